From an optimization exercise on the open Yosys and OpenROAD flow, aimed at small area; shortcuts taken in it are not production practice.
Only simulation tests tie the RTL to the original design; equivalence was not proved.
The runs stand in the order in which they began. Some may have run side by side, so a run need not build on the results above it, and the first need not be the original design.
Not every run is shown, and edits may drop behaviour that the tests do not exercise.
The clock port is modelled as an ideal driver; clocking choices that lean on that would not hold on a real chip.

--- config.mk ---
export PLATFORM = sky130hd
export DESIGN_NAME = top_module
export DESIGN_NICKNAME = top_module
export VERILOG_FILES = /design/flow/design.v
export SDC_FILE = /design/flow/constraint.sdc
export NUM_CORES = 4
export LEC_CHECK = 0
export CAP_MARGIN = 20
export CORE_MARGIN = 2
export CORE_UTILIZATION = 40
export SLEW_MARGIN = 20
--- constraint.sdc ---
create_clock -name core_clock -period 10.0 [get_ports {clk}]
set_input_delay 2.0000 -clock core_clock [delete_from_list [all_inputs] [get_ports {clk}]]
set_output_delay 2.0000 -clock core_clock [all_outputs]
set_load 0.01 [all_outputs]
--- design.v ---
`timescale 1ns / 1ps
module clk_divider(
	input clk_in,
	input rst,
	input [2:0] hit,
	output reg divided_clk,
	output tick
    );
parameter [24:0] toggle_value = 25'd400;
parameter [20:0] step_value = 21'd40;
reg[24:0] cnt;
wire wrap = (cnt == (toggle_value - (hit * step_value)));
assign tick = wrap && !divided_clk;
always@(posedge clk_in or posedge rst)
begin
	if (rst==1) begin
		cnt <= 0;
		divided_clk <= 0;
	end
	else begin
		if (wrap) begin
			cnt <= 0;
			divided_clk <= ~divided_clk;
		end
		else begin
			cnt <= cnt +1;
			divided_clk <= divided_clk;
		end
	end
end
endmodule
`timescale 1ns / 1ps
module debouncer1(
    input clk,
    input reset,
    input button_push,
    output reg clean
    );
    reg [19:0] deb_count;
    reg output_exist;
    parameter top_count=14'd20;
    reg [19:0] n_deb_count;
    reg n_clean;
    reg n_output_exist;
    always @(*) begin
        n_deb_count = deb_count;
        n_clean = clean;
        n_output_exist = output_exist;
        if (button_push == 1) begin
            if (n_output_exist == 0) begin
                if (n_deb_count != top_count)
                    n_deb_count = n_deb_count + 16'd1;
            end
            else begin
                n_clean = 0;
            end
        end
        else begin
            n_clean = 0;
            n_deb_count = 0;
            n_output_exist = 0;
        end
        if (n_deb_count == top_count) begin
            n_clean = 1;
            n_output_exist = 1;
            n_deb_count = 0;
        end
    end
    always @(posedge clk) begin
        if (reset) begin
            deb_count <= 0;
            clean <= 0;
            output_exist <= 0;
        end else begin
            deb_count <= n_deb_count;
            clean <= n_clean;
            output_exist <= n_output_exist;
        end
    end
endmodule
`timescale 1ns / 1ps
module mov_ball(
    input clk,
    input slow_tick,
    input reset,
    input button1,
    input button2,
    input squash_switch,
    output reg [15:0] led,
    output reg [1:0] player1_score,
    output reg [1:0] player2_score,
    output reg [2:0] hit,
    output reg [2:0] player1_match_score,
    output reg [2:0] player2_match_score
    );
    reg [2:0] hit_wire;
    reg [3:0] state;
    reg direction;
    reg [1:0] serving_player;
    reg [1:0] missed_player;
    reg [1:0] temp_player1_score;
    reg [1:0] temp_player2_score;
    reg button1_pressed;
    reg button2_pressed;
    reg [25:0] button_counter;
    reg [2:0] temp_match_score_p1;
    reg [2:0] temp_match_score_p2;
    reg [2:0] player1_pen_count;
    reg [2:0] player2_pen_count;
    parameter SERVE = 4'b0001,
              PLAY = 4'b0010,
              UPDATE_SCORE = 4'b0011,
              PENALTY = 4'b0100;
    parameter [25:0] PRESS_WINDOW = 26'd1000;
    reg n_b1p, n_b2p;
    reg [25:0] n_bcnt;
    always @(*) begin
        n_b1p = button1_pressed;
        n_b2p = button2_pressed;
        n_bcnt = button_counter;
        if((button1 == 1) && !n_b1p)
            n_b1p = 1;
        else if((button2 == 1) && !n_b2p)
            n_b2p = 1;
        if(n_bcnt >= PRESS_WINDOW) begin
            n_b1p = 0;
            n_b2p = 0;
            n_bcnt = 26'd0;
        end
        else begin
            if(n_b1p == 1 || n_b2p == 1)
                n_bcnt = n_bcnt + 1;
        end
    end
    always @(posedge clk) begin
        if(reset == 1) begin
            button1_pressed <= 0;
            button2_pressed <= 0;
            button_counter <= 0;
        end
        else begin
            button1_pressed <= n_b1p;
            button2_pressed <= n_b2p;
            button_counter <= n_bcnt;
        end
    end
    reg [15:0] n_led;
    reg [3:0] n_state;
    reg n_direction;
    reg [1:0] n_serving_player;
    reg [1:0] n_missed_player;
    reg [1:0] n_t1s, n_t2s;
    reg [1:0] n_p1s, n_p2s;
    reg [2:0] n_hit_wire, n_hit;
    reg [2:0] n_tm1, n_tm2;
    reg [2:0] n_p1m, n_p2m;
    reg [2:0] n_pc1, n_pc2;
    reg clr_pc1, clr_pc2;
    always @(*) begin
        n_led = led;
        n_state = state;
        n_direction = direction;
        n_serving_player = serving_player;
        n_missed_player = missed_player;
        n_t1s = temp_player1_score;
        n_t2s = temp_player2_score;
        n_p1s = player1_score;
        n_p2s = player2_score;
        n_hit_wire = hit_wire;
        n_hit = hit;
        n_tm1 = temp_match_score_p1;
        n_tm2 = temp_match_score_p2;
        n_p1m = player1_match_score;
        n_p2m = player2_match_score;
        n_pc1 = player1_pen_count;
        n_pc2 = player2_pen_count;
        clr_pc1 = 0;
        clr_pc2 = 0;
        if(squash_switch == 1) begin
            n_serving_player = 2'b10;
            if (n_pc2 == 3'b000) begin
                n_led = 16'b0000000000000001;
                n_pc2 = 3'b001;
                n_direction = 1;
            end
            else begin
                if(button2_pressed == 1 && n_led[0] == 1) begin
                    n_tm2 = n_tm2 + 1;
                    n_hit_wire = n_hit_wire + 1;
                    n_direction = ~n_direction;
                end
                if(n_direction == 0)
                    n_led = n_led << 1;
                if(n_led[15] == 1)
                    n_direction = ~n_direction;
                if(n_direction == 1)
                    n_led = n_led >> 1;
            end
            n_p2m = n_tm2;
            n_hit = n_hit_wire;
        end
        else begin
            case(state)
                SERVE: begin
                    if(serving_player == 2'b01)
                        n_led = 16'b1000000000000000;
                    else if(serving_player == 2'b10)
                        n_led = 16'b0000000000000001;
                    if(button1_pressed == 1) begin
                        n_direction = 0;
                        n_state = PLAY;
                    end
                    else if(button2_pressed == 1) begin
                        n_direction = 1;
                        n_state = PLAY;
                    end
                    n_pc1 = 3'b000;
                    n_pc2 = 3'b000;
                end
                PLAY: begin
                    if(n_direction == 1)
                        n_led = n_led << 1;
                    else
                        n_led = n_led >> 1;
                    if(n_led[15] == 1 && button1_pressed == 1) begin
                        n_direction = ~n_direction;
                        n_state = PLAY;
                        n_hit_wire = n_hit_wire + 1;
                        n_hit = n_hit_wire;
                        clr_pc1 = 1;
                    end
                    else if(n_led[15] == 0 && button1_pressed == 1) begin
                        if(n_pc1 < 3'b011) begin
                            n_pc1 = n_pc1 + 3'b001;
                            n_state = PLAY;
                        end
                        else begin
                            n_missed_player = 2'b01;
                            n_serving_player = 2'b01;
                            n_state = UPDATE_SCORE;
                            clr_pc1 = 1;
                            clr_pc2 = 1;
                        end
                    end
                    else if(n_led[15] == 1 && button1_pressed == 0) begin
                        n_missed_player = 2'b01;
                        clr_pc1 = 1;
                        clr_pc2 = 1;
                        n_state = UPDATE_SCORE;
                    end
                    if(n_led[0] == 1 && button2_pressed == 1) begin
                        n_direction = ~n_direction;
                        n_state = PLAY;
                        n_hit_wire = n_hit_wire + 1;
                        n_hit = n_hit_wire;
                        clr_pc2 = 1;
                        clr_pc1 = 1;
                    end
                    else if(n_led[0] == 0 && button2_pressed == 1) begin
                        if(n_pc2 < 3'b011) begin
                            n_pc2 = n_pc2 + 3'b001;
                            n_state = PLAY;
                        end
                        else begin
                            n_missed_player = 2'b10;
                            n_serving_player = 2'b10;
                            n_state = UPDATE_SCORE;
                            clr_pc2 = 1;
                            clr_pc1 = 1;
                        end
                    end
                    else if(n_led[0] == 1 && button2_pressed == 0) begin
                        n_missed_player = 2'b10;
                        clr_pc2 = 1;
                        clr_pc1 = 1;
                        n_state = UPDATE_SCORE;
                    end
                end
                UPDATE_SCORE: begin
                    n_pc1 = 3'b000;
                    n_pc2 = 3'b000;
                    if(missed_player == 2'b01) begin
                        n_t2s = n_t2s + 1;
                        n_state = SERVE;
                        if(n_t2s == 3) begin
                            n_tm2 = n_tm2 + 1;
                            n_t2s = 0;
                            n_t1s = 0;
                            n_p2m = n_tm2;
                        end
                    end
                    else if(missed_player == 2'b10) begin
                        n_t1s = n_t1s + 1;
                        n_state = SERVE;
                        if(n_t1s == 3) begin
                            n_tm1 = n_tm1 + 1;
                            n_t1s = 0;
                            n_t2s = 0;
                            n_p1m = n_tm1;
                        end
                    end
                    if(serving_player == 2'b01)
                        n_serving_player = 2'b10;
                    else
                        n_serving_player = 2'b01;
                    n_p1s = n_t1s;
                    n_p2s = n_t2s;
                end
                default: ;
            endcase
        end
        if(clr_pc1) n_pc1 = 3'b000;
        if(clr_pc2) n_pc2 = 3'b000;
    end
    always @(posedge clk or posedge reset) begin
        if(reset) begin
            state <= SERVE;
            led <= 16'b0000000000000001;
            direction <= 1'b0;
            serving_player <= 2'b10;
            temp_player1_score <= 2'b00;
            temp_player2_score <= 2'b00;
            player1_score <= 2'b00;
            player2_score <= 2'b00;
            player1_match_score <= 3'b000;
            player2_match_score <= 3'b000;
            temp_match_score_p1 <= 3'b000;
            temp_match_score_p2 <= 3'b000;
            hit_wire <= 3'b000;
            hit <= 3'b000;
            player1_pen_count <= 3'b000;
            player2_pen_count <= 3'b000;
        end
        else if(slow_tick) begin
            state <= n_state;
            led <= n_led;
            direction <= n_direction;
            serving_player <= n_serving_player;
            temp_player1_score <= n_t1s;
            temp_player2_score <= n_t2s;
            player1_score <= n_p1s;
            player2_score <= n_p2s;
            player1_match_score <= n_p1m;
            player2_match_score <= n_p2m;
            temp_match_score_p1 <= n_tm1;
            temp_match_score_p2 <= n_tm2;
            hit_wire <= n_hit_wire;
            hit <= n_hit;
            player1_pen_count <= n_pc1;
            player2_pen_count <= n_pc2;
        end
    end
    always @(posedge clk) begin
        if(!reset && slow_tick)
            missed_player <= n_missed_player;
    end
endmodule
`timescale 1ns / 1ps
module SevenSegmentLED(clk,rst,AN_In,C_In,AN_Out,C_Out);
input clk,rst;
input [55:0] C_In;
input [7:0] AN_In;
output reg [7:0] AN_Out;
output reg [6:0] C_Out;
reg [2:0] LEDCounter;
reg [16:0] clkCounter;
reg slowClk;
parameter TOGGLE = 17'd10;
wire slow_tick = !slowClk && (clkCounter != TOGGLE) && (clkCounter > TOGGLE/2);
always @ (posedge clk or posedge rst)
begin
    if(rst)
    begin
        AN_Out <= 0;
        C_Out <= 0;
        LEDCounter <= 0;
    end
    else if(slow_tick)
    begin
        LEDCounter <= LEDCounter + 1;
        AN_Out <= ~((8'd1 << LEDCounter)&AN_In);
        C_Out <= ~C_In[LEDCounter*7+:7];
    end
end
always @ (posedge clk or posedge rst)
begin
    if(rst)
    begin
        clkCounter <= 0;
        slowClk <= 0;
    end
    else
    begin
        if(clkCounter == TOGGLE)
        begin
            slowClk <= 0;
            clkCounter <= 0;
        end
        else if(clkCounter > TOGGLE/2)
        begin
            slowClk <= 1;
            clkCounter <= clkCounter + 1;
        end
        else
        begin
            slowClk <= 0;
            clkCounter <= clkCounter + 1;
        end
    end
end
endmodule
`timescale 1ns / 1ps
module SevenLEDDemo(clk,rst,player1_score, player2_score, player1_match_score, player2_match_score, squash_switch, AN_Out,C_Out);
input clk,rst;
input [1:0] player1_score;
input [1:0] player2_score;
input [2:0] player1_match_score;
input [2:0] player2_match_score;
input squash_switch;
output [7:0] AN_Out;
output [6:0] C_Out;
reg [7:0] AN_In; 
reg [55:0] C_In;
reg [4:0] condition;
parameter NUM_0 = 7'b0111111,
          NUM_1 = 7'b0000110, 
          NUM_2 = 7'b1011011,
          NUM_3 = 7'b1001111,
          NUM_4 = 7'b1100110,
          NUM_5 = 7'b1101101,
          NUM_6 = 7'b1111101,
          NUM_7 = 7'b1100111,
          NUM_8 = 7'b1111111,
          NUM_9 = 7'b1100111,
          CHAR_P = 7'b1110011;
reg [6:0] p1_match_variable, p2_match_variable;
reg [6:0] p1_score_variable, p2_score_variable;
reg [6:0] p1_win_p_variable, p2_win_p_variable;
reg normal_or_winning;
SevenSegmentLED SevenSegmentLED(.clk(clk),.rst(rst),.AN_In(AN_In),.C_In(C_In),.AN_Out(AN_Out),.C_Out(C_Out));
always @ (posedge clk or posedge rst)
begin
    if(rst)
    begin
        AN_In <= 8'h0;
        C_In <= 56'h0;
        C_In <= {NUM_0, 7'd0, NUM_0, 7'd0, 7'd0, NUM_0, 7'd0, NUM_0};
    end
    else begin
        if(squash_switch == 1) begin
            if(player2_match_score == 3'b000) begin
                p2_match_variable = NUM_0;
            end
            else if(player2_match_score == 3'b001) begin
                p2_match_variable = NUM_1;
            end
            else if(player2_match_score == 3'b010) begin
                p2_match_variable = NUM_2;
            end
            else if(player2_match_score == 3'b011) begin
                p2_match_variable = NUM_3;
            end
            else if(player2_match_score == 3'b100) begin
                p2_match_variable = NUM_4;
            end
            else if(player2_match_score == 3'b101) begin
                p2_match_variable = NUM_5;
            end
            else if(player2_match_score == 3'b110) begin
                p2_match_variable = NUM_6;
            end
            else if(player2_match_score == 3'b111) begin
                p2_match_variable = NUM_7;
            end
            AN_In <= 8'b11100111;
            C_In <= {7'd0, 7'd0, 7'd0, 7'd0, 7'd0, 7'd0, p2_match_variable, 7'd0};
        end
        else begin
            if(player1_match_score == 3'b011 || player2_match_score == 3'b011) begin
        if(player1_match_score == 3'b011) begin
            AN_In <= 8'b11100111;
            C_In <= {7'd0,CHAR_P,NUM_1,7'd0,7'd0, 7'd0,7'd0,7'd0};
        end
        else if(player2_match_score == 3'b011) begin
            AN_In <= 8'b11100111;
            C_In <= {7'd0,7'd0,7'd0,7'd0,7'd0, CHAR_P,NUM_2,7'd0};
        end
    end
    else begin 
        if(player1_match_score == 3'b000) begin
            p1_match_variable = 7'b0111111;  
        end
        else if(player1_match_score == 3'b001) begin
            p1_match_variable = 7'b0000110;  
        end
        else if(player1_match_score == 3'b010) begin
            p1_match_variable = 7'b1011011;
        end
        if(player2_match_score == 3'b000) begin
            p2_match_variable = 7'b0111111;  
        end
        else if(player2_match_score == 3'b001) begin
            p2_match_variable = 7'b0000110;  
        end
        else if(player2_match_score == 3'b010) begin
            p2_match_variable = 7'b1011011;
        end
        if(player1_score == 2'b00) begin 
            p1_score_variable = 7'b0111111;  
        end
        else if(player1_score == 2'b01) begin
            p1_score_variable = 7'b0000110;
        end
        else if(player1_score == 2'b010) begin
            p1_score_variable = NUM_2;
        end
        if(player2_score == 2'b00) begin 
            p2_score_variable = 7'b0111111;  
        end
        else if(player2_score == 2'b01) begin
            p2_score_variable = 7'b0000110;
        end
        else if(player2_score == 2'b010) begin
            p2_score_variable = NUM_2;
        end
        AN_In <= 8'b11100111;
        C_In <= {p1_match_variable,7'd0,p1_score_variable,7'd0,7'd0, p2_score_variable,7'd0,p2_match_variable};
    end
            end
        end
end
endmodule
`timescale 1ns / 1ps
module top_module(clk, reset, led, player1_button, player2_button, squash_switch, AN_Out, C_Out);
    input clk;
    input reset;
    input player1_button;
    input player2_button;
    input squash_switch;
    output wire [15:0] led;
    output [7:0] AN_Out;
    output [6:0] C_Out;
    wire divided_clk_output;
    wire slow_tick;
    wire player1_wire_output;
    wire player2_wire_output;
    wire [1:0] player1_score_wire;
    wire [1:0] player2_score_wire;
    wire [2:0] hit_wire;
    wire [2:0] player1_match_score_wire;
    wire [2:0] player2_match_score_wire;
    clk_divider c1(.clk_in(clk), .rst(reset), .hit(hit_wire), .divided_clk(divided_clk_output), .tick(slow_tick));
    mov_ball m1(.clk(clk), .slow_tick(slow_tick), .reset(reset), .button1(player1_wire_output), .button2(player2_wire_output), .squash_switch(squash_switch), .led(led), .player1_score(player1_score_wire), .player2_score(player2_score_wire), .hit(hit_wire), .player1_match_score(player1_match_score_wire), .player2_match_score(player2_match_score_wire));
    debouncer1 d2(.clk(clk), .reset(reset), .button_push(player1_button), .clean(player1_wire_output));
    debouncer1 d3(.clk(clk), .reset(reset), .button_push(player2_button), .clean(player2_wire_output));
    SevenLEDDemo s1(.clk(clk), .rst(reset), .player1_score(player1_score_wire), .player2_score(player2_score_wire), .player1_match_score(player1_match_score_wire), .player2_match_score(player2_match_score_wire), .squash_switch(squash_switch), .AN_Out(AN_Out), .C_Out(C_Out));
endmodule
--- run.sh ---
#!/bin/bash
# synth_recipe.tcl (not shown) runs the flow's synth.tcl, then flattens the netlist and writes it again
# the make line also repeats each setting of config.mk as NAME=value (left out here)
make -C /OpenROAD-flow-scripts/flow DESIGN_CONFIG=/design/flow/config.mk WORK_HOME=/design/flow/orfs CLKGATE_MAP_FILE= SYNTH_SCRIPT=/design/flow/synth_recipe.tcl finish
==> flow_summary_export.csv, run 1 <==
group,metric,value,unit
critical_path,reg2regPathDepth,12,
synthesis,postSynthAreaPerCell,9.38,sq um
routing,routedWlPerCell,14.8,um
critical_path,arrival,4.91,ns
timing,fin_crit_sh,44.4,%
worst_hold_path,hold_path_class,"reg -> reg",
grt,grt_pass1_vias,9331,
clock_tree,cts_sinks,243,
timing,skew,0.00986,ns
clock_tree,post-cts-setup-buffers,0,
flow_run,maxCapViolCount,0,
grt,gr-total-overflow,0,
synthesis,synth_edf_count,30,
final_layout,num_antenna_cells,0,
synthesis,seq_area_frac_synth,46.2,%
timing,hold_violations,0,
timing,tns,0,ns
timing,fmax,225,MHz
clock_tree,post_cts_resized,0,
critical_path,r2r_start,"m1.hit[0]",
routing,first_iter_violations,519,
synthesis,synthAdderAreaFrac,3.91,%
synthesis,synth_top_family_by_area,"simple AND/OR/NAND/NOR gates",
floorplan,die_w,183,um
synthesis,muxShareOfSynthArea,3.94,%
grt,grt_max_degree,93,
final_layout,drive_gt1_share,8.86,%
routing,vias,9668,
synthesis,synth_cells,1364,
clock_tree,cts_max_path_buffers,3,
critical_path,cp_max_fo,92,
floorplan,initial_core_util,40.5,%
clock_tree,clkSlewWorstSetupHoldPaths,0.06,ns
floorplan,dieArea,0.0334,sq mm
synthesis,synth_compound_area_share,14.7,%
clock_tree,ctsHtreeMaxLevel,1,
timing,slew_headroom,34.8,%
synthesis,synth-main-ff-cell,"dfrtp_1",
routing,drtPass1Iterations,5,
final_layout,num-nets-final,1424,
clock_tree,clock_latency,0.53,ns
timing,rsz0062_at_grt,"false",
synthesis,async_flop_share,58.0,%
timing,tightestPinTransition,0.978,ns
clock_tree,hold_buffers,0,
floorplan,core_area,0.0316,sq mm
clock_tree,cts_root_buf,"clkbuf_16",
place,finalWeightedCongestion,0.845,
clock_tree,cts_tree,"built",
synthesis,synthSimpleGateAreaFrac,20.8,%
routing,finalWirelength,26600,um
timing,final-setup-viol-count,0,
grt,grt_use_total,16.3,%
routing,via_per_inst,5.37,
grt,antenna_found_initial,0,
routing,drcViolationCount,0,
worst_hold_path,hp-start,"m1.button_counter[9]",
synthesis,ys_seq_elements,243,
critical_path,cp.required,10.46,ns
floorplan,fp-row-count,65,
synthesis,yosys.area_share.xor_xnor,6.85,%
timing,min_period,4.44,ns
floorplan,ios,36,
worst_hold_path,hold_depth,2,
synthesis,syn_area,0.0128,sq mm
floorplan,fp.dieH,183,um
grt,grt_pass1_wl,46100,um
final_layout,synthToLayoutAreaGrowth,12.8,%
critical_path,end_kind,"register",
critical_path,worstSetupStartpoint,"reset",
critical_path,crit_type,"in -> reg",
run_status,status,"finished clean",
synthesis,synth.distinct_cells,79,
synthesis,synth_warnings,5,
routing,final_antenna_net_count,0,
place,hpwl,18000,um
timing,drv_slew,0,
critical_path,start_kind,"input port",
clock_tree,cts_made_buffers,27,
place,portBuffers,35,
-- sequential cells by signal, summed over array words and instances (netlist names), 7 cells and up --
register and cells:
s1.SevenSegmentLED.AN_Out 7, s1.p2_score_variable 7, d2.deb_count 20, s1.p2_match_variable 7, s1.C_In 36, m1.button_counter 26, c1.cnt 25, m1.led 16
s1.SevenSegmentLED.clkCounter 17, d3.deb_count 20, s1.SevenSegmentLED.C_Out 7, s1.p1_match_variable 7, s1.p1_score_variable 7
-- logic make-up (layout without fill, tap and decap cells) --
kind of cell | Yosys count | count (layout)
XOR/XNOR | 100 | 100
flip-flops | 243 | 243
multiplexers | 47 | 47
buffers and inverters | 119 | 139
AO/OA/AOI/OAI | 288 | 288
other | 2 | 17
AND/OR/NAND/NOR | 525 | 525
adder cells (fa/ha/maj) | 40 | 40
-- per-layer routing --
metal / GRT usage (%) / share of wire [%] / vias up
li1: - / - / 4838
met4: 4.22 / 2.4 / 0
met2: 26.9 / 46 / 176
met3: 2.08 / 3.3 / 47
met1: 22.6 / 48 / 4607
met5: 0 / 0 / -
-- path summary, 6_finish.rpt --
check	end	slack, ns
max reg2reg	m1.player2_match_score[1]	5.95
min in group asynchronous	c1.cnt[0]	2.15
min	m1.button_counter[9]	0.47
max	d3.deb_count[4]	5.56
max in group asynchronous	s1.C_In[7]	6.65
min reg2reg	m1.button_counter[9]	0.47
-- cell usage after synthesis, types with 29 or more instances --
cell type / number / area (sq um)
a21oi_1: 102 / 510
and3_1: 29 / 181
clkbuf_1: 56 / 210
dfrtp_1: 114 / 2850
dfxtp_1: 72 / 1440
edfxtp_1: 30 / 901
ha_1: 40 / 500
inv_1: 49 / 184
nand2_1: 115 / 432
nand3_1: 50 / 250
nor2_1: 158 / 593
nor3_1: 33 / 165
o21ai_0: 60 / 300
xnor2_1: 46 / 403
xor2_1: 54 / 473
-- critical path, cell delays in order --
cell and delay (ns):
clkdlybuf4s50_1 0.39, buf_4 0.21, inv_6 0.58, buf_4 0.70, nand2_1 0.51, a41oi_1 0.33, nor2b_1 0.15
-- layout make-up --
| cell class | instances | area [sq um] |
|---|---|---|
| fill | 3050 | 17100 |
| multi-input combinational | 1017 | 6480 |
| sequential | 243 | 5900 |
| clock buffer | 37 | 753 |
| tap | 402 | 503 |
| timing repair buffer | 41 | 395 |
| clock inverter | 12 | 191 |
| inverter | 49 | 189 |
-- placed cells by master (no fill, tap or decap), types with 6 or more instances in the layout --
cell type        count
xnor2_1             46
o21a_1              22
xor2_1              54
and4_1               7
mux2i_1             26
a21o_1              12
o31ai_1              7
conb_1              17
a221oi_1             6
clkbuf_16           27
dfxtp_1             72
and2_1              12
and3_1              29
ha_1                40
nand2_1            115
nand2b_1            14
clkbuf_1             6
dfstp_2             27
o221ai_1            15
inv_1               48
a31oi_1              8
nor4b_1              6
mux2_2              19
clkdlybuf4s50_1     35
nand4_1             22
nor2_1             158
o21ai_0             60
or3_1                9
nor3_1              32
nor2b_1             18
buf_4                6
a211oi_1            14
dfrtp_1            114
a21oi_1            102
nor4_1              16
nand3_1             50
or2_2                6
edfxtp_1            30
-- per-stage QoR --
step	cells	util [%]	setup slack (ns)	cell area [sq um]	hold slack, ns
3_3_place_gp	1752	42.7	4.88	13500	0.447
6_report	1801	45.7	5.56	14400	0.469
2_1_floorplan	1379	-	4.01	12800	0.434
3_5_place_dp	1752	42.7	4.80	13500	0.455
4_1_cts	1801	45.7	5.38	14400	0.469
5_1_grt	1801	45.7	5.12	14400	0.487
Power of run 1 is not shown: the default activity estimate is doubtful for this run.
==> run 2: changes to the inputs <==
==> design.v (replaced) <==
`timescale 1ns / 1ps
module clk_divider(
    input clk_in,
    input rst,
    input [2:0] hit,
    output tick
    );
reg [8:0] cnt;
reg half;
reg [8:0] limit;
always @(*) begin
    case (hit)
        3'd0: limit = 9'd400;
        3'd1: limit = 9'd360;
        3'd2: limit = 9'd320;
        3'd3: limit = 9'd280;
        3'd4: limit = 9'd240;
        3'd5: limit = 9'd200;
        3'd6: limit = 9'd160;
        default: limit = 9'd120;
    endcase
end
wire wrap = (cnt == limit);
assign tick = wrap && !half;
always @(posedge clk_in or posedge rst) begin
    if (rst) begin
        cnt <= 0;
        half <= 0;
    end
    else if (wrap) begin
        cnt <= 0;
        half <= ~half;
    end
    else
        cnt <= cnt + 1'b1;
end
endmodule
`timescale 1ns / 1ps
module debouncer1(
    input clk,
    input reset,
    input button_push,
    output clean
    );
    reg [4:0] c;
    assign clean = (c == 5'd20);
    always @(posedge clk) begin
        if (reset || !button_push)
            c <= 0;
        else if (c != 5'd21)
            c <= c + 1'b1;
    end
endmodule
`timescale 1ns / 1ps
module mov_ball(
    input clk,
    input slow_tick,
    input reset,
    input button1,
    input button2,
    input squash_switch,
    output [15:0] led,
    output reg [1:0] player1_score,
    output reg [1:0] player2_score,
    output reg [2:0] hit,
    output reg [2:0] player1_match_score,
    output reg [2:0] player2_match_score
    );
    localparam SERVE = 2'b00, PLAY = 2'b01, UPD1 = 2'b10, UPD2 = 2'b11;
    localparam [9:0] PRESS_WINDOW = 10'd1000;
    reg b1p, b2p;
    reg [9:0] bcnt;
    wire bwin = (bcnt == PRESS_WINDOW);
    wire set1 = button1 && !b1p;
    wire set2 = !set1 && button2 && !b2p;
    always @(posedge clk) begin
        if (reset || bwin) begin
            b1p <= 0;
            b2p <= 0;
            bcnt <= 0;
        end
        else begin
            if (set1) b1p <= 1;
            if (set2) b2p <= 1;
            if (b1p || b2p || set1 || set2)
                bcnt <= bcnt + 1'b1;
        end
    end
    reg [1:0] state;
    reg [3:0] pos;
    reg lit;
    reg dir;
    reg serve1;           
    reg [1:0] pc1, pc2;
    genvar gi;
    generate
        for (gi = 0; gi < 16; gi = gi + 1) begin : g_led
            assign led[gi] = lit && (pos == gi);
        end
    endgenerate
    reg [1:0] n_state;
    reg [3:0] n_pos;
    reg n_lit, n_dir, n_serve1;
    reg [1:0] n_pc1, n_pc2, n_t1s, n_t2s;
    reg [2:0] n_tm1, n_tm2, n_hit;
    reg clr1, clr2, l15, l0;
    always @(*) begin
        n_state = state;
        n_pos = pos;
        n_lit = lit;
        n_dir = dir;
        n_serve1 = serve1;
        n_pc1 = pc1;
        n_pc2 = pc2;
        n_t1s = player1_score;
        n_t2s = player2_score;
        n_tm1 = player1_match_score;
        n_tm2 = player2_match_score;
        n_hit = hit;
        clr1 = 0;
        clr2 = 0;
        l15 = 0;
        l0 = 0;
        if (squash_switch) begin
            n_serve1 = 0;
            if (pc2 == 2'd0) begin
                n_lit = 1;
                n_pos = 4'd0;
                n_pc2 = 2'd1;
                n_dir = 1;
            end
            else begin
                if (b2p && lit && pos == 4'd0) begin
                    n_tm2 = player2_match_score + 1'b1;
                    n_hit = hit + 1'b1;
                    n_dir = ~dir;
                end
                if (!n_dir) begin
                    n_lit = n_lit && (n_pos != 4'd15);
                    n_pos = n_pos + 1'b1;
                end
                if (n_lit && n_pos == 4'd15)
                    n_dir = ~n_dir;
                if (n_dir) begin
                    n_lit = n_lit && (n_pos != 4'd0);
                    n_pos = n_pos - 1'b1;
                end
            end
        end
        else begin
            case (state)
                SERVE: begin
                    n_lit = 1;
                    n_pos = serve1 ? 4'd15 : 4'd0;
                    if (b1p) begin
                        n_dir = 0;
                        n_state = PLAY;
                    end
                    else if (b2p) begin
                        n_dir = 1;
                        n_state = PLAY;
                    end
                    n_pc1 = 0;
                    n_pc2 = 0;
                end
                PLAY: begin
                    if (dir) begin
                        n_lit = lit && (pos != 4'd15);
                        n_pos = pos + 1'b1;
                    end
                    else begin
                        n_lit = lit && (pos != 4'd0);
                        n_pos = pos - 1'b1;
                    end
                    l15 = n_lit && (n_pos == 4'd15);
                    l0 = n_lit && (n_pos == 4'd0);
                    if (l15 && b1p) begin
                        n_dir = ~n_dir;
                        n_hit = n_hit + 1'b1;
                        clr1 = 1;
                    end
                    else if (!l15 && b1p) begin
                        if (pc1 != 2'd3)
                            n_pc1 = pc1 + 1'b1;
                        else begin
                            n_serve1 = 1;
                            n_state = UPD1;
                            clr1 = 1;
                            clr2 = 1;
                        end
                    end
                    else if (l15 && !b1p) begin
                        n_state = UPD1;
                        clr1 = 1;
                        clr2 = 1;
                    end
                    if (l0 && b2p) begin
                        n_dir = ~n_dir;
                        n_state = PLAY;
                        n_hit = n_hit + 1'b1;
                        clr1 = 1;
                        clr2 = 1;
                    end
                    else if (!l0 && b2p) begin
                        if (pc2 != 2'd3) begin
                            n_pc2 = pc2 + 1'b1;
                            n_state = PLAY;
                        end
                        else begin
                            n_serve1 = 0;
                            n_state = UPD2;
                            clr1 = 1;
                            clr2 = 1;
                        end
                    end
                    else if (l0 && !b2p) begin
                        n_state = UPD2;
                        clr1 = 1;
                        clr2 = 1;
                    end
                end
                default: begin   
                    n_pc1 = 0;
                    n_pc2 = 0;
                    if (state == UPD1) begin
                        n_t2s = player2_score + 1'b1;
                        if (n_t2s == 2'd3) begin
                            n_tm2 = player2_match_score + 1'b1;
                            n_t2s = 0;
                            n_t1s = 0;
                        end
                    end
                    else begin
                        n_t1s = player1_score + 1'b1;
                        if (n_t1s == 2'd3) begin
                            n_tm1 = player1_match_score + 1'b1;
                            n_t1s = 0;
                            n_t2s = 0;
                        end
                    end
                    n_state = SERVE;
                    n_serve1 = ~serve1;
                end
            endcase
        end
        if (clr1) n_pc1 = 0;
        if (clr2) n_pc2 = 0;
    end
    always @(posedge clk or posedge reset) begin
        if (reset) begin
            state <= SERVE;
            pos <= 4'd0;
            lit <= 1'b1;
            dir <= 1'b0;
            serve1 <= 1'b0;
            player1_score <= 2'd0;
            player2_score <= 2'd0;
            player1_match_score <= 3'd0;
            player2_match_score <= 3'd0;
            hit <= 3'd0;
            pc1 <= 2'd0;
            pc2 <= 2'd0;
        end
        else if (slow_tick) begin
            state <= n_state;
            pos <= n_pos;
            lit <= n_lit;
            dir <= n_dir;
            serve1 <= n_serve1;
            player1_score <= n_t1s;
            player2_score <= n_t2s;
            player1_match_score <= n_tm1;
            player2_match_score <= n_tm2;
            hit <= n_hit;
            pc1 <= n_pc1;
            pc2 <= n_pc2;
        end
    end
endmodule
`timescale 1ns / 1ps
module SevenSegmentLED(clk,rst,code_in,digit,AN_Out,C_Out);
input clk,rst;
input [3:0] code_in;
output [2:0] digit;
output [7:0] AN_Out;
output reg [6:0] C_Out;
reg [2:0] LEDCounter;
reg [3:0] clkCounter;
reg [3:0] shown;
assign digit = LEDCounter;
wire slow_tick = (clkCounter == 4'd6);
wire [2:0] on = LEDCounter - 1'b1;
wire started = (shown != 4'b1111);
assign AN_Out = started ? ~((8'd1 << on) & 8'b11100111) : 8'h00;
always @(*) begin
    case (shown)
        4'b0000: C_Out = ~7'b0111111;
        4'b0001: C_Out = ~7'b0000110;
        4'b0010: C_Out = ~7'b1011011;
        4'b0011: C_Out = ~7'b1001111;
        4'b0100: C_Out = ~7'b1100110;
        4'b0101: C_Out = ~7'b1101101;
        4'b0110: C_Out = ~7'b1111101;
        4'b0111: C_Out = ~7'b1100111;
        4'b1001: C_Out = ~7'b1110011;
        4'b1111: C_Out = 7'b0000000;
        default: C_Out = 7'b1111111;
    endcase
end
always @(posedge clk or posedge rst)
begin
    if(rst)
    begin
        LEDCounter <= 0;
        shown <= 4'b1111;
    end
    else if(slow_tick)
    begin
        LEDCounter <= LEDCounter + 1'b1;
        shown <= code_in;
    end
end
always @(posedge clk or posedge rst)
begin
    if(rst)
        clkCounter <= 0;
    else if (clkCounter == 4'd10)
        clkCounter <= 0;
    else
        clkCounter <= clkCounter + 1'b1;
end
endmodule
`timescale 1ns / 1ps
module SevenLEDDemo(clk,rst,player1_score, player2_score, player1_match_score, player2_match_score, squash_switch, AN_Out,C_Out);
input clk,rst;
input [1:0] player1_score;
input [1:0] player2_score;
input [2:0] player1_match_score;
input [2:0] player2_match_score;
input squash_switch;
output [7:0] AN_Out;
output [6:0] C_Out;
localparam [3:0] BLANK = 4'b1000, CHAR_P = 4'b1001;
reg [1:0] p1_match_last;
reg [2:0] p2_match_last;
reg [3:0] code;
wire [2:0] digit;
wire banner1 = (player1_match_score == 3'd3);
wire banner2 = (player2_match_score == 3'd3);
wire normal = !squash_switch && !banner1 && !banner2;
wire [1:0] p1_match_now = (normal && !player1_match_score[2]) ?
                          player1_match_score[1:0] : p1_match_last;
wire [2:0] p2_match_now = (squash_switch || (normal && !player2_match_score[2])) ?
                          player2_match_score : p2_match_last;
reg [3:0] n_code;
always @(*) begin
    n_code = BLANK;
    if (squash_switch) begin
        if (digit == 3'd1) n_code = {1'b0, player2_match_score};
    end
    else if (banner1) begin
        if (digit == 3'd6) n_code = CHAR_P;
        else if (digit == 3'd5) n_code = 4'd1;
    end
    else if (banner2) begin
        if (digit == 3'd2) n_code = CHAR_P;
        else if (digit == 3'd1) n_code = 4'd2;
    end
    else begin
        case (digit)
            3'd7: n_code = {2'b00, p1_match_now};
            3'd5: n_code = {2'b00, player1_score};
            3'd2: n_code = {2'b00, player2_score};
            3'd0: n_code = {1'b0, p2_match_now};
            default: n_code = BLANK;
        endcase
    end
end
always @(posedge clk) begin
    code <= n_code;
    if (!rst) begin
        p1_match_last <= p1_match_now;
        p2_match_last <= p2_match_now;
    end
end
SevenSegmentLED SevenSegmentLED(.clk(clk),.rst(rst),.code_in(code),.digit(digit),.AN_Out(AN_Out),.C_Out(C_Out));
endmodule
`timescale 1ns / 1ps
module top_module(clk, reset, led, player1_button, player2_button, squash_switch, AN_Out, C_Out);
    input clk;
    input reset;
    input player1_button;
    input player2_button;
    input squash_switch;
    output wire [15:0] led;
    output [7:0] AN_Out;
    output [6:0] C_Out;
    wire slow_tick;
    wire player1_clean;
    wire player2_clean;
    wire [1:0] player1_score;
    wire [1:0] player2_score;
    wire [2:0] hit;
    wire [2:0] player1_match_score;
    wire [2:0] player2_match_score;
    clk_divider c1(.clk_in(clk), .rst(reset), .hit(hit), .tick(slow_tick));
    mov_ball m1(.clk(clk), .slow_tick(slow_tick), .reset(reset), .button1(player1_clean), .button2(player2_clean),
                .squash_switch(squash_switch), .led(led), .player1_score(player1_score), .player2_score(player2_score),
                .hit(hit), .player1_match_score(player1_match_score), .player2_match_score(player2_match_score));
    debouncer1 d2(.clk(clk), .reset(reset), .button_push(player1_button), .clean(player1_clean));
    debouncer1 d3(.clk(clk), .reset(reset), .button_push(player2_button), .clean(player2_clean));
    SevenLEDDemo s1(.clk(clk), .rst(reset), .player1_score(player1_score), .player2_score(player2_score),
                    .player1_match_score(player1_match_score), .player2_match_score(player2_match_score),
                    .squash_switch(squash_switch), .AN_Out(AN_Out), .C_Out(C_Out));
endmodule
==> run 2 against run 1 <==
Area after synthesis is 59% lower. Synthesized cell count fell by 55%. Via count fell by 54%. Routed wire length is 56% lower. Setup slack improved by 0.17 ns. Count of clock-buffer cells in the layout shrank 27. Register-to-register slack lost 0.03 ns. Still clean. Non-clock buffer count decreased by 3. First-iteration DRC count shrank 42%. Global-route usage rose by 1.4 points. Cell count shrank 55%.
==> flow_summary_export.csv, run 2 <==
group,metric,value,unit
synthesis,seq_area_frac_synth,35.5,%
floorplan,dieArea,0.0140,sq mm
place,hpwl,8540,um
clock_tree,cts_root_buf,"clkbuf_16",
critical_path,r2r-end,"m1.pos[2]",
floorplan,initial_core_util,41.2,%
timing,drv_slew,0,
floorplan,fp.dieH,118,um
clock_tree,ctsHtreeMaxLevel,3,
place,numPlacedInstances,797,
place,finalWeightedCongestion,0.827,
synthesis,synthTopCellsByArea,"dfrtp_1 (20%), ha_1 (11%), dfxtp_1 (10%), nor2_1 (6.0%), a21oi_1 (3.6%)",
critical_path,crit_buf_inv,2,
synthesis,synth_warnings,5,
place,portBuffers,35,
timing,slew_headroom,38.3,%
synthesis,post-synth-top-count-cell,"nor2_1",
final_layout,largest_reg_flops,10,
critical_path,arrival,2.28,ns
routing,routedWlPerCell,14.3,um
timing,skew,0.00589,ns
critical_path,slowest_delay,0.62,ns
routing,drtPass1Iterations,5,
grt,grt_pass1_vias,4340,
critical_path,reg2regPathDepth,15,
synthesis,synth_edf_count,5,
final_layout,final_util,47.4,%
clock_tree,cts_sinks,78,
timing,fin_crit_sh,42.8,%
clock_tree,hold_buffers,0,
critical_path,crit_type,"reg -> out",
final_layout,final_common_cell,"nor2_1",
floorplan,core_area,0.0127,sq mm
final_layout,fill_cells,1240,
final_layout,final_cells,813,
final_layout,drive_gt1_share,7.02,%
routing,via_per_inst,5.45,
critical_path,start_kind,"register",
grt,gr-total-overflow,0,
synthesis,synth_top_area_cell,"dfrtp_1",
clock_tree,clkSlewWorstSetupHoldPaths,0.06,ns
grt,antenna_found_initial,0,
critical_path,worstSetupStartpoint,"m1.pos[0]",
timing,tns,0,ns
worst_hold_path,hold_path_class,"reg -> reg",
routing,final_antenna_net_count,0,
grt,grt_pass1_wl,20600,um
flow_run,maxCapViolCount,0,
critical_path,cp.depth,4,
critical_path,cp.required,8.00,ns
clock_tree,post-cts-setup-buffers,0,
critical_path,crit_end,"led[0]",
routing,finalWirelength,11600,um
clock_tree,clock_latency,0.34,ns
critical_path,cp_max_fo,8,
floorplan,die_w,118,um
synthesis,syn_area,0.00522,sq mm
final_layout,num_antenna_cells,0,
synthesis,synth_cells,611,
critical_path,path_cells,"inv_1 -> ha_1 -> nor4bb_1 -> clkdlybuf4s50_1",
timing,fmax,234,MHz
grt,grt_max_degree,55,
timing,tightestPinTransition,0.917,ns
final_layout,mostFrequentLayoutCells,"nor2_1 (83), nand2_1 (48), ha_1 (44)",
synthesis,postSynthAreaPerCell,8.55,sq um
final_layout,synthToLayoutAreaGrowth,14.9,%
grt,grt_use_total,17.6,%
synthesis,ys_seq_elements,78,
critical_path,critPathTopFamily,"buffers and inverters",
critical_path,r2r_start,"m1.pos[0]",
clock_tree,cts_tree,"built",
routing,vias,4433,
floorplan,fp-row-count,41,
synthesis,async_flop_share,60.3,%
routing,first_iter_violations,299,
timing,hold_violations,0,
final_layout,reg.largest.list,"m1.bcnt x10, c1.cnt x9",
synthesis,synth-main-ff-cell,"dfrtp_1",
clock_tree,post_cts_resized,0,
critical_path,reg2reg_slack,5.92,ns
final_layout,num-nets-final,685,
floorplan,ios,36,
clock_tree,cts_made_buffers,9,
final_layout,top_register,"m1.bcnt",
run_status,status,"finished clean",
place,place_area,0.00571,sq mm
timing,final-setup-viol-count,0,
synthesis,netlist.area_leader.share,20.1,%
critical_path,end_kind,"output pin",
synthesis,synth.distinct_cells,69,
final_layout,final_cell_area,0.00600,sq mm
synthesis,ys_top_cells_by_count,"nor2_1 (83), nand2_1 (48), ha_1 (44), dfrtp_1 (42)",
clock_tree,cts_max_path_buffers,2,
timing,rsz0062_at_grt,"false",
critical_path,slowest_stage,"clkdlybuf4s50_1",
routing,drcViolationCount,0,
timing,min_period,4.28,ns
## run 2: how the worst min path moves through the flow
stage                          start                          end  slack, ns  cells past startpoint
after floorplan           s1.code[0]  s1.SevenSegmentLED.shown[0]       0.39                      2
after global placement    s1.code[2]  s1.SevenSegmentLED.shown[2]       0.40                      2
after detailed placement  s1.code[2]  s1.SevenSegmentLED.shown[2]       0.41                      2
after CTS                 s1.code[2]  s1.SevenSegmentLED.shown[2]       0.42                      2
after global routing      s1.code[2]  s1.SevenSegmentLED.shown[2]       0.45                      2
final                     s1.code[2]  s1.SevenSegmentLED.shown[2]       0.41                      2
## run 2: worst reg2reg max path: stages, from the launching register on
cell	delay [ns]
dfrtp_1	0.46
inv_1	0.19
ha_1	0.21
nor4bb_1	0.46
nand2_1	0.23
xor2_1	0.53
mux2i_1	0.36
inv_1	0.08
ha_1	0.21
and3_1	0.22
a41oi_1	0.21
o21ai_0	0.11
o21a_1	0.12
a311oi_1	0.28
o21ai_0	0.14
o2bb2ai_1	0.17
## run 2: cells by family after synthesis
| logic type | Yosys count | share of synthesized area (%) |
|---|---|---|
| xor gates and xnor gates | 41 | 6.87 |
| DFF | 78 | 35.5 |
| AOI/OAI and AO/OA | 125 | 15.3 |
| and+or+nand+nor | 234 | 21.7 |
| buffers and inverters | 63 | 4.69 |
| muxes | 26 | 5.37 |
| adders and majority gates | 44 | 10.5 |
## run 2: metrics by stage
stage	hold WS, ns	worst slack [ns]
2_1_floorplan	0.390	6.26
3_3_place_gp	0.399	5.83
3_5_place_dp	0.409	5.88
4_1_cts	0.418	5.71
5_1_grt	0.451	5.49
6_report	0.411	5.72
## run 2: final cells by class
type | count | area (sq um) | area share (%)
multi-input cells | 470 | 3130 | 52.1
clock inverters | 6 | 62.6 | 1.04
clock buffers | 10 | 229 | 3.81
well taps | 172 | 215 | 3.58
inverters | 39 | 146 | 2.44
repair buffers | 38 | 373 | 6.21
flip-flops and latches | 78 | 1850 | 30.9
## run 2: metal layers
layer / vias to the layer above / track usage [%] / wire length (um)
li1: 2194 / - / -
met1: 2124 / 22.9 / 5350
met2: 100 / 29.0 / 5680
met3: 15 / 3.62 / 401
met4: 0 / 6.10 / 173
met5: - / 0 / 0
Power of run 2 is not shown: the default activity estimate is doubtful for this run.
==> run 3: changes to the inputs <==
--- a/design.v
+++ b/design.v
@@ -2,37 +2,40 @@
 module clk_divider(
     input clk_in,
     input rst,
-    input [2:0] hit,
+    input [2:0] hit_next,
     output tick
     );
+localparam [8:0] END = 9'b011100001;
+localparam [8:0] START0 = 9'b111001000;
 reg [8:0] cnt;
 reg half;
-reg [8:0] limit;
+reg [8:0] start;
 always @(*) begin
-    case (hit)
-        3'd0: limit = 9'd400;
-        3'd1: limit = 9'd360;
-        3'd2: limit = 9'd320;
-        3'd3: limit = 9'd280;
-        3'd4: limit = 9'd240;
-        3'd5: limit = 9'd200;
-        3'd6: limit = 9'd160;
-        default: limit = 9'd120;
+    case (hit_next)
+        3'd0: start = 9'b111001000;    
+        3'd1: start = 9'b011000000;    
+        3'd2: start = 9'b101100110;    
+        3'd3: start = 9'b000000010;    
+        3'd4: start = 9'b110000010;    
+        3'd5: start = 9'b010010100;    
+        3'd6: start = 9'b101000100;    
+        3'd7: start = 9'b010101110;    
+        default: start = 9'b0;
     endcase
 end
-wire wrap = (cnt == limit);
+wire wrap = (cnt == END);
 assign tick = wrap && !half;
 always @(posedge clk_in or posedge rst) begin
     if (rst) begin
-        cnt <= 0;
+        cnt <= START0;
         half <= 0;
     end
     else if (wrap) begin
-        cnt <= 0;
+        cnt <= start;
         half <= ~half;
     end
     else
-        cnt <= cnt + 1'b1;
+        cnt <= {cnt[7:0], ~(cnt[8] ^ cnt[4])};
 end
 endmodule
 `timescale 1ns / 1ps
@@ -43,12 +46,13 @@
     output clean
     );
     reg [4:0] c;
-    assign clean = (c == 5'd20);
+    wire fb = !((c[0] && !c[2] && !c[4]) || (c[2] && c[4]));
+    assign clean = (c == 5'b10111);
     always @(posedge clk) begin
         if (reset || !button_push)
-            c <= 0;
-        else if (c != 5'd21)
-            c <= c + 1'b1;
+            c <= 5'b00000;
+        else
+            c <= {c[3:0], fb};
     end
 endmodule
 `timescale 1ns / 1ps
@@ -63,28 +67,30 @@
     output reg [1:0] player1_score,
     output reg [1:0] player2_score,
     output reg [2:0] hit,
+    output [2:0] hit_next,
     output reg [2:0] player1_match_score,
     output reg [2:0] player2_match_score
     );
     localparam SERVE = 2'b00, PLAY = 2'b01, UPD1 = 2'b10, UPD2 = 2'b11;
-    localparam [9:0] PRESS_WINDOW = 10'd1000;
+    localparam [9:0] WINDOW_END = 10'b0101100100;
     reg b1p, b2p;
     reg [9:0] bcnt;
-    wire bwin = (bcnt == PRESS_WINDOW);
+    wire bwin = (bcnt == WINDOW_END);
     wire set1 = button1 && !b1p;
     wire set2 = !set1 && button2 && !b2p;
     always @(posedge clk) begin
         if (reset || bwin) begin
             b1p <= 0;
             b2p <= 0;
-            bcnt <= 0;
         end
         else begin
             if (set1) b1p <= 1;
             if (set2) b2p <= 1;
-            if (b1p || b2p || set1 || set2)
-                bcnt <= bcnt + 1'b1;
         end
+        if (reset || bwin || !(b1p || b2p || button1 || button2))
+            bcnt <= 10'd0;
+        else
+            bcnt <= {bcnt[8:0], ~(bcnt[9] ^ bcnt[6])};
     end
     reg [1:0] state;
     reg [3:0] pos;
@@ -246,6 +252,7 @@
         if (clr1) n_pc1 = 0;
         if (clr2) n_pc2 = 0;
     end
+    assign hit_next = slow_tick ? n_hit : hit;
     always @(posedge clk or posedge reset) begin
         if (reset) begin
             state <= SERVE;
@@ -288,7 +295,14 @@
 reg [3:0] clkCounter;
 reg [3:0] shown;
 assign digit = LEDCounter;
-wire slow_tick = (clkCounter == 4'd6);
+wire slow_tick = clkCounter[0] && clkCounter[2] && !clkCounter[3];
+reg cc_fb;
+always @(*) begin
+    case ({clkCounter[3], clkCounter[1], clkCounter[0]})
+        3'b000, 3'b011, 3'b101: cc_fb = 1'b1;
+        default: cc_fb = 1'b0;
+    endcase
+end
 wire [2:0] on = LEDCounter - 1'b1;
 wire started = (shown != 4'b1111);
 assign AN_Out = started ? ~((8'd1 << on) & 8'b11100111) : 8'h00;
@@ -324,10 +338,8 @@
 begin
     if(rst)
         clkCounter <= 0;
-    else if (clkCounter == 4'd10)
-        clkCounter <= 0;
     else
-        clkCounter <= clkCounter + 1'b1;
+        clkCounter <= {clkCounter[2:0], cc_fb};
 end
 endmodule
 `timescale 1ns / 1ps
@@ -401,12 +413,13 @@
     wire [1:0] player1_score;
     wire [1:0] player2_score;
     wire [2:0] hit;
+    wire [2:0] hit_next;
     wire [2:0] player1_match_score;
     wire [2:0] player2_match_score;
-    clk_divider c1(.clk_in(clk), .rst(reset), .hit(hit), .tick(slow_tick));
+    clk_divider c1(.clk_in(clk), .rst(reset), .hit_next(hit_next), .tick(slow_tick));
     mov_ball m1(.clk(clk), .slow_tick(slow_tick), .reset(reset), .button1(player1_clean), .button2(player2_clean),
                 .squash_switch(squash_switch), .led(led), .player1_score(player1_score), .player2_score(player2_score),
-                .hit(hit), .player1_match_score(player1_match_score), .player2_match_score(player2_match_score));
+                .hit(hit), .hit_next(hit_next), .player1_match_score(player1_match_score), .player2_match_score(player2_match_score));
     debouncer1 d2(.clk(clk), .reset(reset), .button_push(player1_button), .clean(player1_clean));
     debouncer1 d3(.clk(clk), .reset(reset), .button_push(player2_button), .clean(player2_clean));
     SevenLEDDemo s1(.clk(clk), .rst(reset), .player1_score(player1_score), .player2_score(player2_score),
--- a/config.mk
+++ b/config.mk
@@ -8,4 +8,7 @@
 export CAP_MARGIN = 20
 export CORE_MARGIN = 2
 export CORE_UTILIZATION = 40
+export CTS_BUF_LIST = sky130_fd_sc_hd__clkbuf_8
+export CTS_CLUSTER_DIAMETER = 100
+export CTS_CLUSTER_SIZE = 40
 export SLEW_MARGIN = 20
==> run 3 against run 2 <==
Largest cell class unchanged. Setup slack lost 0.064 ns. Utilization down 1.7 points. Critical endpoint is now c1.cnt[1]. Routed wire length fell by 10%. Non-clock buffer count fell by 1. Global-route usage decreased by 0.71 points. Synthesized cell count shrank 13%. Critical path depth is 6 higher. Count of clock-buffer cells in the layout is 1 lower. Area after synthesis fell by 6.7%. Via count decreased by 12%. Cell count decreased by 14%.
==> flow_summary_export.csv, run 3 <==
group,metric,value,unit
run_status,status,"finished clean",
final_layout,num_antenna_cells,0,
final_layout,largest_reg_flops,10,
floorplan,dieArea,0.0131,sq mm
floorplan,ios,36,
routing,routedWlPerCell,14.8,um
critical_path,r2r_start,"m1.pos[0]",
critical_path,cp_max_fo,28,
final_layout,mostFrequentLayoutCells,"nand2_1 (41), nor2_1 (39), dfrtp_1 (38)",
clock_tree,hold_buffers,0,
timing,rsz0062_at_grt,"false",
clock_tree,cts_max_path_buffers,2,
grt,grt_pass1_wl,17900,um
floorplan,die_w,114,um
final_layout,drive_gt1_share,10.5,%
grt,gr-total-overflow,0,
timing,drv_slew,0,
routing,vias,3882,
synthesis,ys_top_cells_by_count,"nand2_1 (41), nor2_1 (39), dfrtp_1 (38), ha_1 (35), inv_1 (32)",
timing,hold_violations,0,
worst_hold_path,hold_path_class,"reg -> reg",
clock_tree,clkSlewWorstSetupHoldPaths,0.08,ns
floorplan,initial_core_util,40.8,%
timing,final-setup-viol-count,0,
final_layout,fill_cells,1157,
synthesis,synth_edf_count,5,
synthesis,synth-main-ff-cell,"dfrtp_1",
critical_path,arrival,4.58,ns
timing,tns,0,ns
place,hpwl,7600,um
synthesis,ys_seq_elements,78,
synthesis,synth.distinct_cells,74,
final_layout,multi_input_area,0.00277,sq mm
flow_run,maxCapViolCount,0,
critical_path,reg2reg_slack,5.72,ns
synthesis,async_flop_share,60.3,%
worst_hold_path,hold_end,"s1.SevenSegmentLED.clkCounter[3]",
clock_tree,cts_sinks,78,
timing,holdWs,0.381,ns
critical_path,start_kind,"input port",
critical_path,crit_type,"in -> reg",
timing,fmax,230,MHz
grt,grt_pass1_vias,3706,
clock_tree,post_cts_resized,0,
timing,slew_headroom,54.8,%
clock_tree,cts_made_buffers,9,
timing,fin_crit_sh,43.4,%
floorplan,fp-row-count,40,
routing,drtPass1Iterations,4,
synthesis,syn_area,0.00488,sq mm
timing,skew,0.0167,ns
synthesis,synth_warnings,5,
clock_tree,cts_tree,"built",
critical_path,end_kind,"register",
routing,finalWirelength,10400,um
critical_path,cp.required,10.24,ns
floorplan,fp.dieH,114,um
synthesis,post-synth-top-count-cell,"nand2_1",
synthesis,postSynthAreaPerCell,9.20,sq um
grt,antenna_found_initial,0,
final_layout,reg.largest.list,"m1.bcnt x10, c1.cnt x9",
routing,first_iter_violations,198,
final_layout,top_register,"m1.bcnt",
synthesis,synth_cells,530,
grt,grt_max_degree,54,
place,portBuffers,35,
critical_path,r2r-end,"c1.cnt[8]",
routing,final_antenna_net_count,0,
final_layout,synthToLayoutAreaGrowth,12.1,%
synthesis,seq_area_frac_synth,38.1,%
grt,grt_use_total,16.9,%
clock_tree,ctsHtreeMaxLevel,3,
timing,min_period,4.34,ns
critical_path,reg2regPathDepth,13,
clock_tree,post-cts-setup-buffers,0,
final_layout,final_common_cell,"nand2_1",
routing,drcViolationCount,0,
clock_tree,cts_root_buf,"clkbuf_8",
routing,via_per_inst,5.54,
synthesis,netlist.area_leader.share,19.5,%
worst_hold_path,hold_depth,0,
final_layout,num-nets-final,589,
synthesis,synth_top_area_cell,"dfrtp_1",
timing,tightestPinTransition,0.678,ns
floorplan,core_area,0.0120,sq mm
clock_tree,clock_latency,0.37,ns
synthesis,synthTopCellsByArea,"dfrtp_1 (20%), dfxtp_1 (11%), ha_1 (9.0%), dfstp_2 (4.8%), mux2_2 (4.6%)",
place,finalWeightedCongestion,0.869,
final_layout,seq_area,0.00186,sq mm
worst_hold_path,hp-start,"s1.SevenSegmentLED.clkCounter[2]",
==> run 3: changes by cell type after synthesis, sizes merged, moves of 9 or more <==
cell,change
ha,-9
xnor2,-9
and2,+16
xor2,-12
nor2,-44
a21oi,-9
nand3,-15
and3,+12
==> run 3: how the worst max path moves through the flow <==
stage / start / endpoint / slack (ns) / cells past startpoint
floorplan: squash_switch / c1.cnt[8] / 6.00 / 10
global placement: squash_switch / c1.cnt[8] / 5.43 / 11
detailed placement: squash_switch / c1.cnt[1] / 5.33 / 10
CTS: m1.pos[0] / led[0] / 5.67 / 4
global route: m1.pos[2] / c1.cnt[8] / 5.40 / 13
finish: squash_switch / c1.cnt[1] / 5.66 / 10
==> run 3: worst max-delay path: stages <==
cell	delay [ns]
clkdlybuf4s50_1	0.46
buf_4	0.28
inv_1	0.22
a21boi_0	0.20
o221ai_1	0.15
a21oi_1	0.51
inv_1	0.19
ha_1	0.33
mux2i_1	0.15
a21boi_1	0.09
==> run 3: metrics by stage <==
| step | cells | area (sq um) | util (%) | worst slack (ns) |
|---|---|---|---|---|
| floorplan | 530 | 4880 | - | 6.00 |
| global placement | 685 | 5300 | 44.3 | 5.43 |
| detailed placement | 685 | 5300 | 44.3 | 5.33 |
| CTS | 701 | 5470 | 45.7 | 5.67 |
| global route | 701 | 5470 | 45.7 | 5.40 |
| finish | 701 | 5470 | 45.7 | 5.66 |
==> run 3: layout make-up <==
cell class                      count  share of cell area (%)
Multi-Input combinational cell    391                    50.6
Sequential cell                    78                    34.0
Timing Repair Buffer               37                    6.68
Tap cell                          147                    3.36
Clock buffer                        9                    2.27
Inverter                           32                    2.20
Clock inverter                      7                   0.870
==> run 3: cells by family after synthesis <==
logic type | Yosys count | share of synthesized area (%)
multiplexers | 31 | 6.88
AND/OR/NAND/NOR | 191 | 21.9
buffers and inverters | 61 | 5.11
XOR/XNOR | 20 | 3.59
adder cells (fa/ha/maj) | 35 | 8.98
AO/OA/AOI/OAI | 114 | 15.4
flip-flops | 78 | 38.1
==> run 3: routing by layer <==
layer | vias to the layer above | track usage, % | wire length [um]
met1 | 1877 | 22.2 | 4900
met2 | 80 | 28.3 | 4940
li1 | 1914 | - | -
met3 | 11 | 3.02 | 432
met5 | - | 0 | 0
met4 | 0 | 5.37 | 135
Power of run 3 is not shown: the default activity estimate is doubtful for this run.
==> run 4: changes to the inputs <==
==> flow/run.sh (new file) <==
#!/bin/bash
# Own layout flow: the standard synthesis, then the combinational logic
# of its netlist re-mapped for area with ABC (every flip-flop instance is
# kept as it is), then the standard layout steps with smaller port buffers
# and a clock tree without dummy loads. Each tool's output goes to a log
# file of its own in the work folder.
set -euo pipefail
W=$PWD
R=$W/orfs/results/$FLOW_PLATFORM/top_module/base
LIB=$FLOW_HOME/platforms/$FLOW_PLATFORM/lib/sky130_fd_sc_hd__tt_025C_1v80.lib

# 1. standard synthesis (the standard flow's own script, unchanged)
bash standard.sh "$R/1_2_yosys.v" > "$W/std_synth.log" 2>&1
cp "$R/1_2_yosys.v" "$W/std_synth.v"

# 2. re-map the combinational logic
LIB="$LIB" IN="$W/std_synth.v" OUT="$W/resynth.v" ABCSCRIPT="$W/flow/area.abc" \
  DONT_USE="$(cat "$W/flow/dont_use.txt")" \
  yosys -c "$W/flow/resynth.tcl" > "$W/resynth.log" 2>&1
cp "$W/resynth.v" "$R/1_2_yosys.v"
touch "$R/1_2_yosys.v"

# 3. the rest of the standard flow
export BUFFER_PORTS_ARGS="-buffer_cell sky130_fd_sc_hd__buf_1"
export CTS_ARGS="$(cat "$W/flow/cts_args.txt")"
bash standard.sh > "$W/layout.log" 2>&1
==> flow/area.abc (new file) <==
strash
&get -n
&deepsyn -T 60
&put
dch -f
&get -n
&nf -R 1000
&put
topo
==> flow/cts_args.txt (new file) <==
-sink_clustering_enable -repair_clock_nets -buf_list sky130_fd_sc_hd__clkbuf_8 -sink_clustering_size 40 -sink_clustering_max_diameter 100 -dont_use_dummy_load
==> flow/dont_use.txt (new file) <==
sky130_fd_sc_hd__probe_p_8 sky130_fd_sc_hd__probec_p_8 sky130_fd_sc_hd__lpflow_bleeder_1 sky130_fd_sc_hd__lpflow_clkbufkapwr_1 sky130_fd_sc_hd__lpflow_clkbufkapwr_16 sky130_fd_sc_hd__lpflow_clkbufkapwr_2 sky130_fd_sc_hd__lpflow_clkbufkapwr_4 sky130_fd_sc_hd__lpflow_clkbufkapwr_8 sky130_fd_sc_hd__lpflow_clkinvkapwr_1 sky130_fd_sc_hd__lpflow_clkinvkapwr_16 sky130_fd_sc_hd__lpflow_clkinvkapwr_2 sky130_fd_sc_hd__lpflow_clkinvkapwr_4 sky130_fd_sc_hd__lpflow_clkinvkapwr_8 sky130_fd_sc_hd__lpflow_decapkapwr_12 sky130_fd_sc_hd__lpflow_decapkapwr_3 sky130_fd_sc_hd__lpflow_decapkapwr_4 sky130_fd_sc_hd__lpflow_decapkapwr_6 sky130_fd_sc_hd__lpflow_decapkapwr_8 sky130_fd_sc_hd__lpflow_inputiso0n_1 sky130_fd_sc_hd__lpflow_inputiso0p_1 sky130_fd_sc_hd__lpflow_inputiso1n_1 sky130_fd_sc_hd__lpflow_inputiso1p_1 sky130_fd_sc_hd__lpflow_inputisolatch_1 sky130_fd_sc_hd__lpflow_isobufsrc_1 sky130_fd_sc_hd__lpflow_isobufsrc_16 sky130_fd_sc_hd__lpflow_isobufsrc_2 sky130_fd_sc_hd__lpflow_isobufsrc_4 sky130_fd_sc_hd__lpflow_isobufsrc_8 sky130_fd_sc_hd__lpflow_isobufsrckapwr_16 sky130_fd_sc_hd__lpflow_lsbuf_lh_hl_isowell_tap_1 sky130_fd_sc_hd__lpflow_lsbuf_lh_hl_isowell_tap_2 sky130_fd_sc_hd__lpflow_lsbuf_lh_hl_isowell_tap_4 sky130_fd_sc_hd__lpflow_lsbuf_lh_isowell_4 sky130_fd_sc_hd__lpflow_lsbuf_lh_isowell_tap_1 sky130_fd_sc_hd__lpflow_lsbuf_lh_isowell_tap_2 sky130_fd_sc_hd__lpflow_lsbuf_lh_isowell_tap_4 
==> flow/resynth.tcl (new file) <==
# Re-map the combinational cells of a synthesized netlist with ABC. The
# flip-flop (and tie) cells stay black boxes, so every register instance
# keeps its name and cell type.
set lib $::env(LIB)
set dont {}
foreach c $::env(DONT_USE) { lappend dont -dont_use $c }
yosys read_liberty -ignore_miss_func $lib
yosys blackbox =sky130_fd_sc_hd__df* =sky130_fd_sc_hd__edf* =sky130_fd_sc_hd__sdf* =sky130_fd_sc_hd__dl* =sky130_fd_sc_hd__conb_1
yosys read_verilog $::env(IN)
yosys hierarchy -top top_module
yosys flatten
yosys opt_clean -purge
yosys tee -o $::env(OUT).before.stat stat
yosys abc -liberty $lib {*}$dont -script $::env(ABCSCRIPT)
yosys opt_clean -purge
yosys hilomap -singleton -hicell sky130_fd_sc_hd__conb_1 HI -locell sky130_fd_sc_hd__conb_1 LO
yosys splitnets
yosys opt_clean -purge
yosys insbuf -buf sky130_fd_sc_hd__buf_1 A X
yosys tee -o $::env(OUT).stat stat -liberty $lib
yosys write_verilog -noattr -nohex -nodec $::env(OUT)
==> standard.sh (new file) <==
#!/bin/bash
# synth_recipe.tcl (not shown) runs the flow's synth.tcl, then flattens the netlist and writes it again
# the make line also repeats each setting of config.mk as NAME=value (left out here)
make -C /OpenROAD-flow-scripts/flow DESIGN_CONFIG=/design/flow/config.mk WORK_HOME=/design/flow/orfs CLKGATE_MAP_FILE= SYNTH_SCRIPT=/design/flow/synth_recipe.tcl "${@:-finish}"
--- a/config.mk
+++ b/config.mk
@@ -8,7 +8,4 @@
 export CAP_MARGIN = 20
 export CORE_MARGIN = 2
 export CORE_UTILIZATION = 40
-export CTS_BUF_LIST = sky130_fd_sc_hd__clkbuf_8
-export CTS_CLUSTER_DIAMETER = 100
-export CTS_CLUSTER_SIZE = 40
 export SLEW_MARGIN = 20
removed: run.sh
==> run 4 against run 3 <==
Non-clock buffer count fell by 1. Maximum frequency fell by 5.8%. Utilization fell by 0.12 points. Count of clock-buffer cells in the layout did not move. Critical path type unchanged. Hold slack barely moved. Setup slack got worse by 0.27 ns. First-iteration DRC count fell by 46%. Routed wire length fell by 33%. Die area fell by 26%. Still clean. Via count fell by 26%.
==> flow_summary_export.csv, run 4 <==
group,metric,value,unit
synthesis,synth_cells,388,
final_layout,mostFrequentLayoutCells,"nor2_1 (57), nand2_1 (41), dfrtp_1 (38)",
final_layout,reg.largest.list,"m1.bcnt x10, c1.cnt x9",
timing,drv_slew,0,
synthesis,synth_warnings,5,
clock_tree,ctsHtreeMaxLevel,3,
final_layout,final_common_cell,"nor2_1",
grt,grt_use_total,15.3,%
timing,fin_crit_sh,46.1,%
critical_path,start_kind,"input port",
critical_path,cp_max_fo,21,
critical_path,arrival,4.87,ns
timing,fmax,217,MHz
clock_tree,cts_made_buffers,9,
clock_tree,post-cts-setup-buffers,0,
timing,rsz0062_at_grt,"false",
floorplan,die_w,98.6,um
critical_path,end_kind,"register",
worst_hold_path,hp-start,"s1.SevenSegmentLED.clkCounter[0]",
timing,hold_violations,0,
run_status,status,"finished clean",
clock_tree,hold_buffers,0,
clock_tree,cts_max_path_buffers,2,
flow_run,maxCapViolCount,0,
clock_tree,clkSlewWorstSetupHoldPaths,0.07,ns
floorplan,dieArea,0.00973,sq mm
timing,tightestPinTransition,0.847,ns
worst_hold_path,hold_path_class,"reg -> reg",
routing,routedWlPerCell,12.9,um
critical_path,reg2regPathDepth,14,
routing,drtPass1Iterations,5,
clock_tree,cts_sinks,78,
floorplan,fp-row-count,34,
timing,min_period,4.61,ns
grt,grt_pass1_wl,12200,um
final_layout,num_antenna_cells,0,
routing,drcViolationCount,0,
final_layout,largest_reg_flops,10,
place,hpwl,5020,um
routing,final_antenna_net_count,0,
critical_path,crit_type,"in -> reg",
grt,antenna_found_initial,0,
synthesis,syn_area,0.00358,sq mm
floorplan,core_area,0.00872,sq mm
final_layout,synthToLayoutAreaGrowth,11.0,%
floorplan,fp.dieH,98.6,um
routing,first_iter_violations,106,
grt,grt_pass1_vias,2686,
timing,tns,0,ns
critical_path,cp.required,10.26,ns
grt,grt_max_degree,53,
critical_path,r2r_start,"c1.cnt[1]",
final_layout,top_register,"m1.bcnt",
clock_tree,post_cts_resized,0,
place,portBuffers,35,
clock_tree,cts_tree,"built",
final_layout,drive_gt1_share,4.63,%
timing,skew,0.0255,ns
final_layout,num-nets-final,439,
routing,finalWirelength,6970,um
routing,via_per_inst,5.30,
floorplan,ios,36,
grt,gr-total-overflow,0,
synthesis,postSynthAreaPerCell,9.23,sq um
floorplan,initial_core_util,41.1,%
routing,vias,2863,
place,finalWeightedCongestion,0.837,
critical_path,worstSetupStartpoint,"squash_switch",
timing,final-setup-viol-count,0,
clock_tree,cts_root_buf,"clkbuf_8",
worst_hold_path,hold_depth,0,
clock_tree,clock_latency,0.35,ns
timing,slew_headroom,43.6,%
## run 4: final timing paths
| path | endpoint | slack [ns] |
|---|---|---|
| min reg2reg | s1.SevenSegmentLED.clkCounter[1] | 0.38 |
| max reg2reg | c1.cnt[5] | 6.31 |
| min | s1.SevenSegmentLED.clkCounter[1] | 0.38 |
| min in group asynchronous | m1.hit[2] | 1.87 |
| max | c1.cnt[3] | 5.39 |
| max in group asynchronous | m1.player2_match_score[2] | 7.68 |
## run 4: cell type report
class                           count  area, sq um
Clock buffer                        9          124
Tap cell                          108          135
Sequential cell                    78         1860
Fill cell                         843         4740
Inverter                           17         63.8
Timing Repair Buffer               36          139
Multi-Input combinational cell    292         1660
## run 4: per-layer routing
| metal | GRT usage [%] | part of all wire [%] | vias up |
|---|---|---|---|
| li1 | - | - | 1445 |
| met2 | 22.7 | 44 | 58 |
| met3 | 3.62 | 3.8 | 6 |
| met4 | 5.80 | 0.87 | 0 |
| met1 | 21.7 | 51 | 1354 |
| met5 | 0 | 0 | - |
## run 4: worst max-delay path: stages
cell and delay (ns):
buf_1 0.62, nor2_1 0.32, and2_0 0.32, nor2_1 0.58
nand4_1 0.27, clkinv_1 0.14, nor2_1 0.10, nand3_1 0.13
nand2_1 0.08, a221o_1 0.30
## run 4: per-stage QoR
step | worst slack (ns) | std cells | hold WS, ns | util, % | instance area, sq um
after floorplan | 6.22 | 388 | 0.361 | - | 3580
after global placement | 5.16 | 531 | 0.367 | 44.2 | 3850
after detailed placement | 5.06 | 531 | 0.369 | 44.2 | 3850
after CTS | 5.43 | 540 | 0.383 | 45.6 | 3980
after global routing | 5.01 | 540 | 0.412 | 45.6 | 3980
final | 5.39 | 540 | 0.380 | 45.6 | 3980
Power of run 4 is not shown: the default activity estimate is doubtful for this run.
==> run 5: changes to the inputs <==
--- a/design.v
+++ b/design.v
@@ -11,7 +11,7 @@
 reg half;
 reg [8:0] start;
 always @(*) begin
-    case (hit_next)
+    case (hsel)
         3'd0: start = 9'b111001000;    
         3'd1: start = 9'b011000000;    
         3'd2: start = 9'b101100110;    
@@ -25,15 +25,12 @@
 end
 wire wrap = (cnt == END);
 assign tick = wrap && !half;
-always @(posedge clk_in or posedge rst) begin
-    if (rst) begin
-        cnt <= START0;
-        half <= 0;
-    end
-    else if (wrap) begin
+wire [2:0] hsel = rst ? 3'd0 : hit_next;
+wire load = wrap || rst;
+always @(posedge clk_in) begin
+    half <= !rst && (half ^ wrap);
+    if (load)
         cnt <= start;
-        half <= ~half;
-    end
     else
         cnt <= {cnt[7:0], ~(cnt[8] ^ cnt[4])};
 end
@@ -255,9 +252,17 @@
     assign hit_next = slow_tick ? n_hit : hit;
     always @(posedge clk or posedge reset) begin
         if (reset) begin
-            state <= SERVE;
             pos <= 4'd0;
             lit <= 1'b1;
+        end
+        else if (slow_tick) begin
+            pos <= n_pos;
+            lit <= n_lit;
+        end
+    end
+    always @(posedge clk) begin
+        if (reset) begin
+            state <= SERVE;
             dir <= 1'b0;
             serve1 <= 1'b0;
             player1_score <= 2'd0;
@@ -270,8 +275,6 @@
         end
         else if (slow_tick) begin
             state <= n_state;
-            pos <= n_pos;
-            lit <= n_lit;
             dir <= n_dir;
             serve1 <= n_serve1;
             player1_score <= n_t1s;
@@ -334,7 +337,7 @@
         shown <= code_in;
     end
 end
-always @(posedge clk or posedge rst)
+always @(posedge clk)
 begin
     if(rst)
         clkCounter <= 0;
==> flow/cts_args.txt (replaced) <==
-sink_clustering_enable -repair_clock_nets -buf_list sky130_fd_sc_hd__clkbuf_16 -sink_clustering_size 80 -sink_clustering_max_diameter 500 -dont_use_dummy_load
==> run 5 against run 4 <==
Still clean on timing, DRC and antenna. Setup slack worse by 0.20 ns. Die area shrank 3.7%. Global-route usage rose by 0.40 points. Critical path depth grew 2. Register-to-register slack worse by 0.33 ns. Non-clock buffer count unchanged. Synthesized cell count grew 4.1%. Largest cell class is now multi-input gates. Highest routed layer unchanged.
==> flow_summary_export.csv, run 5 <==
group,metric,value,unit
clock_tree,cts_tree,"built",
final_layout,num_antenna_cells,0,
final_layout,drive_gt1_share,3.35,%
final_layout,mostFrequentLayoutCells,"nor2_1 (79), dfxtp_1 (61), nand2_1 (36)",
worst_hold_path,hold_path_class,"reg -> reg",
grt,antenna_found_initial,0,
timing,fin_crit_sh,48.1,%
routing,via_per_inst,5.28,
timing,fmax,208,MHz
place,place_area,0.00371,sq mm
grt,gr-total-overflow,0,
timing,tns,0,ns
clock_tree,cts_made_buffers,9,
timing,skew,0.0177,ns
flow_run,maxCapViolCount,0,
run_status,status,"finished clean",
clock_tree,ctsHtreeMaxLevel,3,
worst_hold_path,hp-start,"s1.code[3]",
clock_tree,cts_sinks,78,
timing,fin_ws,5.19,ns
place,dp_slack,4.85,ns
timing,tightestPinTransition,0.761,ns
timing,rsz0062_at_grt,"false",
synthesis,synth_cells,404,
floorplan,ios,36,
critical_path,reg2regPathDepth,13,
worst_hold_path,hold_depth,2,
timing,min_period,4.81,ns
routing,routedWlPerCell,12.8,um
clock_tree,post-cts-setup-buffers,0,
final_layout,final_cell_area,0.00394,sq mm
floorplan,fp.dieH,96.8,um
synthesis,postSynthAreaPerCell,8.53,sq um
final_layout,largest_reg_flops,10,
critical_path,arrival,5.02,ns
critical_path,start_kind,"input port",
synthesis,syn_area,0.00345,sq mm
critical_path,r2r_start,"c1.cnt[4]",
critical_path,r2r-end,"c1.cnt[4]",
clock_tree,clock_latency,0.33,ns
critical_path,cp.required,10.21,ns
floorplan,dieArea,0.00937,sq mm
floorplan,die_w,96.8,um
routing,finalWirelength,7060,um
worst_hold_path,hold_end,"s1.SevenSegmentLED.shown[3]",
final_layout,reg.largest.list,"m1.bcnt x10, c1.cnt x9",
clock_tree,hold_buffers,0,
timing,drv_slew,0,
critical_path,reg2reg_slack,5.98,ns
final_layout,top_register,"m1.bcnt",
routing,drcViolationCount,0,
clock_tree,clkSlewWorstSetupHoldPaths,0.06,ns
grt,grt_max_degree,27,
critical_path,end_kind,"register",
final_layout,num-nets-final,455,
place,portBuffers,35,
timing,slew_headroom,48.9,%
critical_path,cp_max_fo,16,
timing,holdWs,0.426,ns
place,hpwl,5160,um
grt,grt_use_total,15.6,%
routing,first_iter_violations,116,
floorplan,initial_core_util,41.5,%
grt,grt_pass1_vias,2725,
clock_tree,cts_root_buf,"clkbuf_16",
timing,hold_violations,0,
clock_tree,post_cts_resized,0,
routing,drtPass1Iterations,4,
timing,final-setup-viol-count,0,
clock_tree,cts_max_path_buffers,2,
final_layout,final_common_cell,"nor2_1",
routing,vias,2918,
floorplan,core_area,0.00830,sq mm
final_layout,synthToLayoutAreaGrowth,14.3,%
synthesis,synth_warnings,5,
routing,final_antenna_net_count,0,
floorplan,fp-row-count,33,
place,finalWeightedCongestion,0.830,
grt,grt_pass1_wl,12200,um
critical_path,crit_type,"in -> reg",
==> run 5: routing by layer <==
metal	routed length [um]	global-route usage, %	part of all wire, %	vias up
li1	-	-	-	1505
met1	3560	20.5	50	1335
met2	3120	24.9	44	70
met3	281	3.54	4.0	8
met4	97	6.39	1.4	0
met5	0	0	0	-
==> run 5: worst max path at each step <==
stage	from	to	slack (ns)
detailed placement	squash_switch	c1.cnt[4]	4.85
floorplan	squash_switch	c1.cnt[4]	5.94
CTS	squash_switch	c1.cnt[4]	5.18
global route	squash_switch	c1.cnt[4]	4.74
finish	squash_switch	c1.cnt[4]	5.19
global placement	squash_switch	c1.cnt[4]	4.96
==> run 5: final cells by class <==
class	instances	area (sq um)
Timing Repair Buffer	36	139
Multi-Input combinational cell	316	1730
Fill cell	816	4360
Inverter	9	33.8
Sequential cell	78	1680
Tap cell	105	131
Clock buffer	9	225
==> run 5: critical path, cell delays in order <==
cell	delay (ns)
buf_1	0.51
nor2_1	0.24
nand2_1	0.19
nand2_1	0.15
o41a_1	0.47
nor2b_1	0.22
and2_0	0.21
nor2_1	0.05
o21ai_0	0.11
o21ai_0	0.31
o22a_1	0.27
mux2_1	0.28
==> run 5: through the flow <==
stage | util, % | instances
6_report | 47.4 | 553
3_5_place_dp | 44.7 | 544
5_1_grt | 47.4 | 553
2_1_floorplan | - | 404
3_3_place_gp | 44.7 | 544
4_1_cts | 47.4 | 553
Power of run 5 is not shown: the default activity estimate is doubtful for this run.
==> run 6: changes to the inputs <==
==> flow/cts_args.txt (replaced) <==
-sink_clustering_enable -repair_clock_nets -buf_list sky130_fd_sc_hd__clkbuf_8 -sink_clustering_size 80 -sink_clustering_max_diameter 500 -dont_use_dummy_load
==> run 6 against run 5 <==
Non-clock buffer count unchanged. Clock skew up 0.0073 ns. Still clean on timing, DRC and antenna. Via count up 0.69%. Die area unchanged. Highest routed layer unchanged.
==> flow_summary_export.csv, run 6 <==
group,metric,value,unit
final_layout,drive_gt1_share,3.35,%
routing,drcViolationCount,0,
floorplan,dieArea,0.00937,sq mm
routing,drtPass1Iterations,5,
final_layout,top_register,"m1.bcnt",
synthesis,synth_cells,404,
worst_hold_path,hold_path_class,"reg -> reg",
grt,grt_max_degree,27,
critical_path,arrival,5.03,ns
clock_tree,cts_root_buf,"clkbuf_8",
timing,slew_headroom,47.9,%
synthesis,syn_area,0.00345,sq mm
timing,fmax,208,MHz
final_layout,seq_area,0.00168,sq mm
place,finalWeightedCongestion,0.830,
grt,grt_pass1_wl,12200,um
floorplan,core_area,0.00830,sq mm
routing,via_per_inst,5.31,
grt,met3_usage,3.97,%
synthesis,postSynthAreaPerCell,8.53,sq um
timing,hold_violations,0,
grt,met1_usage,20.5,%
final_layout,synthToLayoutAreaGrowth,11.3,%
clock_tree,cts_max_path_buffers,2,
timing,tightestPinTransition,0.777,ns
place,dp_slack,4.85,ns
floorplan,ios,36,
timing,skew,0.0251,ns
routing,final_antenna_net_count,0,
critical_path,crit_type,"in -> reg",
flow_run,maxCapViolCount,0,
final_layout,num_antenna_cells,0,
grt,grt_pass1_vias,2718,
floorplan,initial_core_util,41.5,%
final_layout,final_util,46.2,%
critical_path,cp_max_fo,16,
timing,fin_crit_sh,48.0,%
critical_path,start_kind,"input port",
floorplan,fp-row-count,33,
timing,rsz0062_at_grt,"false",
timing,tns,0,ns
final_layout,mostFrequentLayoutCells,"nor2_1 (79), dfxtp_1 (61), nand2_1 (36)",
clock_tree,cts_made_buffers,9,
synthesis,synth_warnings,5,
floorplan,fp.dieH,96.8,um
clock_tree,post_cts_resized,0,
critical_path,cp.required,10.23,ns
timing,drv_slew,0,
grt,antenna_found_initial,0,
clock_tree,clkSlewWorstSetupHoldPaths,0.07,ns
timing,final-setup-viol-count,0,
final_layout,final_common_cell,"nor2_1",
final_layout,fill_cells,834,
clock_tree,clock_latency,0.34,ns
place,hpwl,5160,um
timing,holdWs,0.428,ns
critical_path,end_kind,"register",
grt,gr-total-overflow,0,
place,portBuffers,35,
clock_tree,cts_sinks,78,
grt,busiest_layer,"met2",
clock_tree,post-cts-setup-buffers,0,
final_layout,reg.largest.list,"m1.bcnt x10, c1.cnt x9",
routing,finalWirelength,7060,um
grt,grt_use_total,15.5,%
timing,min_period,4.80,ns
clock_tree,ctsHtreeMaxLevel,3,
final_layout,largest_reg_flops,10,
floorplan,die_w,96.8,um
clock_tree,hold_buffers,0,
timing,fin_ws,5.20,ns
routing,routedWlPerCell,12.8,um
final_layout,num-nets-final,455,
clock_tree,cts_tree,"built",
run_status,status,"finished clean",
final_layout,multi_input_area,0.00173,sq mm
routing,vias,2938,
grt,grt_use_met2,24.9,%
routing,first_iter_violations,114,
run 6: cell type report:
class	instances	share of cell area, %
flip-flops and latches	78	43.7
inverters	9	0.881
well taps	105	3.42
clock buffers	9	3.23
multi-input cells	316	45.1
repair buffers	36	3.62
run 6: metrics by stage:
stage | instances | area [sq um]
4_1_cts | 553 | 3840
3_5_place_dp | 544 | 3710
6_report | 553 | 3840
5_1_grt | 553 | 3840
3_3_place_gp | 544 | 3710
2_1_floorplan | 404 | 3450
run 6: critical path, stage by stage:
cell     delay, ns
buf_1         0.52
nor2_1        0.24
nand2_1       0.20
nand2_1       0.16
o41a_1        0.47
nor2b_1       0.22
and2_0        0.21
nor2_1        0.05
o21ai_0       0.11
o21ai_0       0.30
o22a_1        0.26
mux2_1        0.28
run 6: path summary, 6_finish.rpt:
check                               from  slack [ns]  cells after the start                          endpoint
max                        squash_switch        5.20                     12                         c1.cnt[4]
min                           s1.code[3]        0.43                      2       s1.SevenSegmentLED.shown[3]
max reg2reg                    c1.cnt[4]        5.95                     13                         c1.cnt[4]
min reg2reg                   s1.code[3]        0.43                      2       s1.SevenSegmentLED.shown[3]
max in group asynchronous          reset        7.65                      3       s1.SevenSegmentLED.shown[0]
min in group asynchronous          reset        1.95                      3  s1.SevenSegmentLED.LEDCounter[2]
run 6: layer usage:
metal  part of all wire (%)  routed length (um)  vias to the layer above
li1                       -                   -                     1508
met1                     50                3550                     1355
met2                     44                3130                       68
met3                    4.3                 302                        7
met4                    1.0                  73                        0
met5                      0                   0                        -
Power of run 6 is not shown: the default activity estimate is doubtful for this run.
==> run 7: changes to the inputs <==
--- a/design.v
+++ b/design.v
@@ -307,7 +307,7 @@
     endcase
 end
 wire [2:0] on = LEDCounter - 1'b1;
-wire started = (shown != 4'b1111);
+wire started = (shown != 4'b1010);
 assign AN_Out = started ? ~((8'd1 << on) & 8'b11100111) : 8'h00;
 always @(*) begin
     case (shown)
@@ -319,9 +319,10 @@
         4'b0101: C_Out = ~7'b1101101;
         4'b0110: C_Out = ~7'b1111101;
         4'b0111: C_Out = ~7'b1100111;
-        4'b1001: C_Out = ~7'b1110011;
-        4'b1111: C_Out = 7'b0000000;
-        default: C_Out = 7'b1111111;
+        4'b1101: C_Out = ~7'b1110011;    
+        4'b1010: C_Out = 7'b0000000;     
+        4'b1001: C_Out = 7'b1111111;     
+        default: C_Out = 7'b1111111;     
     endcase
 end
 always @(posedge clk or posedge rst)
@@ -329,7 +330,7 @@
     if(rst)
     begin
         LEDCounter <= 0;
-        shown <= 4'b1111;
+        shown <= 4'b1010;
     end
     else if(slow_tick)
     begin
@@ -355,7 +356,7 @@
 input squash_switch;
 output [7:0] AN_Out;
 output [6:0] C_Out;
-localparam [3:0] BLANK = 4'b1000, CHAR_P = 4'b1001;
+localparam [3:0] BLANK = 4'b1001, CHAR_P = 4'b1101;
 reg [1:0] p1_match_last;
 reg [2:0] p2_match_last;
 reg [3:0] code;
@@ -363,10 +364,10 @@
 wire banner1 = (player1_match_score == 3'd3);
 wire banner2 = (player2_match_score == 3'd3);
 wire normal = !squash_switch && !banner1 && !banner2;
-wire [1:0] p1_match_now = (normal && !player1_match_score[2]) ?
-                          player1_match_score[1:0] : p1_match_last;
-wire [2:0] p2_match_now = (squash_switch || (normal && !player2_match_score[2])) ?
-                          player2_match_score : p2_match_last;
+wire take1 = !rst && normal && !player1_match_score[2];
+wire take2 = !rst && (squash_switch || (normal && !player2_match_score[2]));
+wire [1:0] p1_match_now = take1 ? player1_match_score[1:0] : p1_match_last;
+wire [2:0] p2_match_now = take2 ? player2_match_score : p2_match_last;
 reg [3:0] n_code;
 always @(*) begin
     n_code = BLANK;
@@ -393,10 +394,8 @@
 end
 always @(posedge clk) begin
     code <= n_code;
-    if (!rst) begin
-        p1_match_last <= p1_match_now;
-        p2_match_last <= p2_match_now;
-    end
+    p1_match_last <= (player1_match_score[1:0] & {2{take1}}) | (p1_match_last & {2{!take1}});
+    p2_match_last <= (player2_match_score & {3{take2}}) | (p2_match_last & {3{!take2}});
 end
 SevenSegmentLED SevenSegmentLED(.clk(clk),.rst(rst),.code_in(code),.digit(digit),.AN_Out(AN_Out),.C_Out(C_Out));
 endmodule
==> flow/run.sh (replaced) <==
#!/bin/bash
# Own layout flow: the standard synthesis, then the combinational logic
# of its netlist re-mapped for area with ABC (every flip-flop instance is
# kept as it is; several ABC seeds run side by side and the smallest
# netlist is kept), then the standard layout steps with buf_1 port buffers
# and a clock tree without dummy loads. Each tool's output goes to a log
# file of its own in the work folder.
set -euo pipefail
W=$PWD
R=$W/orfs/results/$FLOW_PLATFORM/top_module/base
LIB=$FLOW_HOME/platforms/$FLOW_PLATFORM/lib/sky130_fd_sc_hd__tt_025C_1v80.lib

# 1. standard synthesis (the standard flow's own script, unchanged)
bash standard.sh "$R/1_2_yosys.v" > "$W/std_synth.log" 2>&1
cp "$R/1_2_yosys.v" "$W/std_synth.v"

# 2. re-map the combinational logic with a few ABC seeds
SEEDS="1 2 3"
for s in $SEEDS; do
  sed "s/@SEED@/$s/" "$W/flow/area.abc" > "$W/area_$s.abc"
  LIB="$LIB" IN="$W/std_synth.v" OUT="$W/resynth_$s.v" ABCSCRIPT="$W/area_$s.abc" \
    DONT_USE="$(cat "$W/flow/dont_use.txt")" \
    yosys -c "$W/flow/resynth.tcl" > "$W/resynth_$s.log" 2>&1 &
done
wait
best=""; barea=""
for s in $SEEDS; do
  a=$(awk '/Chip area/ {print $NF}' "$W/resynth_$s.v.stat")
  echo "seed $s area $a" >> "$W/resynth_pick.log"
  if [[ -z "$best" ]] || awk -v a="$a" -v b="$barea" 'BEGIN {exit !(a < b)}'; then best=$s; barea=$a; fi
done
echo "picked seed $best ($barea)" >> "$W/resynth_pick.log"
cp "$W/resynth_$best.v" "$R/1_2_yosys.v"
touch "$R/1_2_yosys.v"

# 3. the rest of the standard flow
export BUFFER_PORTS_ARGS="-buffer_cell sky130_fd_sc_hd__buf_1"
export CTS_ARGS="$(cat "$W/flow/cts_args.txt")"
bash standard.sh > "$W/layout.log" 2>&1
==> flow/area.abc (replaced) <==
strash
&get -n
&deepsyn -T 120 -S @SEED@
&dch -f
&nf -R 1000
&put
topo
==> run 7 against run 6 <==
Die area down 2.1%. Design area down 1.9%. Synthesized cell count down 0.25%. Critical path depth decreased by 4. Hold slack better by 0.0097 ns. Maximum frequency up 9.0%.
==> flow_summary_export.csv, run 7 <==
group,metric,value,unit
run_status,status,"finished clean",
routing,routedWlPerCell,12.5,um
timing,slew_headroom,53.2,%
final_layout,fill_cells,841,
grt,grt_use_total,15.9,%
clock_tree,hold_buffers,0,
timing,tns,0,ns
timing,skew,0.0164,ns
floorplan,ios,36,
final_layout,final_common_cell,"nor2_1",
final_layout,reg.largest.list,"m1.bcnt x10, c1.cnt x9",
clock_tree,cts_made_buffers,9,
clock_tree,post-cts-setup-buffers,0,
final_layout,largest_reg_flops,10,
critical_path,cp.required,8.00,ns
final_layout,multi_input_area,0.00167,sq mm
grt,antenna_found_initial,0,
place,portBuffers,35,
worst_hold_path,hp-start,"s1.code[1]",
final_layout,synthToLayoutAreaGrowth,11.6,%
grt,grt_pass1_vias,2436,
clock_tree,cts_sinks,78,
critical_path,worstSetupStartpoint,"s1.SevenSegmentLED.shown[1]",
place,dp_slack,5.78,ns
place,hpwl,5050,um
synthesis,synth_warnings,5,
floorplan,fp.dieH,95.8,um
final_layout,seq_area,0.00163,sq mm
final_layout,mostFrequentLayoutCells,"nor2_1 (68), dfxtp_1 (66), nand2_1 (44)",
routing,finalWirelength,6930,um
critical_path,cp_max_fo,10,
critical_path,start_kind,"register",
final_layout,num-nets-final,454,
timing,min_period,4.40,ns
clock_tree,clock_latency,0.33,ns
clock_tree,cts_root_buf,"clkbuf_8",
critical_path,crit_type,"reg -> out",
synthesis,synth_cells,403,
timing,fmax,227,MHz
timing,fin_ws,5.60,ns
timing,final-setup-viol-count,0,
routing,vias,2931,
routing,drcViolationCount,0,
worst_hold_path,hold_depth,2,
routing,drtPass1Iterations,4,
timing,rsz0062_at_grt,"false",
clock_tree,post_cts_resized,0,
critical_path,arrival,2.40,ns
grt,gr-total-overflow,0,
critical_path,reg2regPathDepth,10,
floorplan,die_w,95.8,um
routing,final_antenna_net_count,0,
grt,grt_max_degree,32,
critical_path,r2r_start,"c1.cnt[1]",
place,finalWeightedCongestion,0.879,
grt,grt_pass1_wl,11400,um
floorplan,fp-row-count,33,
critical_path,end_kind,"output pin",
timing,drv_slew,0,
clock_tree,ctsHtreeMaxLevel,3,
clock_tree,cts_tree,"built",
routing,first_iter_violations,188,
final_layout,num_antenna_cells,0,
timing,fin_crit_sh,44.0,%
floorplan,initial_core_util,41.2,%
floorplan,core_area,0.00818,sq mm
final_layout,drive_gt1_share,2.91,%
clock_tree,clkSlewWorstSetupHoldPaths,0.07,ns
worst_hold_path,hold_path_class,"reg -> reg",
clock_tree,cts_max_path_buffers,2,
synthesis,syn_area,0.00337,sq mm
routing,via_per_inst,5.31,
floorplan,dieArea,0.00918,sq mm
synthesis,postSynthAreaPerCell,8.37,sq um
timing,hold_violations,0,
flow_run,maxCapViolCount,0,
timing,tightestPinTransition,0.698,ns
final_layout,top_register,"m1.bcnt",
## run 7: area by class of cell
cell class / count / share of cell area [%]
Timing Repair Buffer: 36 / 3.69
Tap cell: 105 / 3.49
Clock buffer: 9 / 3.29
Sequential cell: 78 / 43.2
Multi-Input combinational cell: 305 / 44.4
Inverter: 19 / 1.90
## run 7: final timing paths
check | slack (ns) | end
worst max-delay path | 5.60 | C_Out[3]
worst min-delay path | 0.44 | s1.SevenSegmentLED.shown[1]
worst max register to register | 6.99 | m1.player1_match_score[2]
worst min register to register | 0.44 | s1.SevenSegmentLED.shown[1]
max in group asynchronous | 7.68 | m1.lit
min in group asynchronous | 1.96 | s1.SevenSegmentLED.LEDCounter[0]
## run 7: metal layers
metal / track usage (%) / share of wire [%] / wire length [um]
met1: 22.3 / 50 / 3450
met4: 4.76 / 0.65 / 45
met3: 3.99 / 5.4 / 375
met2: 24.0 / 44 / 3060
met5: 0 / 0 / 0
## run 7: worst max-delay path, cell delays in order (launching register included)
cell      delay [ns]
dfstp_2         0.55
clkinv_1        0.10
nor3_1          0.31
and2_0          0.51
nor2_1          0.10
o21ai_0         0.12
a31o_1          0.17
o21ai_0         0.09
buf_1           0.13
## run 7: per-stage QoR
stage / utilization (%) / hold slack (ns) / cells / instance area (sq um)
3_5_place_dp: 44.5 / 0.427 / 543 / 3640
3_3_place_gp: 44.5 / 0.428 / 543 / 3640
5_1_grt: 46.0 / 0.455 / 552 / 3760
2_1_floorplan: - / 0.412 / 403 / 3370
4_1_cts: 46.0 / 0.440 / 552 / 3760
6_report: 46.0 / 0.438 / 552 / 3760
Power of run 7 is not shown: the default activity estimate is doubtful for this run.
==> run 8: changes to the inputs <==
--- a/design.v
+++ b/design.v
@@ -91,7 +91,8 @@
     end
     reg [1:0] state;
     reg [3:0] pos;
-    reg lit;
+    reg dark;             
+    wire lit = !dark;
     reg dir;
     reg serve1;           
     reg [1:0] pc1, pc2;
@@ -106,11 +107,10 @@
     reg n_lit, n_dir, n_serve1;
     reg [1:0] n_pc1, n_pc2, n_t1s, n_t2s;
     reg [2:0] n_tm1, n_tm2, n_hit;
-    reg clr1, clr2, l15, l0;
+    reg clr1, clr2, l15, l0, hitq, d1;
+    reg ld, ld15, mv_up, mv_dn;
     always @(*) begin
         n_state = state;
-        n_pos = pos;
-        n_lit = lit;
         n_dir = dir;
         n_serve1 = serve1;
         n_pc1 = pc1;
@@ -124,37 +124,49 @@
         clr2 = 0;
         l15 = 0;
         l0 = 0;
+        hitq = 0;
+        d1 = 0;
+        ld = 0;
+        ld15 = 0;
+        mv_up = 0;
+        mv_dn = 0;
         if (squash_switch) begin
             n_serve1 = 0;
             if (pc2 == 2'd0) begin
-                n_lit = 1;
-                n_pos = 4'd0;
+                ld = 1;
                 n_pc2 = 2'd1;
                 n_dir = 1;
             end
             else begin
-                if (b2p && lit && pos == 4'd0) begin
+                hitq = b2p && lit && pos == 4'd0;
+                if (hitq) begin
                     n_tm2 = player2_match_score + 1'b1;
                     n_hit = hit + 1'b1;
-                    n_dir = ~dir;
                 end
-                if (!n_dir) begin
-                    n_lit = n_lit && (n_pos != 4'd15);
-                    n_pos = n_pos + 1'b1;
-                end
-                if (n_lit && n_pos == 4'd15)
-                    n_dir = ~n_dir;
-                if (n_dir) begin
-                    n_lit = n_lit && (n_pos != 4'd0);
-                    n_pos = n_pos - 1'b1;
+                d1 = dir ^ hitq;
+                if (!d1) begin
+                    if (lit && pos == 4'd14)
+                        n_dir = 1;
+                    else begin
+                        mv_up = 1;
+                        n_dir = 0;
+                    end
+                end
+                else begin
+                    if (lit && pos == 4'd15)
+                        n_dir = 0;
+                    else begin
+                        mv_dn = 1;
+                        n_dir = 1;
+                    end
                 end
             end
         end
         else begin
             case (state)
                 SERVE: begin
-                    n_lit = 1;
-                    n_pos = serve1 ? 4'd15 : 4'd0;
+                    ld = 1;
+                    ld15 = serve1;
                     if (b1p) begin
                         n_dir = 0;
                         n_state = PLAY;
@@ -167,16 +179,10 @@
                     n_pc2 = 0;
                 end
                 PLAY: begin
-                    if (dir) begin
-                        n_lit = lit && (pos != 4'd15);
-                        n_pos = pos + 1'b1;
-                    end
-                    else begin
-                        n_lit = lit && (pos != 4'd0);
-                        n_pos = pos - 1'b1;
-                    end
-                    l15 = n_lit && (n_pos == 4'd15);
-                    l0 = n_lit && (n_pos == 4'd0);
+                    mv_up = dir;
+                    mv_dn = !dir;
+                    l15 = dir && lit && pos == 4'd14;
+                    l0 = !dir && lit && pos == 4'd1;
                     if (l15 && b1p) begin
                         n_dir = ~n_dir;
                         n_hit = n_hit + 1'b1;
@@ -248,16 +254,32 @@
         end
         if (clr1) n_pc1 = 0;
         if (clr2) n_pc2 = 0;
+        if (ld) begin
+            n_pos = {4{ld15}};
+            n_lit = 1;
+        end
+        else if (mv_up) begin
+            n_pos = pos + 1'b1;
+            n_lit = lit && (pos != 4'd15);
+        end
+        else if (mv_dn) begin
+            n_pos = pos - 1'b1;
+            n_lit = lit && (pos != 4'd0);
+        end
+        else begin
+            n_pos = pos;
+            n_lit = lit;
+        end
     end
     assign hit_next = slow_tick ? n_hit : hit;
     always @(posedge clk or posedge reset) begin
         if (reset) begin
             pos <= 4'd0;
-            lit <= 1'b1;
+            dark <= 1'b0;
         end
         else if (slow_tick) begin
             pos <= n_pos;
-            lit <= n_lit;
+            dark <= !n_lit;
         end
     end
     always @(posedge clk) begin
@@ -296,7 +318,8 @@
 output reg [6:0] C_Out;
 reg [2:0] LEDCounter;
 reg [3:0] clkCounter;
-reg [3:0] shown;
+reg [3:0] shown_x;    
+wire [3:0] shown = shown_x ^ 4'b1010;
 assign digit = LEDCounter;
 wire slow_tick = clkCounter[0] && clkCounter[2] && !clkCounter[3];
 reg cc_fb;
@@ -330,12 +353,12 @@
     if(rst)
     begin
         LEDCounter <= 0;
-        shown <= 4'b1010;
+        shown_x <= 4'b0000;
     end
     else if(slow_tick)
     begin
         LEDCounter <= LEDCounter + 1'b1;
-        shown <= code_in;
+        shown_x <= code_in ^ 4'b1010;
     end
 end
 always @(posedge clk)
--- a/flow/run.sh
+++ b/flow/run.sh
@@ -3,7 +3,7 @@
 # of its netlist re-mapped for area with ABC (every flip-flop instance is
 # kept as it is; several ABC seeds run side by side and the smallest
 # netlist is kept), then the standard layout steps with buf_1 port buffers
-# and a clock tree without dummy loads. Each tool's output goes to a log
+# and a clock tree without dummy loads whose buffers are then sized down. Each tool's output goes to a log
 # file of its own in the work folder.
 set -euo pipefail
 W=$PWD
@@ -15,7 +15,7 @@
 cp "$R/1_2_yosys.v" "$W/std_synth.v"
 
 # 2. re-map the combinational logic with a few ABC seeds
-SEEDS="1 2 3"
+SEEDS="1 2 3 4"
 for s in $SEEDS; do
   sed "s/@SEED@/$s/" "$W/flow/area.abc" > "$W/area_$s.abc"
   LIB="$LIB" IN="$W/std_synth.v" OUT="$W/resynth_$s.v" ABCSCRIPT="$W/area_$s.abc" \
@@ -36,4 +36,8 @@
 # 3. the rest of the standard flow
 export BUFFER_PORTS_ARGS="-buffer_cell sky130_fd_sc_hd__buf_1"
 export CTS_ARGS="$(cat "$W/flow/cts_args.txt")"
+# after clock_tree_synthesis: resize the clock buffers (flow/cts_opt.tcl)
+export POST_CTS_TCL="$W/flow/cts_opt.tcl"
+export CTS_MERGE=1
+export CTS_SLEW_TARGET=0.100
 bash standard.sh > "$W/layout.log" 2>&1
==> flow/area.abc (replaced) <==
strash
&get -n
&deepsyn -T 90 -S @SEED@
&dch -f
&nf -R 1000
&put
topo
==> flow/cts_opt.tcl (new file) <==
# Post-CTS clock tree trim: merge the leaf buffers of the clock tree into
# groups of CTS_MERGE neighbours, move each kept buffer to the centre of its
# flip-flops, then give each buffer the smallest clkbuf size whose
# flip-flop clock pins stay under CTS_SLEW_TARGET (ns). All flip-flops keep
# the same number of buffers on their clock path.
set ctsdb [ord::get_db]
set ctsblock [ord::get_db_block]
set target $::env(CTS_SLEW_TARGET)
set gsize $::env(CTS_MERGE)
set sizes {sky130_fd_sc_hd__clkbuf_2 sky130_fd_sc_hd__clkbuf_4 sky130_fd_sc_hd__clkbuf_8 sky130_fd_sc_hd__clkbuf_16}
proc cts_loc {i} { set b [$i getBBox]; return [list [expr {([$b xMin]+[$b xMax])/2}] [expr {([$b yMin]+[$b yMax])/2}]] }
set clknet [$ctsblock findNet clk]
set root ""
foreach it [$clknet getITerms] { set root [$it getInst] }
set rootnet [[$root findITerm X] getNet]
set leaves {}
foreach it [$rootnet getITerms] { if {[$it getInst] != $root} { lappend leaves [$it getInst] } }
puts "cts_opt: root [$root getName], [llength $leaves] leaf buffers"
set left $leaves
set kept {}
while {[llength $left] > 0} {
  set a [lindex $left 0]; set left [lrange $left 1 end]
  set g [list $a]
  while {[llength $g] < $gsize && [llength $left] > 0} {
    set la [cts_loc $a]; set best ""; set bd 1e18
    foreach b $left { set lb [cts_loc $b]; set d [expr {abs([lindex $la 0]-[lindex $lb 0]) + abs([lindex $la 1]-[lindex $lb 1])}]; if {$d < $bd} {set bd $d; set best $b} }
    lappend g $best
    set i [lsearch -exact $left $best]; set left [lreplace $left $i $i]
  }
  set anet [[$a findITerm X] getNet]
  foreach b [lrange $g 1 end] {
    set bnet [[$b findITerm X] getNet]
    foreach it [$bnet getITerms] { if {[$it getInst] == $b} continue; $it disconnect; $it connect $anet }
    [$b findITerm A] disconnect; [$b findITerm X] disconnect
    odb::dbInst_destroy $b; odb::dbNet_destroy $bnet
  }
  set sx 0; set sy 0; set n 0
  foreach it [$anet getITerms] { if {[$it getInst] == $a} continue; set l [cts_loc [$it getInst]]; set sx [expr {$sx+[lindex $l 0]}]; set sy [expr {$sy+[lindex $l 1]}]; incr n }
  $a setLocation [expr {$sx/$n}] [expr {$sy/$n}]
  lappend kept $a
}
detailed_placement
proc cts_leaf_slew {a} {
  set w 0
  foreach it [[[$a findITerm X] getNet] getITerms] {
    if {[$it getInst] == $a} continue
    set p [get_pins [[$it getInst] getName]/[[$it getMTerm] getName]]
    set s [get_property $p slew_max]
    if {$s > $w} {set w $s}
  }
  return $w
}
foreach a [concat $kept [list $root]] {
  foreach m $sizes {
    $a swapMaster [$ctsdb findMaster $m]
    estimate_parasitics -placement
    set ok 1
    if {$a == $root} { foreach k $kept { if {[cts_leaf_slew $k] > $target} {set ok 0} } } else { if {[cts_leaf_slew $a] > $target} {set ok 0} }
    if {$ok} break
  }
  puts "cts_opt: [$a getName] -> [[$a getMaster] getName]"
}
detailed_placement
estimate_parasitics -placement
set w 0; foreach k $kept { set s [cts_leaf_slew $k]; if {$s > $w} {set w $s} }
puts "cts_opt: worst clock-pin slew $w"
==> run 8 against run 7 <==
Still clean on timing, DRC and antenna. Maximum frequency up 1.2%. First-iteration DRC count shrank 32%. Cell count down 2.4%. Area after synthesis is 0.89% lower. Sequential cell count stayed put. Setup slack improved by 0.052 ns. Routed wire length shrank 3.6%. Utilization down 0.60 points. Register-to-register slack worse by 0.62 ns. Clock skew grew 0.012 ns. Critical path depth grew 6.
==> flow_summary_export.csv, run 8 <==
group,metric,value,unit
timing,tightestPinTransition,0.679,ns
place,hpwl,4770,um
timing,fin_crit_sh,43.5,%
timing,hold_violations,0,
critical_path,slowest_stage,"nor3_1",
clock_tree,cts_tree,"built",
floorplan,ios,36,
critical_path,arrival,4.60,ns
routing,final_antenna_net_count,0,
critical_path,start_kind,"input port",
clock_tree,cts_sinks,78,
critical_path,slowest_delay,0.49,ns
routing,finalWirelength,6680,um
place,finalWeightedCongestion,0.877,
timing,tns,0,ns
final_layout,drive_gt1_share,2.53,%
routing,first_iter_violations,128,
worst_hold_path,hold_path_class,"reg -> reg",
grt,antenna_found_initial,0,
grt,grt_pass1_wl,11300,um
synthesis,synth_cells,390,
final_layout,num-nets-final,441,
timing,final-setup-viol-count,0,
final_layout,synthToLayoutAreaGrowth,11.1,%
synthesis,synth_warnings,5,
floorplan,dieArea,0.00910,sq mm
routing,drcViolationCount,0,
synthesis,postSynthAreaPerCell,8.57,sq um
final_layout,top_register,"m1.bcnt",
grt,grt_use_total,16.1,%
critical_path,end_kind,"register",
critical_path,crit_type,"in -> reg",
floorplan,fp-row-count,33,
routing,vias,2772,
place,portBuffers,35,
synthesis,syn_area,0.00334,sq mm
grt,grt_pass1_vias,2505,
timing,rsz0062_at_grt,"false",
timing,skew,0.0280,ns
critical_path,path_cells,"buf_1 -> nor3_1 -> and2_0 -> nand2_1 -> o21ai_0 -> nand2_1 -> nand2_1 -> and2_0 -> a21oi_1 -> o21ai_0 -> clkinv_1 -> a21oi_1 -> o21ai_0 -> o22a_1",
clock_tree,clkSlewWorstSetupHoldPaths,0.08,ns
grt,grt_max_degree,29,
routing,drtPass1Iterations,4,
timing,slew_headroom,54.4,%
floorplan,fp.dieH,95.4,um
routing,routedWlPerCell,12.4,um
flow_run,maxCapViolCount,0,
critical_path,cp_max_fo,8,
final_layout,num_antenna_cells,0,
routing,via_per_inst,5.14,
floorplan,die_w,95.4,um
critical_path,cp.required,10.25,ns
final_layout,reg.largest.list,"m1.bcnt x10, c1.cnt x9",
floorplan,initial_core_util,40.9,%
clock_tree,clock_latency,0.35,ns
timing,fmax,230,MHz
timing,drv_slew,0,
final_layout,final_common_cell,"nor2_1",
timing,holdWs,0.401,ns
grt,gr-total-overflow,0,
final_layout,largest_reg_flops,10,
floorplan,core_area,0.00818,sq mm
run_status,status,"finished clean",
timing,min_period,4.35,ns
final_layout,mostFrequentLayoutCells,"nor2_1 (67), dfxtp_1 (66), nand2_1 (39)",
[run 8: metrics by stage]
| step | utilization, % | std cells | instance area, sq um | worst slack, ns |
|---|---|---|---|---|
| global placement | 44.1 | 530 | 3610 | 5.42 |
| floorplan | - | 390 | 3340 | 5.95 |
| detailed placement | 44.1 | 530 | 3610 | 5.32 |
| global route | 45.4 | 539 | 3710 | 5.36 |
| finish | 45.4 | 539 | 3710 | 5.65 |
[run 8: final timing paths]
check | start | endpoint | slack, ns | cells past startpoint
worst max-delay path | squash_switch | m1.hit[2] | 5.65 | 14
worst min-delay path | s1.code[3] | s1.SevenSegmentLED.shown_x[3] | 0.40 | 1
worst max register to register | c1.cnt[4] | m1.hit[2] | 6.37 | 16
worst min register to register | s1.code[3] | s1.SevenSegmentLED.shown_x[3] | 0.40 | 1
max in group asynchronous | reset | m1.pos[0] | 7.73 | 3
min in group asynchronous | reset | m1.pos[1] | 1.91 | 3
[run 8: cell type report]
type / instances / area [sq um]
repair buffers: 36 / 139
multi-input cells: 297 / 1670
inverters: 14 / 52.6
flip-flops and latches: 78 / 1620
fillers: 817 / 4460
well taps: 105 / 131
clock buffers: 9 / 98.8
[run 8: metal layers]
metal	global-route usage (%)	part of all wire (%)
met1	20.8	50
met2	25.1	45
met3	4.98	3.3
met4	6.07	1.6
met5	0	0
[run 8: worst max-delay path: cells and delay by family]
| kind | cells | cell delay (ns) |
|---|---|---|
| compound gates | 6 | 1.00 |
| simple gates | 6 | 1.28 |
| buf+inv | 2 | 0.30 |
Power of run 8 is not shown: the default activity estimate is doubtful for this run.
==> run 9: changes to the inputs <==
--- a/config.mk
+++ b/config.mk
@@ -7,5 +7,5 @@
 export LEC_CHECK = 0
 export CAP_MARGIN = 20
 export CORE_MARGIN = 2
-export CORE_UTILIZATION = 40
+export CORE_UTILIZATION = 65
 export SLEW_MARGIN = 20
==> run 9 against run 8 <==
Still clean on timing, DRC and antenna. Synthesized cell count unchanged. Sequential share of layout area grew 0.55 points. Routed wire length decreased by 1.6%. First-iteration DRC count fell by 10%. Global-route usage is 9.0 points higher. Count of clock-buffer cells in the layout unchanged. Cell count shrank 6.5%. Largest cell class unchanged.
==> flow_summary_export.csv, run 9 <==
group,metric,value,unit
run_status,status,"finished clean",
critical_path,cp_max_fo,10,
final_layout,mostFrequentLayoutCells,"nor2_1 (67), dfxtp_1 (66), nand2_1 (39)",
clock_tree,cts_tree,"built",
critical_path,start_kind,"register",
final_layout,seq_area,0.00162,sq mm
grt,grt_use_total,25.0,%
critical_path,r2r_start,"c1.cnt[2]",
worst_hold_path,hold_end,"s1.SevenSegmentLED.shown_x[1]",
final_layout,largest_reg_flops,10,
final_layout,final_common_cell,"nor2_1",
routing,finalWirelength,6570,um
worst_hold_path,hold_path_class,"reg -> reg",
routing,drcViolationCount,0,
timing,drv_slew,0,
routing,first_iter_violations,115,
grt,grt_pass1_vias,2557,
routing,routedWlPerCell,13.0,um
critical_path,cp.required,8.00,ns
critical_path,reg2regPathDepth,15,
place,portBuffers,35,
critical_path,r2r-end,"m1.hit[2]",
floorplan,fp-row-count,26,
floorplan,die_w,75.7,um
worst_hold_path,hold_depth,1,
floorplan,ios,36,
final_layout,num_antenna_cells,0,
timing,fin_crit_sh,43.3,%
synthesis,postSynthAreaPerCell,8.57,sq um
timing,min_period,4.33,ns
grt,gr-total-overflow,0,
final_layout,num-nets-final,441,
timing,final-setup-viol-count,0,
timing,rsz0062_at_grt,"false",
routing,vias,2854,
critical_path,end_kind,"output pin",
timing,tightestPinTransition,1.05,ns
final_layout,fill_cells,426,
critical_path,arrival,2.33,ns
routing,via_per_inst,5.66,
flow_run,maxCapViolCount,0,
critical_path,reg2reg_slack,6.42,ns
synthesis,synth_cells,390,
worst_hold_path,hp-start,"s1.code[1]",
final_layout,top_register,"m1.bcnt",
floorplan,initial_core_util,66.3,%
clock_tree,clkSlewWorstSetupHoldPaths,0.07,ns
critical_path,worstSetupStartpoint,"s1.SevenSegmentLED.shown_x[3]",
clock_tree,cts_sinks,78,
final_layout,synthToLayoutAreaGrowth,9.73,%
clock_tree,clock_latency,0.52,ns
timing,hold_violations,0,
floorplan,core_area,0.00504,sq mm
grt,antenna_found_initial,0,
synthesis,synth_warnings,5,
floorplan,fp.dieH,75.7,um
grt,grt_pass1_wl,10900,um
final_layout,multi_input_area,0.00166,sq mm
place,hpwl,4780,um
place,finalWeightedCongestion,0.847,
timing,tns,0,ns
timing,fmax,231,MHz
final_layout,drive_gt1_share,2.30,%
routing,final_antenna_net_count,0,
grt,grt_max_degree,29,
synthesis,syn_area,0.00334,sq mm
timing,skew,0.0234,ns
routing,drtPass1Iterations,4,
final_layout,reg.largest.list,"m1.bcnt x10, c1.cnt x9",
timing,slew_headroom,29.4,%
floorplan,dieArea,0.00573,sq mm
critical_path,crit_type,"reg -> out",
## run 9: cell count changes in the layout (fill, tap and decap cells not counted)
| cell | before | now |
|---|---|---|
| nor4_2 | 1 | 0 |
| nor4_1 | 1 | 2 |
| clkbuf_4 | 4 | 2 |
| clkbuf_8 | 5 | 6 |
| clkbuf_2 | 0 | 1 |
## run 9: worst max-delay path by stage
stage / slack [ns] / end
after global placement: 5.52 / m1.hit[2]
after detailed placement: 5.40 / m1.hit[2]
after floorplan: 5.95 / m1.hit[2]
after global routing: 5.44 / AN_Out[4]
final: 5.67 / AN_Out[4]
## run 9: final cells by class
type | instances | share of cell area (%)
clock buffers | 9 | 2.80
well taps | 70 | 2.39
flip-flops and latches | 78 | 44.2
repair buffers | 36 | 3.79
inverters | 14 | 1.43
multi-input cells | 297 | 45.4
## run 9: worst max-delay path: stages (launching register included)
cell and delay (ns):
dfrtp_1 0.48, nor4_1 0.92, clkinv_1 0.24, buf_1 0.19
## run 9: metrics by stage
step | instance area [sq um] | setup WS (ns) | cells | hold slack [ns] | util [%]
2_1_floorplan | 3340 | 5.95 | 390 | 0.378 | -
3_3_place_gp | 3560 | 5.52 | 495 | 0.384 | 70.7
3_5_place_dp | 3560 | 5.40 | 495 | 0.387 | 70.7
5_1_grt | 3670 | 5.44 | 504 | 0.409 | 72.7
6_report | 3670 | 5.67 | 504 | 0.395 | 72.7
## run 9: metal layers
metal	track usage [%]	routed length, um
met5	0	0
met4	11.1	123
met3	6.35	301
met2	41.2	3070
met1	31.1	3070
Power of run 9 is not shown: the default activity estimate is doubtful for this run.
==> run 10: changes to the inputs <==
--- a/design.v
+++ b/design.v
@@ -23,7 +23,7 @@
         default: start = 9'b0;
     endcase
 end
-wire wrap = (cnt == END);
+wire wrap = ({cnt[8:6], cnt[4:0]} == {END[8:6], END[4:0]});
 assign tick = wrap && !half;
 wire [2:0] hsel = rst ? 3'd0 : hit_next;
 wire load = wrap || rst;
@@ -232,16 +232,16 @@
                     n_pc1 = 0;
                     n_pc2 = 0;
                     if (state == UPD1) begin
-                        n_t2s = player2_score + 1'b1;
-                        if (n_t2s == 2'd3) begin
+                        n_t2s = {player2_score[0], 1'b1};
+                        if (player2_score[1]) begin
                             n_tm2 = player2_match_score + 1'b1;
                             n_t2s = 0;
                             n_t1s = 0;
                         end
                     end
                     else begin
-                        n_t1s = player1_score + 1'b1;
-                        if (n_t1s == 2'd3) begin
+                        n_t1s = {player1_score[0], 1'b1};
+                        if (player1_score[1]) begin
                             n_tm1 = player1_match_score + 1'b1;
                             n_t1s = 0;
                             n_t2s = 0;
@@ -372,7 +372,7 @@
 `timescale 1ns / 1ps
 module SevenLEDDemo(clk,rst,player1_score, player2_score, player1_match_score, player2_match_score, squash_switch, AN_Out,C_Out);
 input clk,rst;
-input [1:0] player1_score;
+input [1:0] player1_score;    
 input [1:0] player2_score;
 input [2:0] player1_match_score;
 input [2:0] player2_match_score;
@@ -408,8 +408,8 @@
     else begin
         case (digit)
             3'd7: n_code = {2'b00, p1_match_now};
-            3'd5: n_code = {2'b00, player1_score};
-            3'd2: n_code = {2'b00, player2_score};
+            3'd5: n_code = {2'b00, player1_score[1], player1_score[0] & !player1_score[1]};
+            3'd2: n_code = {2'b00, player2_score[1], player2_score[0] & !player2_score[1]};
             3'd0: n_code = {1'b0, p2_match_now};
             default: n_code = BLANK;
         endcase
==> run 10 against run 9 <==
Sequential share of layout area rose by 0.060 points. Register-to-register slack barely moved. Still clean on timing, DRC and antenna. Clock skew rose by 0.0063 ns. Synthesized cell count rose by 3.3%. Critical path type is now in -> reg.
==> flow_summary_export.csv, run 10 <==
group,metric,value,unit
critical_path,arrival,4.73,ns
grt,grt_pass1_vias,2589,
final_layout,multi_input_area,0.00166,sq mm
final_layout,largest_reg_flops,10,
flow_run,maxCapViolCount,0,
critical_path,slowest_delay,0.86,ns
critical_path,cp_max_fo,11,
final_layout,top_register,"m1.bcnt",
timing,final-setup-viol-count,0,
final_layout,num-nets-final,454,
timing,fmax,225,MHz
routing,via_per_inst,5.72,
grt,gr-total-overflow,0,
floorplan,core_area,0.00504,sq mm
timing,tns,0,ns
critical_path,cp_common_cell,"nor2_1",
clock_tree,cts_tree,"built",
timing,tightestPinTransition,0.922,ns
place,hpwl,4940,um
grt,grt_use_total,25.9,%
worst_hold_path,hold_path_class,"reg -> reg",
final_layout,drive_gt1_share,2.46,%
grt,grt_pass1_wl,11300,um
final_layout,final_common_cell,"dfxtp_1",
routing,drtPass1Iterations,5,
place,finalWeightedCongestion,0.892,
synthesis,synth_cells,403,
timing,hold_violations,0,
synthesis,synth_warnings,5,
place,dp_slack,5.26,ns
floorplan,ios,36,
routing,drcViolationCount,0,
timing,drv_slew,0,
routing,finalWirelength,6870,um
critical_path,slowest_stage,"nor4_1",
routing,final_antenna_net_count,0,
grt,antenna_found_initial,0,
floorplan,fp-row-count,26,
floorplan,die_w,75.7,um
synthesis,syn_area,0.00334,sq mm
final_layout,fill_cells,420,
final_layout,synthToLayoutAreaGrowth,9.63,%
critical_path,path_cells,"buf_1 -> nor4_1 -> nand3_1 -> o21ai_0 -> nor2_1 -> nor3_1 -> and3_1 -> nor2_1 -> o22ai_1",
final_layout,seq_area,0.00162,sq mm
critical_path,critPathTopFamily,"simple AND/OR/NAND/NOR gates",
critical_path,crit_type,"in -> reg",
floorplan,fp.dieH,75.7,um
routing,first_iter_violations,220,
timing,rsz0062_at_grt,"false",
run_status,status,"finished clean",
timing,fin_crit_sh,44.4,%
critical_path,cp.required,10.29,ns
timing,fin_ws,5.56,ns
timing,skew,0.0296,ns
routing,routedWlPerCell,13.3,um
timing,min_period,4.44,ns
floorplan,initial_core_util,66.3,%
final_layout,reg.largest.list,"m1.bcnt x10, c1.cnt x9",
critical_path,start_kind,"input port",
timing,slew_headroom,37.9,%
grt,grt_max_degree,28,
floorplan,dieArea,0.00573,sq mm
critical_path,end_kind,"register",
final_layout,mostFrequentLayoutCells,"dfxtp_1 (66), nor2_1 (65), nand2_1 (54)",
clock_tree,cts_sinks,78,
clock_tree,clkSlewWorstSetupHoldPaths,0.10,ns
synthesis,postSynthAreaPerCell,8.29,sq um
routing,vias,2956,
critical_path,crit_buf_inv,1,
clock_tree,clock_latency,0.35,ns
final_layout,num_antenna_cells,0,
place,portBuffers,35,
[run 10: final timing paths]
check | endpoint | slack (ns) | cells after the start | from
setup / recovery | c1.cnt[3] | 5.56 | 9 | squash_switch
hold / removal | s1.SevenSegmentLED.shown_x[0] | 0.42 | 2 | s1.code[0]
setup reg to reg | c1.cnt[3] | 6.43 | 10 | c1.cnt[2]
hold reg to reg | s1.SevenSegmentLED.shown_x[0] | 0.42 | 2 | s1.code[0]
max in group asynchronous | s1.SevenSegmentLED.shown_x[2] | 7.80 | 3 | reset
min in group asynchronous | s1.SevenSegmentLED.shown_x[1] | 1.88 | 3 | reset
[run 10: stage by stage]
stage	cell area (sq um)	util, %	hold WS, ns	std cells
floorplan	3340	-	0.398	403
global placement	3560	70.7	0.404	508
detailed placement	3560	70.7	0.412	508
global route	3660	72.6	0.451	517
finish	3660	72.6	0.418	517
[run 10: layout make-up]
type	count	share of cell area [%]
Clock buffer	9	2.53
Timing Repair Buffer	36	3.79
Tap cell	70	2.39
Inverter	17	1.74
Multi-Input combinational cell	307	45.3
Sequential cell	78	44.3
[run 10: metal layers]
metal	wire [um]	track usage (%)
met1	3230	34.3
met2	3180	41.3
met3	331	5.29
met5	0	0
met4	126	11.3
[run 10: worst reg2reg max path, cell delays in order, from the launching register on]
cell and delay (ns):
dfxtp_1 0.33, nor4b_1 0.38, nand4_1 0.36, nor4_1 0.80, nand3_1 0.21, o21ai_0 0.20
nor2_1 0.08, nor3_1 0.58, and3_1 0.36, nor2_1 0.06, o22ai_1 0.13
Power of run 10 is not shown: the default activity estimate is doubtful for this run.
==> run 11: changes to the inputs <==
--- a/flow/run.sh
+++ b/flow/run.sh
@@ -39,5 +39,5 @@
 # after clock_tree_synthesis: resize the clock buffers (flow/cts_opt.tcl)
 export POST_CTS_TCL="$W/flow/cts_opt.tcl"
 export CTS_MERGE=1
-export CTS_SLEW_TARGET=0.100
+export CTS_SLEW_TARGET=0.110
 bash standard.sh > "$W/layout.log" 2>&1
==> flow/area.abc (replaced) <==
strash
&get -n
&deepsyn -T 90 -S @SEED@
&dch -f
&nf -R 1000 -p -E 100
&put
topo
==> run 11 against run 10 <==
Register-to-register slack better by 0.40 ns. Via count down 2.2%. Die area about the same. Global-route usage down 1.1 points. Cell count down 2.1%. Setup slack better by 0.38 ns. Critical path type is now reg -> out. Non-clock buffer count unchanged. Sequential share of layout area up 0.17 points. Critical endpoint is now AN_Out[3]. Critical path depth down 6. Utilization down 0.27 points.
==> flow_summary_export.csv, run 11 <==
group,metric,value,unit
floorplan,fp.dieH,75.7,um
timing,fmax,247,MHz
critical_path,reg2reg_slack,6.83,ns
routing,drcViolationCount,0,
grt,grt_use_total,24.9,%
critical_path,r2r-end,"c1.cnt[4]",
timing,hold_violations,0,
floorplan,fp-row-count,26,
place,portBuffers,35,
final_layout,num_antenna_cells,0,
timing,fin_ws,5.94,ns
final_layout,largest_reg_flops,10,
clock_tree,clock_latency,0.42,ns
timing,tightestPinTransition,0.921,ns
final_layout,final_cells,506,
critical_path,arrival,2.06,ns
grt,met1_usage,32.2,%
routing,first_iter_violations,182,
worst_hold_path,hold_end,"s1.SevenSegmentLED.clkCounter[1]",
final_layout,top_register,"m1.bcnt",
critical_path,reg2regPathDepth,12,
routing,vias,2892,
final_layout,synthToLayoutAreaGrowth,9.25,%
place,numPlacedInstances,497,
final_layout,mostFrequentLayoutCells,"nor2_1 (67), dfxtp_1 (66), nand2_1 (40)",
worst_hold_path,hp-start,"s1.SevenSegmentLED.clkCounter[0]",
synthesis,syn_area,0.00334,sq mm
worst_hold_path,hold_path_class,"reg -> reg",
timing,drv_slew,0,
routing,finalWirelength,6730,um
routing,final_antenna_net_count,0,
floorplan,core_area,0.00504,sq mm
routing,drtPass1Iterations,4,
final_layout,reg.largest.list,"m1.bcnt x10, c1.cnt x9",
timing,rsz0062_at_grt,"false",
final_layout,drive_gt1_share,2.29,%
grt,grt_max_degree,30,
clock_tree,cts_sinks,78,
grt,met3_usage,6.48,%
grt,gr-total-overflow,0,
timing,tns,0,ns
final_layout,final_common_cell,"nor2_1",
floorplan,initial_core_util,66.2,%
routing,routedWlPerCell,13.3,um
grt,grt_pass1_wl,10700,um
flow_run,maxCapViolCount,0,
worst_hold_path,hold_depth,2,
synthesis,synth_warnings,5,
critical_path,r2r_start,"c1.cnt[2]",
clock_tree,clkSlewWorstSetupHoldPaths,0.08,ns
routing,via_per_inst,5.72,
critical_path,cp_max_fo,7,
synthesis,synth_cells,392,
timing,min_period,4.06,ns
floorplan,dieArea,0.00573,sq mm
final_layout,num-nets-final,443,
critical_path,end_kind,"output pin",
place,finalWeightedCongestion,0.914,
clock_tree,cts_tree,"built",
grt,grt_use_met2,39.1,%
timing,fin_crit_sh,40.6,%
critical_path,start_kind,"register",
grt,grt_pass1_vias,2474,
timing,skew,0.0274,ns
timing,final-setup-viol-count,0,
place,hpwl,4740,um
critical_path,cp.required,8.00,ns
critical_path,crit_type,"reg -> out",
place,dp_slack,5.76,ns
grt,antenna_found_initial,0,
grt,busiest_layer,"met2",
floorplan,die_w,75.7,um
floorplan,ios,36,
timing,slew_headroom,38.1,%
run_status,status,"finished clean",
synthesis,postSynthAreaPerCell,8.52,sq um
[run 11: final cells by class]
type,instances,area (sq um)
tap,70,87.6
fill,408,1390
timing repair buffer,36,139
sequential,78,1620
multi-input combinational,301,1670
clock buffer,9,86.3
inverter,12,45.0
[run 11: through the flow]
stage | util [%] | hold WS (ns) | area [sq um]
after floorplan | - | 0.399 | 3340
after global placement | 70.6 | 0.419 | 3560
after detailed placement | 70.6 | 0.424 | 3560
after global routing | 72.4 | 0.443 | 3650
final | 72.4 | 0.439 | 3650
[run 11: critical path, stage by stage, from the launching register on]
cell and delay, ns:
dfrtp_1 0.47, nor4_1 0.83, clkinv_1 0.19, buf_1 0.17
[run 11: worst max path at each step]
stage,start,to,slack (ns),depth (start not counted)
floorplan,squash_switch,c1.cnt[4],6.30,9
global placement,squash_switch,c1.cnt[3],5.90,10
detailed placement,squash_switch,c1.cnt[4],5.76,10
global route,s1.SevenSegmentLED.shown_x[3],AN_Out[4],5.61,3
finish,s1.SevenSegmentLED.shown_x[3],AN_Out[3],5.94,3
[run 11: layer usage]
layer  up-vias  routed length, um
li1       1480                  -
met1      1309               3190
met2        88               2970
met3        15                414
met4         0                145
met5         -                  0
Power of run 11 is not shown: the default activity estimate is doubtful for this run.
==> run 12: changes to the inputs <==
==> flow/area.abc (replaced) <==
strash
&get -n
&deepsyn -J 4000 -T 1500 -S @SEED@
&dch -f
&nf -R 1000 -p -E 100
&put
topo
==> run 12 against run 11 <==
Still clean on timing, DRC and antenna. Non-clock buffer count unchanged. Sequential cell count did not move. Cell count decreased by 2.4%. Maximum frequency fell by 7.6%. Design area is 1.5% lower. First-iteration DRC count shrank 6.0%. Clock skew rose by 0.0061 ns. Global-route usage up 1.9 points. Highest routed layer unchanged.
==> flow_summary_export.csv, run 12 <==
group,metric,value,unit
place,portBuffers,35,
routing,finalWirelength,6670,um
clock_tree,clock_latency,0.53,ns
routing,final_antenna_net_count,0,
timing,final-setup-viol-count,0,
final_layout,final_util,74.6,%
floorplan,fp-row-count,25,
floorplan,fp.dieH,75.2,um
floorplan,die_w,75.2,um
critical_path,cp_max_fo,8,
synthesis,synth_warnings,5,
critical_path,path_cells,"or3_1 -> nand3_1 -> a21oi_1 -> a21o_1 -> a22oi_1 -> a31o_1 -> a21o_1 -> buf_1",
grt,grt_pass1_vias,2523,
final_layout,largest_reg_flops,10,
floorplan,dieArea,0.00566,sq mm
synthesis,synth_cells,383,
place,hpwl,4810,um
final_layout,mostFrequentLayoutCells,"dfxtp_1 (66), nor2_1 (60), nand2_1 (53)",
critical_path,start_kind,"register",
clock_tree,cts_sinks,78,
routing,via_per_inst,5.71,
timing,drv_slew,0,
final_layout,num-nets-final,434,
timing,fin_crit_sh,43.9,%
flow_run,maxCapViolCount,0,
critical_path,end_kind,"output pin",
final_layout,fill_cells,407,
floorplan,ios,36,
final_layout,reg.largest.list,"m1.bcnt x10, c1.cnt x9",
routing,first_iter_violations,171,
clock_tree,clkSlewWorstSetupHoldPaths,0.10,ns
grt,gr-total-overflow,0,
floorplan,initial_core_util,68.4,%
timing,hold_violations,0,
critical_path,slowest_stage,"dfrtp_1",
place,finalWeightedCongestion,0.913,
grt,grt_max_degree,27,
timing,slew_headroom,45.4,%
clock_tree,cts_tree,"built",
final_layout,top_register,"m1.bcnt",
critical_path,r2r_start,"c1.cnt[3]",
timing,tns,0,ns
synthesis,syn_area,0.00330,sq mm
critical_path,cp_common_cell,"a21o_1",
critical_path,worstSetupStartpoint,"s1.SevenSegmentLED.shown_x[2]",
routing,drcViolationCount,0,
worst_hold_path,hp-start,"s1.code[1]",
final_layout,final_common_cell,"dfxtp_1",
critical_path,crit_buf_inv,1,
final_layout,drive_gt1_share,2.34,%
routing,routedWlPerCell,13.5,um
critical_path,crit_type,"reg -> out",
grt,grt_pass1_wl,11400,um
timing,fmax,228,MHz
critical_path,critPathTopFamily,"compound AO/OA/AOI/OAI gates",
critical_path,slowest_delay,0.45,ns
critical_path,arrival,2.39,ns
timing,skew,0.0336,ns
worst_hold_path,hold_path_class,"reg -> reg",
timing,min_period,4.39,ns
routing,drtPass1Iterations,5,
final_layout,num_antenna_cells,0,
critical_path,cp.required,8.00,ns
grt,antenna_found_initial,0,
timing,tightestPinTransition,0.814,ns
routing,vias,2820,
floorplan,core_area,0.00482,sq mm
run_status,status,"finished clean",
final_layout,synthToLayoutAreaGrowth,9.00,%
timing,rsz0062_at_grt,"false",
synthesis,postSynthAreaPerCell,8.60,sq um
grt,grt_use_total,26.7,%
==> run 12: through the flow <==
stage | setup slack (ns) | instances | hold WS, ns | area, sq um
final | 5.61 | 494 | 0.412 | 3590
after global routing | 5.47 | 494 | 0.447 | 3590
after detailed placement | 5.42 | 485 | 0.425 | 3510
after global placement | 5.67 | 485 | 0.408 | 3510
after floorplan | 6.21 | 383 | 0.399 | 3300
==> run 12: metal layers <==
layer  vias up  wire [um]  share of wire (%)  GRT usage (%)
met1      1299       3170                 47           35.8
met5         -          0                  0              0
li1       1430          -                  -              -
met4         0        123                1.8           11.7
met3        15        344                5.2           8.03
met2        76       3040                 45           40.3
==> run 12: cell type report <==
| cell class | count | area (sq um) | share of cell area, % |
|---|---|---|---|
| flip-flops and latches | 78 | 1620 | 45.1 |
| clock buffers | 9 | 77.6 | 2.16 |
| well taps | 67 | 83.8 | 2.33 |
| inverters | 14 | 52.6 | 1.46 |
| multi-input cells | 290 | 1620 | 45.0 |
| repair buffers | 36 | 139 | 3.87 |
==> run 12: final timing paths <==
kind / endpoint / slack [ns] / depth (start not counted)
max: C_Out[3] / 5.61 / 8
min: s1.SevenSegmentLED.shown_x[1] / 0.41 / 1
max reg2reg: c1.cnt[5] / 6.49 / 11
min reg2reg: s1.SevenSegmentLED.shown_x[1] / 0.41 / 1
max in group asynchronous: s1.SevenSegmentLED.LEDCounter[1] / 7.85 / 3
min in group asynchronous: s1.SevenSegmentLED.shown_x[1] / 1.74 / 3
Power of run 12 is not shown: the default activity estimate is doubtful for this run.

[re-timing with driven ports]
No port has a modelled driver above. Below, the same layouts with a new extraction and two added sets of constraints.
Step 1, drivers: a clkbuf_16 drives clk and a buf_2 each remaining input, both assumed.
Step 2 also shifts input and output timing later by t, the mid clock arrival at the registers, as if the neighbouring blocks saw the same clock.
a / b / c = ideal / step 1 / step 2; a / b = the first two.
run | t, ns | setup slack, ns | hold slack, ns | worst setup path at the end | worst register clock-pin slew, ns
run 1 | 0.569 | 5.557 / 5.585 / 5.016 | 0.469 / 0.469 / 0.469 | input to register | 0.06 / 0.06
run 2 | 0.370 | 5.723 / 5.686 / 5.833 | 0.411 / 0.411 / 0.411 | input to register | 0.06 / 0.06
run 3 | 0.389 | 5.658 / 5.638 / 5.278 | 0.381 / 0.381 / 0.381 | input to register | 0.09 / 0.09
run 4 | 0.364 | 5.392 / 5.390 / 5.026 | 0.380 / 0.380 / 0.380 | input to register | 0.09 / 0.09
run 5 | 0.354 | 5.192 / 5.202 / 4.847 | 0.426 / 0.426 / 0.426 | input to register | 0.06 / 0.06
run 6 | 0.361 | 5.200 / 5.203 / 4.842 | 0.428 / 0.428 / 0.428 | input to register | 0.08 / 0.08
run 7 | 0.352 | 5.597 / 5.566 / 5.753 | 0.438 / 0.438 / 0.438 | input to register | 0.08 / 0.08
run 8 | 0.366 | 5.648 / 5.657 / 5.291 | 0.401 / 0.401 / 0.401 | input to register | 0.09 / 0.09
run 9 | 0.537 | 5.673 / 5.645 / 5.360 | 0.395 / 0.395 / 0.395 | input to register | 0.09 / 0.09
run 10 | 0.363 | 5.561 / 5.567 / 5.203 | 0.418 / 0.418 / 0.418 | input to register | 0.10 / 0.10
run 11 | 0.434 | 5.944 / 5.917 / 5.710 | 0.439 / 0.439 / 0.439 | input to register | 0.10 / 0.10
run 12 | 0.540 | 5.610 / 5.585 / 5.365 | 0.412 / 0.412 / 0.412 | input to register | 0.11 / 0.11
After both steps every run listed still meets setup and hold. The setup slack of run 1, which loses most, moves by +0.028 ns with the drivers and by -0.541 ns with both steps.
